This is an optimization exercise on Yosys and OpenROAD, whose aim is small area and a short achievable clock period, not a production implementation.
In this exercise RTL edits were held to simulation tests only and were not proved equivalent to the original.
Order is by start time. A run may have started before the one above it ended, and the first run may already hold edits.
Not every run is shown, and edits may drop behaviour that the tests do not exercise.

## design.v

```verilog
module ALU(
    input [2:0] ALUOp,   
    input [15:0] A,      
    input [15:0] B,      
    output reg [15:0] ALUResult,    
    output reg zero     
);
    always @(*) begin
        case(ALUOp)
            3'b000 : ALUResult = A + B;
            3'b001 : ALUResult = A - B;
            3'b010 : ALUResult = A & B;
            3'b011 : ALUResult = A | B;
            3'b100 : ALUResult = (A == B);
            3'b101 : ALUResult = (A <= B);
            default : ALUResult = 16'b0;
        endcase
            if (ALUResult) zero = 0;
            else zero = 1;
    end
endmodule
module ControlUnit(
    input  wire[3:0]  op,    
    input wire zero,  
    output reg[1:0]    m2reg,  
    output reg[1:0]    PCsrc,     
    output reg    wmem,  
    output reg memc,     
    output reg[2:0]  ALUOp,  
    output reg    alucsrc,   
    output reg    wreg   
);
always @(*) begin
    m2reg = 0;
    PCsrc = 0;
    wmem = 0;
    memc = 0;
    ALUOp = 0;
    alucsrc = 0;
    wreg = 0;
    case(op)
        4'b0000:begin    
            m2reg = 2;
            PCsrc = 1;  
            wmem = 0;
            ALUOp = 3'b000;
            alucsrc = 0;    
            wreg = 1'b1;
        end
        4'b0001:begin    
            m2reg = 2;
            PCsrc = 2;  
            wmem = 0;
            ALUOp = 3'b000;
            alucsrc = 1;     
            wreg = 1'b1;
        end
        4'b0010:begin    
            PCsrc = 0;
            memc = 0;
            m2reg = 1'b0;    
            wmem = 1'b0;
            ALUOp = 3'b100;
            alucsrc = 0;
            wreg = 1'b0;
            if (!zero) begin     
                PCsrc = 2'b01;   
            end
            else begin   
                PCsrc = 2'b00;   
            end
        end
        4'b0011:begin    
            m2reg = 1'b0;    
            wmem = 1'b0;
            ALUOp = 3'b101;
            alucsrc = 1'b0;
            wreg = 1'b0;
            if (!zero) begin     
                PCsrc = 2'b01;   
            end
            else begin   
                PCsrc = 2'b00;   
            end
        end
        4'b0100:begin    
            m2reg = 1'b1;
            PCsrc = 0;
            wmem = 1'b0;
            memc = 0;
            ALUOp = 0;
            alucsrc = 1;
            wreg = 1;
        end
        4'b0101:begin    
            m2reg = 1;
            PCsrc = 0;
            wmem = 0;
            memc = 1;
            ALUOp = 0;
            alucsrc = 1;
            wreg = 1;
        end
        4'b0110:begin    
            m2reg = 0;
            PCsrc = 0;
            wmem = 1;
            memc = 0;
            ALUOp = 0;
            alucsrc = 1;
            wreg = 0;
        end
        4'b0111:begin    
            m2reg = 0;
            PCsrc = 0;  
            wmem = 1'b1;
            memc = 1;
            ALUOp = 0;
            alucsrc = 1;
            wreg = 0;
        end
        4'b1000:begin    
            m2reg = 0;
            PCsrc = 0;
            wmem = 0;
            memc = 0;
            ALUOp = 3'b000;
            alucsrc = 1'b0;
            wreg = 1'b1;
        end
        4'b1001:begin    
            m2reg = 0;
            PCsrc = 0;
            wmem = 0;
            memc = 0;
            ALUOp = 3'b001;
            alucsrc = 1'b0;
            wreg = 1'b1;
        end
        4'b1010:begin    
            m2reg = 0;
            PCsrc = 0;
            wmem = 0;
            memc = 0;
            ALUOp = 3'b010;
            alucsrc = 1'b0;
            wreg = 1'b1;
        end
        4'b1011:begin    
            m2reg = 0;
            PCsrc = 0;
            wmem = 0;
            memc = 0;
            ALUOp = 3'b011;
            alucsrc = 1'b0;
            wreg = 1'b1;
        end
        4'b1100:begin    
            m2reg = 0;
            PCsrc = 0;
            wmem = 0;
            memc = 0;
            ALUOp = 3'b000;
            alucsrc = 1'b1;
            wreg = 1'b1;
        end
        4'b1101:begin    
            m2reg = 0;
            PCsrc = 0;
            wmem = 0;
            memc = 0;
            ALUOp = 3'b001;
            alucsrc = 1'b1;
            wreg = 1'b1;
        end
        4'b1110:begin    
            m2reg = 3;
            PCsrc = 0;
            wmem = 0;
            memc = 0;
            ALUOp = 3'b000;
            alucsrc = 0;
            wreg = 1'b1;
        end
    endcase
end
endmodule
module ImmExt(
    input [15:0] instruction,    
    output reg[15:0] immExt     
);  
    reg[3:0] op;
    reg[3:0] imm_4;
    reg[7:0] imm_8;
always @(*)begin
    imm_4 = 4'b0;
    imm_8 = 8'b0;
    immExt = 16'b0;
    op = instruction[3:0];
    case(op)    
        4'b0000:begin    
            imm_8 = (instruction[15:8]);
            immExt = {{7{imm_8[7]}}, imm_8, 1'b0};
        end
        4'b0001:begin    
            imm_4 = instruction[15:12];
            immExt = {{11{imm_4[3]}}, imm_4, 1'b0};                        
        end
        4'b0010, 4'b0011:begin   
            imm_4 = instruction[7:4];
            immExt = {{11{imm_4[3]}}, imm_4, 1'b0};   
        end
        4'b0100, 4'b0101:begin   
            imm_4 = instruction[15:12];
            immExt[15:4] = imm_4[3] ? 12'b1111_1111_1111 : 0;
            immExt[3:0] = imm_4; 
        end
        4'b0110, 4'b0111:begin   
            imm_4 = instruction[7:4];
            immExt[15:4] = imm_4[3] ? 12'b1111_1111_1111 : 0;
            immExt[3:0] = imm_4; 
        end
        4'b1100, 4'b1101:begin   
            imm_4 = instruction[15:12];
            immExt[15:4] = imm_4[3] ? 12'b1111_1111_1111 : 0;
            immExt[3:0] = imm_4; 
        end
        4'b1110: begin   
            imm_8 = instruction[15:8];
            immExt = {imm_8, 8'b0};
        end
    endcase
end
endmodule
module InstructionMemory(
    input CLK,
    input instr_mem_write_enable,      
    input [15:0] MachineCodeAddress,     
    input [15:0] MachineCodeData,    
    input [15:0] ROMDataAddress,     
    input [15:0] IAddress,    
    output reg[3:0] op,     
    output reg[3:0] rs,     
    output reg[3:0] rt,     
    output reg[3:0] rd,     
    output reg[15:0] instruction,  
    output reg[15:0] DataFromROM
);
    reg[15:0] ROM[0:255];  
    integer i;
    always @(posedge CLK)begin
        if(instr_mem_write_enable) begin
            ROM[MachineCodeAddress[7:0]] <= MachineCodeData;
        end
    end
    always @(*)begin
        op = ROM[IAddress[8:1]][3:0];
        rd = ROM[IAddress[8:1]][7:4];
        rs = ROM[IAddress[8:1]][11:8];
        rt = ROM[IAddress[8:1]][15:12];
        instruction = ROM[IAddress[8:1]];
        if(ROMDataAddress[0] == 0)
            DataFromROM = {8'b0, ROM[ROMDataAddress[8:1]][15:8]};
        else
            DataFromROM = {8'b0, ROM[ROMDataAddress[8:1]][7:0]};
    end
endmodule
module Multiplexer21 (
    input control,
    input [15:0] in0,
    input [15:0] in1,
    output [15:0] out
);
    assign out = control ? in1 : in0;
endmodule
module Multiplexer31 (
    input [1:0] PCsrc,
    input [15:0] currentAddress_2,
    input [15:0] currentAddress_immediate,
    input [15:0] result,
    output reg[15:0] newAddress
);
    always @(*)begin
        case(PCsrc)
            0:  newAddress = currentAddress_2;
            1:  newAddress = currentAddress_immediate;
            2:  newAddress = result;
            default: newAddress = currentAddress_2;
        endcase
    end
endmodule
module Multiplexer41 (
    input [1:0] control,
    input [15:0] in0,
    input [15:0] in1,
    input [15:0] in2,
    input [15:0] in3,
    output reg[15:0] out
);
    always @(*)begin
        case(control)
            0:  out = in0;
            1:  out = in1;
            2:  out = in2;
            3:  out = in3;
        endcase
    end
endmodule
module PC(
    input  CLK,      
    input  RESET,    
    input PCWre,     
    input  [15:0] newAddress,    
    output reg [15:0] currentAddress     
);
    always @(posedge CLK or negedge RESET)
    begin
        if(!RESET) begin
            currentAddress <= 0;
        end
        else if(PCWre)
            currentAddress <= newAddress;
        else
            currentAddress <= currentAddress;
    end
endmodule
module RegisterFile(
    input CLK,
    input RESET,
    input wreg,    
    input [3:0] rs,             
    input [3:0] rt,             
    input [3:0] rd,              
    input [15:0] WriteData,     
    output [15:0] ReadData1,    
    output [15:0] ReadData2     
);
    reg [15:0] register[0:15];   
    integer i;
    assign ReadData1 = register[rs];
    assign ReadData2 = register[rt];
    always @(posedge CLK or negedge RESET)
    begin
        if(!RESET) begin
            for(i = 0; i < 16; i = i + 1) register[i] <= 16'b0;
        end
        else begin
            if (wreg) begin
                register[rd] <= WriteData;
            end
        end
    end
endmodule
module SixDigitDisplay 
#(
    parameter SCAN_MAX = 50000
)
(
    input sys_clk,            
    input sys_rst_n,          
    input [7:0] data0,    
    input [7:0] data1,    
    input [7:0] data2,    
    input [7:0] data3,    
    input [7:0] data4,    
    input [7:0] data5,    
    output reg dig1,     
    output reg dig2,
    output reg dig3,
    output reg dig4, 
    output reg dig5, 
    output reg dig6, 
    output reg[6:0] out 
);
reg[2:0] digit_select;  
reg[15:0] dig_counter;  
always @(posedge sys_clk or negedge sys_rst_n) begin
        if(!sys_rst_n) begin
            digit_select <= 2'b00;
            dig_counter <= 0;
        end
        else begin
            if (dig_counter < SCAN_MAX) begin       
                dig_counter <= dig_counter + 1;
            end
            else begin       
                dig_counter <= 0;
                if (digit_select == 3'b101) begin
                    digit_select <= 3'b000;
                end
                else begin
                    digit_select <= digit_select + 1;
                end
            end 
        end
    end
always@(posedge sys_clk) begin
        case(digit_select)
            3'b000: begin
                dig1 <= 1'b1; dig2 <= 1'b0; dig3 <= 1'b0; dig4 <= 1'b0; dig5 <= 1'b0; dig6 <= 1'b0;
                case(data5[3:0])
                    4'b0000: out <= 7'b1000000;  
                    4'b0001: out <= 7'b1111001;  
                    4'b0010: out <= 7'b0100100;  
                    4'b0011: out <= 7'b0110000;  
                    4'b0100: out <= 7'b0011001;  
                    4'b0101: out <= 7'b0010010;  
                    4'b0110: out <= 7'b0000010;  
                    4'b0111: out <= 7'b1111000;  
                    4'b1000: out <= 7'b0000000;  
                    4'b1001: out <= 7'b0010000;  
                    4'b1010: out <= 7'b0001000;  
                    4'b1011: out <= 7'b0000011;  
                    4'b1100: out <= 7'b1000110;  
                    4'b1101: out <= 7'b0100001;  
                    4'b1110: out <= 7'b0000110;  
                    4'b1111: out <= 7'b0001110;  
                endcase
            end
            3'b001: begin
                dig1 <= 1'b0; dig2 <= 1'b1; dig3 <= 1'b0; dig4 <= 1'b0; dig5 <= 1'b0; dig6 <= 1'b0;
                case(data4[3:0])
                    4'b0000: out <= 7'b1000000;  
                    4'b0001: out <= 7'b1111001;  
                    4'b0010: out <= 7'b0100100;  
                    4'b0011: out <= 7'b0110000;  
                    4'b0100: out <= 7'b0011001;  
                    4'b0101: out <= 7'b0010010;  
                    4'b0110: out <= 7'b0000010;  
                    4'b0111: out <= 7'b1111000;  
                    4'b1000: out <= 7'b0000000;  
                    4'b1001: out <= 7'b0010000;  
                    4'b1010: out <= 7'b0001000;  
                    4'b1011: out <= 7'b0000011;  
                    4'b1100: out <= 7'b1000110;  
                    4'b1101: out <= 7'b0100001;  
                    4'b1110: out <= 7'b0000110;  
                    4'b1111: out <= 7'b0001110;  
                endcase
            end
            3'b010: begin
                dig1 <= 1'b0; dig2 <= 1'b0; dig3 <= 1'b1; dig4 <= 1'b0; dig5 <= 1'b0; dig6 <= 1'b0;
                case(data3[3:0])
                    4'b0000: out <= 7'b1000000;  
                    4'b0001: out <= 7'b1111001;  
                    4'b0010: out <= 7'b0100100;  
                    4'b0011: out <= 7'b0110000;  
                    4'b0100: out <= 7'b0011001;  
                    4'b0101: out <= 7'b0010010;  
                    4'b0110: out <= 7'b0000010;  
                    4'b0111: out <= 7'b1111000;  
                    4'b1000: out <= 7'b0000000;  
                    4'b1001: out <= 7'b0010000;  
                    4'b1010: out <= 7'b0001000;  
                    4'b1011: out <= 7'b0000011;  
                    4'b1100: out <= 7'b1000110;  
                    4'b1101: out <= 7'b0100001;  
                    4'b1110: out <= 7'b0000110;  
                    4'b1111: out <= 7'b0001110;  
                endcase
            end
            3'b011: begin
                dig1 <= 1'b0; dig2 <= 1'b0; dig3 <= 1'b0; dig4 <= 1'b1; dig5 <= 1'b0; dig6 <= 1'b0;
                case(data2[3:0])
                    4'b0000: out <= 7'b1000000;  
                    4'b0001: out <= 7'b1111001;  
                    4'b0010: out <= 7'b0100100;  
                    4'b0011: out <= 7'b0110000;  
                    4'b0100: out <= 7'b0011001;  
                    4'b0101: out <= 7'b0010010;  
                    4'b0110: out <= 7'b0000010;  
                    4'b0111: out <= 7'b1111000;  
                    4'b1000: out <= 7'b0000000;  
                    4'b1001: out <= 7'b0010000;  
                    4'b1010: out <= 7'b0001000;  
                    4'b1011: out <= 7'b0000011;  
                    4'b1100: out <= 7'b1000110;  
                    4'b1101: out <= 7'b0100001;  
                    4'b1110: out <= 7'b0000110;  
                    4'b1111: out <= 7'b0001110;  
                endcase
            end
            3'b100: begin
                dig1 <= 1'b0; dig2 <= 1'b0; dig3 <= 1'b0; dig4 <= 1'b0; dig5 <= 1'b1; dig6 <= 1'b0;
                case(data1[3:0])
                    4'b0000: out <= 7'b1000000;  
                    4'b0001: out <= 7'b1111001;  
                    4'b0010: out <= 7'b0100100;  
                    4'b0011: out <= 7'b0110000;  
                    4'b0100: out <= 7'b0011001;  
                    4'b0101: out <= 7'b0010010;  
                    4'b0110: out <= 7'b0000010;  
                    4'b0111: out <= 7'b1111000;  
                    4'b1000: out <= 7'b0000000;  
                    4'b1001: out <= 7'b0010000;  
                    4'b1010: out <= 7'b0001000;  
                    4'b1011: out <= 7'b0000011;  
                    4'b1100: out <= 7'b1000110;  
                    4'b1101: out <= 7'b0100001;  
                    4'b1110: out <= 7'b0000110;  
                    4'b1111: out <= 7'b0001110;  
                endcase
            end
            3'b101: begin
                dig1 <= 1'b0; dig2 <= 1'b0; dig3 <= 1'b0; dig4 <= 1'b0; dig5 <= 1'b0; dig6 <= 1'b1;
                case(data0[3:0])
                    4'b0000: out <= 7'b1000000;  
                    4'b0001: out <= 7'b1111001;  
                    4'b0010: out <= 7'b0100100;  
                    4'b0011: out <= 7'b0110000;  
                    4'b0100: out <= 7'b0011001;  
                    4'b0101: out <= 7'b0010010;  
                    4'b0110: out <= 7'b0000010;  
                    4'b0111: out <= 7'b1111000;  
                    4'b1000: out <= 7'b0000000;  
                    4'b1001: out <= 7'b0010000;  
                    4'b1010: out <= 7'b0001000;  
                    4'b1011: out <= 7'b0000011;  
                    4'b1100: out <= 7'b1000110;  
                    4'b1101: out <= 7'b0100001;  
                    4'b1110: out <= 7'b0000110;  
                    4'b1111: out <= 7'b0001110;  
                endcase
            end
        endcase
    end
endmodule
module DataMemory(
    input CLK,
    input RESET,
    input wmem,            
    input [15:0] DAddress,   
    input [15:0] DataIn,      
    input memc,              
    input [15:0] DataFromROM,
    output reg [15:0] DataOut,   
    output reg led1,      
    output reg led2,
    output reg led3,
    output reg led4,
    output reg [15:0] ROMDataAddress,
    output  dig1,     
    output  dig2,
    output  dig3,
    output  dig4, 
    output  dig5, 
    output  dig6, 
    output [6:0] out 
); 
    localparam RAMStartAddress = 16'h1000;
    localparam ledAddr = 16'h2000;
    localparam digitAddress = 16'h3000;
    reg[7:0] RAM[0:63]; 
    reg[7:0] digit[0:5];
    wire [15:0] RAM_address_standard;    
    wire [15:0] RAMaddress;       
    assign RAMaddress = {4'b0, DAddress[11:0]};      
    assign RAM_address_standard = (RAMaddress >> 1) << 1;
    integer i;
    always @(posedge CLK or negedge RESET)
    begin
        if (!RESET) begin
            for(i = 0; i < 64; i = i + 1) RAM[i] <= 8'b0;
            led1 <= 1'b0;    led2 <= 1'b0;    led3 <= 1'b0;    led4 <= 1'b0;
            for(i = 0; i < 6; i = i + 1) digit[i] <= 8'b0;
        end
        else if (wmem) begin
            if(DAddress == ledAddr) begin
                led1 <= DataIn[0];
            end
            else if(DAddress == ledAddr + 1) begin
                led2 <= DataIn[0];
            end
            else if(DAddress == ledAddr + 2) begin
                led3 <= DataIn[0];
            end
            else if(DAddress == ledAddr + 3) begin
                led4 <= DataIn[0];
            end
            else if(DAddress >= RAMStartAddress && DAddress < ledAddr)begin
                    if(memc == 1) begin
                        RAM[RAM_address_standard[5:0] + 6'd1] <= DataIn[15:8];
                        RAM[RAM_address_standard[5:0]] <= DataIn[7:0];
                    end
                    else begin
                        RAM[RAMaddress[5:0]] <= DataIn[7:0];
                    end
            end
            else if(DAddress >= digitAddress && DAddress < digitAddress + 6)begin
                digit[DAddress[2:0]] <= DataIn[7:0];
            end
        end
    end
    always@(*)begin
        ROMDataAddress = DAddress;
        if (DAddress < RAMStartAddress) begin
                ROMDataAddress = DAddress;
                DataOut = DataFromROM;
        end
        else begin
            if(memc == 1) begin
                DataOut[15:8] = RAM[RAM_address_standard[5:0] + 6'd1];
                DataOut[7:0] = RAM[RAM_address_standard[5:0]];
            end
            else begin
                DataOut[7:0] = RAM[RAMaddress[5:0]];
                DataOut[15:8] = 8'b0;
            end
        end
    end   
SixDigitDisplay #(.SCAN_MAX(3)) display(CLK, RESET, digit[0], digit[1], digit[2], digit[3],digit[4], digit[5], dig1, dig2, dig3, dig4, dig5, dig6, out);
endmodule
`timescale 1ns / 1ps
module uart_rx
#(
    parameter BPS =  9600,    
    CLK_FRE = 50_000_000,     
    CNT_BIT_CLK_MAX = 5208,       
    CNT_BYTE_BIT = 10         
)
(
    input wire sys_clk,       
    input wire sys_rst_n,     
    input wire rx,      
    output reg [7:0] po_data,    
    output reg po_flag         
);
    reg rx_reg1 ;            
    reg rx_reg2 ;            
    reg rx_reg3 ;            
    reg start_nedge ;        
    reg work_en ;            
    reg [12:0] baud_cnt;     
    reg bit_flag ;           
    reg [3:0] bit_cnt ;      
    reg [7:0] rx_data ;      
    reg rx_flag ;            
always@(posedge sys_clk or negedge sys_rst_n)
    if(sys_rst_n == 1'b0)
        rx_reg1 <= 1'b1;
    else
        rx_reg1 <= rx;
always@(posedge sys_clk or negedge sys_rst_n)
    if(sys_rst_n == 1'b0)
        rx_reg2 <= 1'b1;
    else
        rx_reg2 <= rx_reg1;
always@(posedge sys_clk or negedge sys_rst_n)
    if(sys_rst_n == 1'b0)
        rx_reg3 <= 1'b1;
    else
        rx_reg3 <= rx_reg2;
always@(posedge sys_clk or negedge sys_rst_n)
    if(sys_rst_n == 1'b0)
        start_nedge <= 1'b0;
    else if((~rx_reg2) && (rx_reg3))     
        start_nedge <= 1'b1;
    else
    start_nedge <= 1'b0;
always@(posedge sys_clk or negedge sys_rst_n)
    if(sys_rst_n == 1'b0)
        work_en <= 1'b0;
    else if(start_nedge == 1'b1)
        work_en <= 1'b1;
    else if((bit_cnt == 4'd8) && (bit_flag == 1'b1))
        work_en <= 1'b0;
always@(posedge sys_clk or negedge sys_rst_n)
    if(sys_rst_n == 1'b0)
        baud_cnt <= 13'b0;
    else if((baud_cnt == CNT_BIT_CLK_MAX - 1) || (work_en == 1'b0))
        baud_cnt <= 13'b0;
    else if(work_en == 1'b1)
        baud_cnt <= baud_cnt + 1;
always@(posedge sys_clk or negedge sys_rst_n)
    if(sys_rst_n == 1'b0)
        bit_flag <= 1'b0;
    else if(baud_cnt == CNT_BIT_CLK_MAX/2 - 1)
        bit_flag <= 1'b1;
    else
        bit_flag <= 1'b0;
always@(posedge sys_clk or negedge sys_rst_n)
    if(sys_rst_n == 1'b0)
        bit_cnt <= 4'b0;
    else if((bit_cnt == 8) && (bit_flag == 1))
        bit_cnt <= 4'b0;
    else if(bit_flag == 1)
        bit_cnt <= bit_cnt + 1;
 always@(posedge sys_clk or negedge sys_rst_n)
    if(sys_rst_n == 1'b0)
        rx_data <= 8'b0;
    else if((bit_cnt >= 4'd1)&&(bit_cnt <= 4'd8)&&(bit_flag == 1'b1))
        rx_data <= {rx_reg3, rx_data[7:1]};  
 always@(posedge sys_clk or negedge sys_rst_n)
    if(sys_rst_n == 1'b0)
        rx_flag <= 1'b0;
    else if((bit_cnt == 4'd8) && (bit_flag == 1'b1))
        rx_flag <= 1'b1;
    else
        rx_flag <= 1'b0;        
 always@(posedge sys_clk or negedge sys_rst_n)
    if(sys_rst_n == 1'b0)
        po_data <= 8'b0;
    else if(rx_flag == 1'b1)
        po_data <= rx_data;
 always@(posedge sys_clk or negedge sys_rst_n)
    if(sys_rst_n == 1'b0)
        po_flag <= 1'b0;
    else
        po_flag <= rx_flag;
endmodule
`timescale 1ns / 1ps
module SingleCPU(
    input CLK,
    input RESET,     
    input wait_transport,    
    input uart_rx_pin,     
    output  led1,      
    output  led2,
    output  led3,
    output  led4,     
    output  dig1,     
    output  dig2,
    output  dig3,
    output  dig4, 
    output  dig5, 
    output  dig6, 
    output [6:0] out 
    );
    localparam S_WAIT_COUNT    = 4'b0001;  
    localparam S_WAIT_COUNT_MSB    = 4'b0010;  
    localparam S_LOADING_INSTR_LSB = 4'b0011;  
    localparam S_LOADING_INSTR_MSB = 4'b0100;  
    localparam S_LOAD_DONE         = 4'b0101;  
    localparam S_RUNNING           = 4'b0110;  
    reg [3:0] state_reg;
    reg [7:0] temp_lsb_reg;  
    reg [15:0] expected_instr_count_reg;     
    reg [15:0] received_instr_count_reg;     
    wire [7:0] uart_received_byte;  
    wire uart_byte_valid;    
    wire [15:0] MachineCodeData;    
    reg [15:0] MachineCodeAddress;     
    wire cpu_rst;  
    wire cpu_run_enable;         
    wire instr_mem_write_enable;  
    wire [3:0] op;
    wire [3:0] rs;
    wire [3:0] rt;
    wire [3:0] rd;
    wire [15:0] ReadData1;
    wire [15:0] ReadData2;
    wire [15:0] WriteData;
    wire [15:0] DataOut;
    wire [15:0] currentAddress;
    wire [15:0] result;
    wire [15:0] DataFromROM;
    wire [15:0] ROMDataAddress;     
    wire [2:0] ALUOp; 
    wire[1:0]  m2reg;
    wire wmem, alucsrc, wreg, memc;   
    wire[1:0] PCsrc;
    wire [15:0] newAddress;
    wire [15:0] currentAddress_2, currentAddress_immediate;
    wire [15:0] B;
    wire [15:0] immExt; 
    wire [15:0] instruction;
    wire [15:0] back_regiser;
    wire zero;
    wire led1_from_DM;
    wire led2_from_DM;
    wire led3_from_DM;
    wire led4_from_DM;
    assign MachineCodeData = {uart_received_byte, temp_lsb_reg};  
    assign led1 = ((state_reg == S_LOAD_DONE) || (state_reg == S_RUNNING)) ? led1_from_DM : 1'b0;
    assign led2 = ((state_reg == S_LOAD_DONE) || (state_reg == S_RUNNING)) ? led2_from_DM : 1'b0;
    assign led3 = ((state_reg == S_LOAD_DONE) || (state_reg == S_RUNNING)) ? led3_from_DM : 1'b0;
    assign led4 = ((state_reg == S_LOAD_DONE) || (state_reg == S_RUNNING)) ? led4_from_DM : 1'b1;
    assign cpu_run_enable = (state_reg == S_RUNNING);
    assign cpu_rst = RESET || !((state_reg == S_LOAD_DONE) || (state_reg == S_RUNNING));
    always @(posedge CLK or negedge RESET) begin
        if (!RESET) begin
            state_reg <= S_RUNNING;
        end
        else if(wait_transport == 0)
            state_reg <= S_WAIT_COUNT;
        else begin
            case (state_reg)
                S_WAIT_COUNT: begin
                    if (uart_byte_valid) begin
                        temp_lsb_reg <= uart_received_byte;
                        state_reg <= S_WAIT_COUNT_MSB;
                    end
                end
                S_WAIT_COUNT_MSB: begin
                    if (uart_byte_valid) begin
                        expected_instr_count_reg <= MachineCodeData;  
                        received_instr_count_reg <= 0;
                        MachineCodeAddress <= 0;
                        if (MachineCodeData == 0) begin
                            state_reg <= S_LOAD_DONE;
                        end else begin
                            state_reg <= S_LOADING_INSTR_LSB;
                        end
                    end
                end
                S_LOADING_INSTR_LSB: begin
                    if (uart_byte_valid) begin
                        temp_lsb_reg <= uart_received_byte;
                        state_reg <= S_LOADING_INSTR_MSB;
                    end
                end
                S_LOADING_INSTR_MSB: begin
                    if (uart_byte_valid) begin
                        received_instr_count_reg <= received_instr_count_reg + 1;
                        MachineCodeAddress <= MachineCodeAddress + 1;
                        if ((received_instr_count_reg + 1) == expected_instr_count_reg) begin
                            state_reg <= S_LOAD_DONE;
                        end else begin
                            state_reg <= S_LOADING_INSTR_LSB;  
                        end
                    end
                end
                S_LOAD_DONE: begin
                end
                S_RUNNING: begin
                end
            endcase
        end
    end
    assign instr_mem_write_enable = (state_reg == S_LOADING_INSTR_MSB) && uart_byte_valid;
    uart_rx #(.CNT_BIT_CLK_MAX(16)) u_uart_rx (
        .sys_clk(CLK),
        .sys_rst_n(RESET),  
        .rx(uart_rx_pin),
        .po_data(uart_received_byte),
        .po_flag(uart_byte_valid)
    );
    ControlUnit cu(op, zero, m2reg, PCsrc, wmem, memc, ALUOp, alucsrc, wreg);
    PC pc(CLK, RESET, cpu_run_enable,  newAddress, currentAddress);
    InstructionMemory im(CLK, instr_mem_write_enable, MachineCodeAddress, MachineCodeData, ROMDataAddress, currentAddress, op, rs, rt, rd, instruction, DataFromROM);
    ImmExt ImmE(instruction, immExt);
    RegisterFile rf(CLK, RESET, wreg && cpu_run_enable, rs, rt, rd, WriteData, ReadData1, ReadData2);
    ALU alu(ALUOp, ReadData1, B,  result, zero);
    DataMemory DM(CLK, RESET, wmem && cpu_run_enable, result, ReadData2, memc ,DataFromROM, DataOut, led1_from_DM, led2_from_DM, led3_from_DM, led4_from_DM, ROMDataAddress, dig1, dig2, dig3, dig4, dig5, dig6, out);
    assign currentAddress_2 = currentAddress + 2;
    assign currentAddress_immediate = currentAddress + immExt;
    Multiplexer21 m21(alucsrc, ReadData2, immExt, B);
    Multiplexer41 m41(m2reg, result, DataOut, currentAddress_2, immExt, WriteData);
    Multiplexer31 m31(PCsrc, currentAddress_2, currentAddress_immediate, result, newAddress);
endmodule
```

## run.sh

```bash
#!/bin/bash
# synth_recipe.tcl (not shown) runs the flow's synth.tcl, then flattens the netlist and writes it again
# the make line also repeats each setting of config.mk as NAME=value (left out here)
make -C /OpenROAD-flow-scripts/flow DESIGN_CONFIG=/design/flow/config.mk WORK_HOME=/design/flow/orfs CLKGATE_MAP_FILE= SYNTH_SCRIPT=/design/flow/synth_recipe.tcl finish
```

## config.mk

```make
export PLATFORM = sky130hd
export DESIGN_NAME = SingleCPU
export DESIGN_NICKNAME = SingleCPU
export VERILOG_FILES = /design/flow/design.v
export SDC_FILE = /design/flow/constraint.sdc
export NUM_CORES = 4
export LEC_CHECK = 0
export CAP_MARGIN = 20
export CORE_MARGIN = 2
export CORE_UTILIZATION = 30
export PLACE_DENSITY = 0.45
export SLEW_MARGIN = 20
```

## constraint.sdc

```tcl
create_clock -name core_clock -period 17.0 [get_ports {CLK}]
set_input_delay 3.4000 -clock core_clock [delete_from_list [all_inputs] [get_ports {CLK}]]
set_output_delay 3.4000 -clock core_clock [all_outputs]
set_load 0.01 [all_outputs]
```

==> results of run 1 <==
==> cell families after synthesis <==
logic type | share of synthesized area
AND/OR/NAND/NOR | 0.1053
buffers and inverters | 0.03189
AO/OA/AOI/OAI | 0.08092
other | 0.00001529
adder cells (fa/ha/maj) | 0.006265
flip-flops | 0.5983
XOR/XNOR | 0.002928
multiplexers | 0.1744
==> metal layers <==
layer  track usage  routed length, um  up-vias
met5      0.004800                741        -
met4        0.1753              90140       60
met3       0.08778             145300     2921
met2        0.4186             524500    13050
met1        0.3738             467700    96370
li1              -                  -    70790
==> worst max-delay path: cells and delay by family (launching register included) <==
family,cells,cell delay [ns]
buffers and inverters,9,3.64
DFF,1,0.91
adders and majority gates,1,0.30
muxes,5,2.66
xor gates and xnor gates,1,0.15
and+or+nand+nor,8,3.27
AOI/OAI and AO/OA,13,3.63
==> worst paths after layout <==
| path | end | cells past startpoint |
|---|---|---|
| worst min register to register | u_uart_rx.rx_reg2$_DFF_PN1_ | 0 |
| min in group asynchronous | u_uart_rx.po_data[7]$_DFFE_PN0P_ | 1 |
| worst max register to register | rf.register[2][1]$_DFFE_PN0P_ | 37 |
| max in group asynchronous | DM.RAM[41][7]$_DFFE_PN0P_ | 5 |
| worst min-delay path | u_uart_rx.rx_reg2$_DFF_PN1_ | 0 |
| worst max-delay path | rf.register[2][1]$_DFFE_PN0P_ | 37 |
==> Yosys cell counts, types with 30 or more instances <==
master,number,area (sq um)
a2111oi_0,46,402.9
a211oi_1,91,683.2
a21o_1,37,277.8
a21oi_1,443,2217
a221o_1,37,370.4
a221oi_1,160,1401
a22o_1,117,1025
a22oi_1,437,3281
a311oi_1,49,429.2
a31oi_1,139,869.6
a32o_1,31,310.3
a32oi_1,69,604.3
and2_1,30,187.7
and3_1,138,863.3
and4_1,39,341.6
buf_1,107,401.6
buf_2,417,2087
buf_4,197,1479
buf_6,71,799.5
clkbuf_1,615,2308
dfrtp_1,870,21770
edfxtp_1,4157,124800
ha_1,118,1476
inv_1,159,596.8
mux2_2,253,2849
mux2i_1,626,6266
mux4_2,1494,33650
nand2_1,3156,11850
nand2b_1,32,200.2
nand3_1,1117,5590
nand4_1,255,1595
nor2_1,735,2759
nor2b_1,33,206.5
nor3_1,143,715.7
nor4_1,77,481.7
o2111ai_1,40,350.3
o211ai_1,55,412.9
o21ai_0,691,3458
o22ai_1,119,744.5
o31ai_1,54,405.4
xnor2_1,44,385.4
xor2_1,38,332.8
==> final cells by class <==
type	count	area, sq um	area share
flip-flops and latches	5032	146800	0.5216
inverters	160	600.6	0.002134
repair buffers	930	8279	0.02942
well taps	10860	13580	0.04826
clock buffers	760	15720	0.05585
diodes	135	337.8	0.001200
multi-input cells	11380	93410	0.3319
clock inverters	278	2723	0.009674
==> through the flow <==
step | hold WS (ns) | setup slack [ns] | std cells | area [sq um]
global route | 0.3646 | 2.016 | 29440 | 281200
CTS | 0.3560 | 2.183 | 29380 | 280900
floorplan | 0.3452 | 6.136 | 17980 | 245300
finish | 0.3551 | 1.913 | 29530 | 281400
global placement | 0.3516 | 1.473 | 28330 | 262000
detailed placement | 0.3468 | 2.201 | 28340 | 262400
==> qor.csv, run 1 <==
metric,value,unit
status,"complete, no violations",
RSZ-0062 raised after global routing,false,
Final ANT Viol Nets,0,
Die Y,908.2,um
Synth Flop Type,edfxtp_1,
Reg-to-Reg Start,pc.currentAddress[2]$_DFFE_PN0N_,
"Arr. time, crit path",16.12,ns
mean cell area of the mapped netlist,13.65,sq um
post-synthesis cell area,0.2453,sq mm
sequential-to-total area share from yosys stat,0.5983,
crit path launch type,flip-flop,
"EDFF count, synth",4157,
P&R area growth vs syn,14.75,%
fillcell total,78990,
clock period minus worst slack,15.09,ns
Slew @ Worst Pin,1.325,ns
initial drt markers,30440,
Slew Limit Fails,0,
Core Region,0.8158,sq mm
deepest clock path buffer count,4,
period utilization,0.8875,
GRT overflow,0,
count of clock tree sinks,5032,
"flops & latches, synth",5032,
max reg flops,4096,
maxcap violations,0,
Cell variety after synth,113,
PortBufs,20,
Finished Core Util,0.3450,
Wirelength per Cell,41.60,um
crit-path max FO,61,
Worst Hold Class,reg2reg,
DRT Pass-1 Iters,10,
Clock Pin Slew Worst Setup and Hold Paths,0.06,ns
Ys Warns,17,
Total GRT Usage,0.2870,
crit path from,pc.currentAddress[2]$_DFFE_PN0N_,
I/O Pins,21,
die width,908.2,um
Crit path top cell by count,buf_4,
first-pass GRT wire length,1617,mm
Final Hold Viols,0,
"setup slack, reg-to-reg",1.91,ns
"Setup Fix Bufs, Post-CTS",0,
TNS Setup,0,ns
Worst-Skew Late Latency,1.18,ns
vias in the first global route,171400,
"FFs w/ async S/R, synth",0.1739,
largest net degree at the start of global routing,164,
Root Driver,clkbuf_16,
CTS H-tree depth,6,
initial antenna violation count,145,
crit-path max cell delay,0.91,ns
Setup CP Type,reg2reg,
critical path capture point type,flip-flop,
Initial Util,0.3006,
Min-Delay Startpoint,u_uart_rx.rx_reg1$_DFF_PN1_,
die area,0.8248,sq mm
Slew headroom,0.1166,
clock skew,0.08131,ns
GPL Wtd Cong,1.004,
"commonest non-fill, non-tap cell in the layout",edfxtp_1,
most frequent cells in the layout,"4,157 x edfxtp_1, 3,117 x nand2_1, 1,494 x mux4_2",
via count,183200,
final setup fails,0,
CP max stage cell,dfrtp_4,
CTS buffer count,582,
Critical Path RT,18.03,ns
row count,332,
Final HPWL DP,803.0,mm
detailed-route DRC error count,0,
Final #Nets,18210,
share of cells above drive strength 1,0.2180,
CTS tree,built,
vias per inst,6.204,
Max Freq,66.28,MHz
post_cts resized,0,
Synth Instances,17970,
CTS Hold Bufs,0,
final wirelength,1228,mm
Power of run 1 is not shown: the default activity estimate is doubtful for this run.
==> run 2: changes to the inputs <==
==> design.v (replaced) <==
module SingleCPU(
    input CLK,
    input RESET,
    input wait_transport,
    input uart_rx_pin,
    output led1,
    output led2,
    output led3,
    output led4,
    output reg dig1,
    output reg dig2,
    output reg dig3,
    output reg dig4,
    output reg dig5,
    output reg dig6,
    output reg [6:0] out
);
    reg rx_reg1, rx_reg2, rx_reg3;
    reg start_nedge, work_en, bit_flag, rx_flag, po_flag;
    reg [3:0] baud_cnt;
    reg [3:0] bit_cnt;
    reg [7:0] rx_data;
    wire last_bit = (bit_cnt == 4'd8) && bit_flag;
    always @(posedge CLK or negedge RESET) begin
        if (!RESET) begin
            rx_reg1 <= 1'b1;
            rx_reg2 <= 1'b1;
            rx_reg3 <= 1'b1;
            start_nedge <= 1'b0;
            work_en <= 1'b0;
            baud_cnt <= 4'd0;
            bit_flag <= 1'b0;
            bit_cnt <= 4'd0;
            rx_flag <= 1'b0;
            po_flag <= 1'b0;
        end else begin
            rx_reg1 <= uart_rx_pin;
            rx_reg2 <= rx_reg1;
            rx_reg3 <= rx_reg2;
            start_nedge <= ~rx_reg2 & rx_reg3;
            if (start_nedge)
                work_en <= 1'b1;
            else if (last_bit)
                work_en <= 1'b0;
            if (!work_en)
                baud_cnt <= 4'd0;
            else
                baud_cnt <= baud_cnt + 4'd1;
            bit_flag <= (baud_cnt == 4'd7);
            if (last_bit)
                bit_cnt <= 4'd0;
            else if (bit_flag)
                bit_cnt <= bit_cnt + 4'd1;
            rx_flag <= last_bit;
            po_flag <= rx_flag;
        end
    end
    always @(posedge CLK) begin
        if (bit_flag && bit_cnt != 4'd0 && bit_cnt <= 4'd8)
            rx_data <= {rx_reg3, rx_data[7:1]};
    end
    localparam S_WAIT_COUNT     = 3'd1;
    localparam S_WAIT_COUNT_MSB = 3'd2;
    localparam S_LOAD_LSB       = 3'd3;
    localparam S_LOAD_MSB       = 3'd4;
    localparam S_LOAD_DONE      = 3'd5;
    localparam S_RUNNING        = 3'd6;
    reg [2:0] state;
    reg [7:0] temp_lsb;
    reg [15:0] remaining;        
    reg [7:0] waddr;             
    wire [15:0] rx_word = {rx_data, temp_lsb};
    wire running = (state == S_RUNNING);
    wire show_leds = (state == S_LOAD_DONE) || running;
    always @(posedge CLK or negedge RESET) begin
        if (!RESET)
            state <= S_RUNNING;
        else if (!wait_transport)
            state <= S_WAIT_COUNT;
        else if (po_flag) begin
            case (state)
                S_WAIT_COUNT:     state <= S_WAIT_COUNT_MSB;
                S_WAIT_COUNT_MSB: state <= (rx_word == 16'd0) ? S_LOAD_DONE : S_LOAD_LSB;
                S_LOAD_LSB:       state <= S_LOAD_MSB;
                S_LOAD_MSB:       state <= (remaining == 16'd1) ? S_LOAD_DONE : S_LOAD_LSB;
                default:          state <= state;
            endcase
        end
    end
    always @(posedge CLK) begin
        if (wait_transport && po_flag) begin
            if (state == S_WAIT_COUNT || state == S_LOAD_LSB)
                temp_lsb <= rx_data;
            if (state == S_WAIT_COUNT_MSB) begin
                remaining <= rx_word;
                waddr <= 8'd0;
            end else if (state == S_LOAD_MSB) begin
                remaining <= remaining - 16'd1;
                waddr <= waddr + 8'd1;
            end
        end
    end
    wire imem_we = (state == S_LOAD_MSB) && po_flag;
    reg [15:0] imem [0:255];
    always @(posedge CLK) begin
        if (imem_we)
            imem[waddr] <= rx_word;
    end
    reg [15:0] pc;
    reg [15:0] ir;
    reg first;                   
    reg [15:0] regs [0:15];
    wire [15:0] instr = first ? imem[0] : ir;
    wire [3:0] op = instr[3:0];
    wire [3:0] f1 = instr[7:4];
    wire [3:0] f2 = instr[11:8];
    wire [3:0] f3 = instr[15:12];
    wire [15:0] ra = regs[ir[11:8]];
    wire [15:0] rb = regs[ir[15:12]];
    wire is_jalr  = (op == 4'd1);
    wire is_store = (op[3:1] == 3'b011);
    wire [3:0] imm4 = is_store ? f1 : f3;
    wire [15:0] agen_off = is_jalr ? {{11{f3[3]}}, f3, 1'b0} : {{12{imm4[3]}}, imm4};
    wire [15:0] addr = ra + agen_off;
    wire [15:0] opb = op[2] ? {{12{f3[3]}}, f3} : rb;
    wire [15:0] sum = ra + opb;
    wire [15:0] dif = ra - opb;
    reg [15:0] alu;
    always @(*) begin
        case (op[1:0])
            2'd0: alu = sum;
            2'd1: alu = dif;
            2'd2: alu = ra & rb;
            default: alu = ra | rb;
        endcase
    end
    wire eq = (ra == rb);
    wire le = (ra <= rb);
    wire taken = (op == 4'd2 && eq) || (op == 4'd3 && le);
    wire [15:0] pc_plus2 = pc + 16'd2;
    wire [15:0] br_off = (op == 4'd0) ? {{7{f3[3]}}, f3, f2, 1'b0} : {{11{f1[3]}}, f1, 1'b0};
    wire [15:0] pc_br = pc + br_off;
    reg [15:0] npc;
    always @(*) begin
        if (op == 4'd0 || taken)
            npc = pc_br;
        else if (is_jalr)
            npc = addr;
        else
            npc = pc_plus2;
    end
    wire [15:0] rom_word = imem[addr[8:1]];
    wire [7:0] rom_byte = addr[0] ? rom_word[7:0] : rom_word[15:8];
    reg [7:0] ram [0:63];
    wire [15:0] ram_word = {ram[{addr[5:1], 1'b1}], ram[{addr[5:1], 1'b0}]};
    wire [7:0] ram_byte = addr[0] ? ram_word[15:8] : ram_word[7:0];
    wire in_rom = (addr[15:12] == 4'd0);
    wire [15:0] load_data = in_rom ? {8'd0, rom_byte} :
                            op[0] ? ram_word : {8'd0, ram_byte};
    reg [15:0] wdata;
    reg wreg;
    always @(*) begin
        wreg = 1'b1;
        case (op)
            4'd0, 4'd1:       wdata = pc_plus2;
            4'd4, 4'd5:       wdata = load_data;
            4'd14:            wdata = {f3, f2, 8'd0};
            4'd2, 4'd3, 4'd6, 4'd7, 4'd15: begin
                wdata = alu;
                wreg = 1'b0;
            end
            default:          wdata = alu;
        endcase
    end
    integer i;
    always @(posedge CLK or negedge RESET) begin
        if (!RESET) begin
            for (i = 0; i < 16; i = i + 1)
                regs[i] <= 16'd0;
        end else if (running && wreg) begin
            regs[f1] <= wdata;
        end
    end
    always @(posedge CLK or negedge RESET) begin
        if (!RESET) begin
            pc <= 16'd0;
            first <= 1'b1;
        end else begin
            first <= 1'b0;
            if (running)
                pc <= npc;
        end
    end
    always @(posedge CLK)
        ir <= imem[npc[8:1]];
    wire store = running && is_store;
    wire st_ram = store && (addr[15:12] == 4'd1);
    wire st_led = store && (addr[15:2] == 14'h0800);
    wire st_dig = store && (addr[15:3] == 13'h0600) && (addr[2:1] != 2'b11);
    reg ledr1, ledr2, ledr3, ledr4;
    reg [3:0] digit [0:5];
    always @(posedge CLK or negedge RESET) begin
        if (!RESET) begin
            for (i = 0; i < 64; i = i + 1)
                ram[i] <= 8'd0;
            ledr1 <= 1'b0;
            ledr2 <= 1'b0;
            ledr3 <= 1'b0;
            ledr4 <= 1'b0;
            for (i = 0; i < 6; i = i + 1)
                digit[i] <= 4'd0;
        end else begin
            if (st_ram) begin
                if (op[0]) begin
                    ram[{addr[5:1], 1'b0}] <= rb[7:0];
                    ram[{addr[5:1], 1'b1}] <= rb[15:8];
                end else begin
                    ram[addr[5:0]] <= rb[7:0];
                end
            end
            if (st_led) begin
                case (addr[1:0])
                    2'd0: ledr1 <= rb[0];
                    2'd1: ledr2 <= rb[0];
                    2'd2: ledr3 <= rb[0];
                    default: ledr4 <= rb[0];
                endcase
            end
            if (st_dig)
                digit[addr[2:0]] <= rb[3:0];
        end
    end
    assign led1 = show_leds ? ledr1 : 1'b0;
    assign led2 = show_leds ? ledr2 : 1'b0;
    assign led3 = show_leds ? ledr3 : 1'b0;
    assign led4 = show_leds ? ledr4 : 1'b1;
    reg [1:0] scan_cnt;
    reg [2:0] digit_select;
    always @(posedge CLK or negedge RESET) begin
        if (!RESET) begin
            scan_cnt <= 2'd0;
            digit_select <= 3'd0;
        end else begin
            scan_cnt <= scan_cnt + 2'd1;
            if (scan_cnt == 2'd3)
                digit_select <= (digit_select == 3'd5) ? 3'd0 : digit_select + 3'd1;
        end
    end
    reg [3:0] shown;
    always @(*) begin
        case (digit_select)
            3'd0: shown = digit[5];
            3'd1: shown = digit[4];
            3'd2: shown = digit[3];
            3'd3: shown = digit[2];
            3'd4: shown = digit[1];
            default: shown = digit[0];
        endcase
    end
    always @(posedge CLK) begin
        dig1 <= (digit_select == 3'd0);
        dig2 <= (digit_select == 3'd1);
        dig3 <= (digit_select == 3'd2);
        dig4 <= (digit_select == 3'd3);
        dig5 <= (digit_select == 3'd4);
        dig6 <= (digit_select == 3'd5);
        case (shown)
            4'h0: out <= 7'b1000000;
            4'h1: out <= 7'b1111001;
            4'h2: out <= 7'b0100100;
            4'h3: out <= 7'b0110000;
            4'h4: out <= 7'b0011001;
            4'h5: out <= 7'b0010010;
            4'h6: out <= 7'b0000010;
            4'h7: out <= 7'b1111000;
            4'h8: out <= 7'b0000000;
            4'h9: out <= 7'b0010000;
            4'hA: out <= 7'b0001000;
            4'hB: out <= 7'b0000011;
            4'hC: out <= 7'b1000110;
            4'hD: out <= 7'b0100001;
            4'hE: out <= 7'b0000110;
            default: out <= 7'b0001110;
        endcase
    end
endmodule
==> run 2 against run 1 <==
Compared with the run above: still clean on timing, DRC and antenna; global-route usage down 5.0 points; non-clock buffer count down 217; register-to-register slack better by 4.3 ns; synthesized cell count down 14%; hold slack worse by 0.0019 ns; critical path depth down 14; utilization up 0.10 points; critical endpoint is now ir[15]$_DFF_P_.
==> qor.csv, run 2 <==
metric,value,unit,change
Min-Delay Startpoint,rx_flag$_DFF_PN0_,,
Slew Limit Fails,0,,unchanged
Setup CP Type,reg2reg,,
final setup fails,0,,unchanged
initial antenna violation count,65,,-55%
WHS Endpoint,po_flag$_DFF_PN0_,,
Cells on Worst Hold Path,0,,unchanged
GPL Wtd Cong,0.8773,,-13%
row count,329,,-0.90%
CTS tree,built,,
clock period minus worst slack,10.74,ns,-4.342 ns
worst reg2reg endpoint,ir[15]$_DFF_P_,,
Total GRT Usage,0.2365,,-0.05042
most numerous cell in the Yosys netlist,edfxtp_1,,
fillcell total,76550,,-3.1%
Synth Instances,15520,,-14%
deepest clock path buffer count,4,,unchanged
P&R area growth vs syn,14.88,%,
first-pass GRT wire length,1351,mm,-16%
Synth Flop Type,edfxtp_1,,
PortBufs,20,,unchanged
"FFs w/ async S/R, synth",0.1673,,-0.006554
status,"complete, no violations",,
vias in the first global route,155300,,-9.4%
"commonest non-fill, non-tap cell in the layout",edfxtp_1,,
Cell variety after synth,111,,-1.8%
Worst Hold Class,reg2reg,,
Final #Nets,15740,,-14%
Synth top cells by count,"4,136 x edfxtp_1, 1,700 x mux2i_1, 1,486 x mux4_2",,
final wirelength,995.0,mm,-19%
post-synthesis cell area,0.2419,sq mm,-1.4%
Initial Util,0.3012,,+0.0005841
Core Region,0.8031,sq mm,-1.6%
most frequent cells in the layout,"4,136 x edfxtp_1, 1,680 x mux2i_1, 1,486 x mux4_2",,
Finished Core Util,0.3460,,+0.001044
CTS buffer count,595,,+2.2%
"Arr. time, crit path",11.61,ns,-4.51 ns
die width,902.0,um,-0.68%
Wirelength per Cell,36.97,um,-11%
Reg-to-Reg Start,ir[13]$_DFF_P_,,
largest net degree at the start of global routing,173,,+5.5%
Area contributors post-synth,"edfxtp_1 51%, mux4_2 14%, dfrtp_1 8.6%",,
mean cell area of the mapped netlist,15.59,sq um,+14%
via count,158100,,-14%
max reg flops,4096,,unchanged
"setup slack, reg-to-reg",6.26,ns,+4.34 ns
detailed-route DRC error count,0,,unchanged
GRT overflow,0,,unchanged
Clock Pin Slew Worst Setup and Hold Paths,0.06,ns,about the same
die area,0.8135,sq mm,-1.4%
maxcap violations,0,,unchanged
top cell type's share of synthesized area,0.5134,,+0.004454
leading area contributor after synthesis,edfxtp_1,,
Max Freq,93.07,MHz,+40%
crit path launch type,flip-flop,,
crit-path max FO,55,,-9.8%
Worst-Skew Late Latency,1.15,ns,-0.03 ns
Root Driver,clkbuf_16,,
"Setup Fix Bufs, Post-CTS",0,,unchanged
Final ANT Viol Nets,0,,unchanged
share of cells above drive strength 1,0.2640,,+0.04598
placed insts,25780,,-9.0%
Slew headroom,0.1249,,+0.008320
critical path capture point type,flip-flop,,
vias per inst,5.874,,-5.3%
clock skew,0.07331,ns,-0.007991 ns
Die Y,902.0,um,-0.68%
Reg2Reg Depth,23,,-38%
period utilization,0.6320,,-0.2554
TNS Setup,0,ns,unchanged
Slew @ Worst Pin,1.276,ns,-0.04899 ns
initial drt markers,20050,,-34%
post_cts resized,0,,unchanged
CTS H-tree depth,6,,unchanged
"flops & latches, synth",5002,,-0.60%
Ys Warns,4,,-13
I/O Pins,21,,unchanged
"EDFF count, synth",4136,,-0.51%
Final HPWL DP,618.9,mm,-23%
CTS Hold Bufs,0,,unchanged
Critical Path RT,17.87,ns,-0.16 ns
Final Hold Viols,0,,unchanged
sequential-to-total area share from yosys stat,0.6025,,+0.004167
count of clock tree sinks,5002,,-0.60%
RSZ-0062 raised after global routing,false,,
DRT Pass-1 Iters,9,,-1
non-filler instance count after layout,26920,,-8.8%
-- run 2: worst max path at each step --
stage | from | to | slack, ns | depth (start not counted)
detailed placement | ir[13]$_DFF_P_ | ir[15]$_DFF_P_ | 6.64 | 25
global route | ir[13]$_DFF_P_ | ir[15]$_DFF_P_ | 5.99 | 25
finish | ir[13]$_DFF_P_ | ir[15]$_DFF_P_ | 6.26 | 23
global placement | ir[13]$_DFF_P_ | ir[9]$_DFF_P_ | 5.81 | 24
floorplan | first$_DFF_PN1_ | regs[15][5]$_DFFE_PN0P_ | 10.68 | 26
CTS | ir[13]$_DFF_P_ | ir[15]$_DFF_P_ | 6.58 | 25
-- run 2: kinds of logic (layout without fill, tap and decap cells) --
group / count (synthesis) / in the layout / share of synthesized area
multiplexers: 3837 / 3837 / 0.2390
XOR/XNOR: 91 / 91 / 0.003326
AND/OR/NAND/NOR: 2666 / 2666 / 0.04941
adder cells (fa/ha/maj): 114 / 114 / 0.005990
buffers and inverters: 1302 / 1890 / 0.02646
AO/OA/AOI/OAI: 2502 / 2502 / 0.07335
other: 1 / 58 / 0.00001550
flip-flops: 5002 / 5002 / 0.6025
-- run 2: area by class of cell --
type,count,area [sq um],area share
multi-input cells,9211,92970,0.3346
diodes,57,142.6,0.0005133
well taps,10760,13460,0.04843
repair buffers,713,6166,0.02219
clock inverters,311,3132,0.01127
flip-flops and latches,5002,145700,0.5245
inverters,100,391.6,0.001409
clock buffers,766,15890,0.05717
-- run 2: stage by stage --
step | cell area [sq um] | hold WS (ns) | setup WS (ns)
after CTS | 277700 | 0.3521 | 6.580
after global placement | 258100 | 0.3401 | 5.806
after global routing | 277800 | 0.3646 | 5.992
after detailed placement | 258700 | 0.3420 | 6.640
after floorplan | 241900 | 0.3312 | 10.68
final | 277900 | 0.3531 | 6.255
-- run 2: worst max-delay path, stage by stage, from the launching register on --
cell	delay, ns
dfxtp_4	0.58
buf_4	0.64
inv_1	0.53
nor3_1	0.56
a221oi_1	0.19
o22a_1	0.28
a31oi_4	0.18
buf_4	0.39
inv_1	0.17
ha_1	0.34
nand4_1	0.19
or4_1	0.48
o211ai_1	0.50
a31o_4	0.65
mux2_8	0.70
buf_4	0.64
buf_4	0.59
buf_4	0.52
o221ai_1	0.21
o22ai_1	0.23
nor3_1	0.12
buf_4	0.19
nor4_4	1.02
nor4_1	0.30
-- run 2: per-layer routing --
| metal | track usage | wire, um | share of wire |
|---|---|---|---|
| met2 | 0.3732 | 455500 | 0.46 |
| met5 | 0 | 97 | 0.000097 |
| met3 | 0.03929 | 77570 | 0.078 |
| met1 | 0.3249 | 413600 | 0.42 |
| met4 | 0.09729 | 48290 | 0.049 |
Power of run 2 is not shown: the default activity estimate is doubtful for this run.
==> run 3: changes to the inputs <==
--- a/design.v
+++ b/design.v
@@ -103,12 +103,62 @@
     wire imem_we = (state == S_LOAD_MSB) && po_flag;
-    reg [15:0] imem [0:255];
+    reg [7:0] nrot;              
+    reg [7:0] pend_addr;
+    reg [15:0] pend_data;
+    reg [15:0] word0;
+    always @(posedge CLK)
+        nrot <= nrot - 8'd1;
     always @(posedge CLK) begin
-        if (imem_we)
-            imem[waddr] <= rx_word;
+        if (imem_we) begin
+            pend_addr <= waddr;
+            pend_data <= rx_word;
+            if (waddr == 8'd0)
+                word0 <= rx_word;
+        end
     end
+    wire [15:0] slot [0:255];
+    genvar k;
+    generate
+        for (k = 0; k < 256; k = k + 1) begin : ring
+            reg [15:0] q;
+            if (k < 255) begin : mid
+                always @(posedge CLK)
+                    q <= slot[k + 1];
+            end else begin : ins
+                always @(posedge CLK)
+                    q <= (pend_addr + nrot == 8'd0) ? pend_data : slot[0];
+            end
+            assign slot[k] = q;
+        end
+    endgenerate
+    function [15:0] ring_read;
+        input [255:0] sel;
+        integer j;
+        begin
+            ring_read = 16'd0;
+            for (j = 0; j < 256; j = j + 1)
+                ring_read = ring_read | (slot[j] & {16{sel[j]}});
+        end
+    endfunction
+    function [15:0] reg_read;
+        input [15:0] sel;
+        input [255:0] flat;
+        integer j;
+        begin
+            reg_read = 16'd0;
+            for (j = 0; j < 16; j = j + 1)
+                reg_read = reg_read | (flat[16*j +: 16] & {16{sel[j]}});
+        end
+    endfunction
     reg [15:0] pc;
     reg [15:0] ir;
+    reg [15:0] sel_a, sel_b;     
     reg first;                   
     reg [15:0] regs [0:15];
-    wire [15:0] instr = first ? imem[0] : ir;
+    wire [255:0] regs_flat;
+    generate
+        for (k = 0; k < 16; k = k + 1) begin : rflat
+            assign regs_flat[16*k +: 16] = regs[k];
+        end
+    endgenerate
+    wire [15:0] instr = first ? word0 : ir;
     wire [3:0] op = instr[3:0];
@@ -117,9 +167,23 @@
     wire [3:0] f3 = instr[15:12];
-    wire [15:0] ra = regs[ir[11:8]];
-    wire [15:0] rb = regs[ir[15:12]];
+    wire [15:0] ra = reg_read(sel_a, regs_flat);
+    wire [15:0] rb = reg_read(sel_b, regs_flat);
+    wire [8:0] nrot2 = {nrot, 1'b0};
+    function [5:0] agen_of;
+        input [15:0] w;
+        begin
+            if (w[3:0] == 4'd1)
+                agen_of = {w[15], w[15:12], 1'b0};
+            else if (w[3:1] == 3'b011)
+                agen_of = {w[7], w[7], w[7:4]};
+            else
+                agen_of = {w[15], w[15], w[15:12]};
+        end
+    endfunction
+    reg [5:0] agen_q;
+    wire [5:0] agen = first ? agen_of(word0) : agen_q;
+    wire [15:0] agen_off = {{11{agen[5]}}, agen[4:0]};
     wire is_jalr  = (op == 4'd1);
     wire is_store = (op[3:1] == 3'b011);
-    wire [3:0] imm4 = is_store ? f1 : f3;
-    wire [15:0] agen_off = is_jalr ? {{11{f3[3]}}, f3, 1'b0} : {{12{imm4[3]}}, imm4};
     wire [15:0] addr = ra + agen_off;
+    wire [8:0] addr_phys = ra[8:0] + (agen_off[8:0] + nrot2);
     wire [15:0] opb = op[2] ? {{12{f3[3]}}, f3} : rb;
@@ -142,12 +206,22 @@
     wire [15:0] pc_br = pc + br_off;
+    reg [7:0] pphys_q;
+    wire [7:0] pphys = first ? nrot : pphys_q;
+    wire [7:0] seq_phys = pphys + 8'd1;
+    wire [7:0] br_phys = pphys + br_off[8:1];
     reg [15:0] npc;
+    reg [7:0] npc_phys;
     always @(*) begin
-        if (op == 4'd0 || taken)
+        if (op == 4'd0 || taken) begin
             npc = pc_br;
-        else if (is_jalr)
+            npc_phys = br_phys;
+        end else if (is_jalr) begin
             npc = addr;
-        else
+            npc_phys = addr_phys[8:1];
+        end else begin
             npc = pc_plus2;
+            npc_phys = seq_phys;
+        end
     end
-    wire [15:0] rom_word = imem[addr[8:1]];
+    wire [15:0] rom_ring = ring_read(256'd1 << addr_phys[8:1]);
+    wire [15:0] rom_word = (addr[8:1] == pend_addr) ? pend_data : rom_ring;
     wire [7:0] rom_byte = addr[0] ? rom_word[7:0] : rom_word[15:8];
@@ -193,4 +267,11 @@
     end
-    always @(posedge CLK)
-        ir <= imem[npc[8:1]];
+    wire [15:0] fetch_ring = ring_read(256'd1 << npc_phys);
+    wire [15:0] fetch = (npc[8:1] == pend_addr) ? pend_data : fetch_ring;
+    always @(posedge CLK) begin
+        ir <= fetch;
+        pphys_q <= npc_phys - 8'd1;
+        agen_q <= agen_of(fetch);
+        sel_a <= 16'd1 << fetch[11:8];
+        sel_b <= 16'd1 << fetch[15:12];
+    end
     wire store = running && is_store;
--- a/config.mk
+++ b/config.mk
@@ -9,4 +9,4 @@
 export CORE_MARGIN = 2
-export CORE_UTILIZATION = 30
-export PLACE_DENSITY = 0.45
+export CORE_UTILIZATION = 55
+export PLACE_DENSITY = 0.65
 export SLEW_MARGIN = 20
==> run 3 against run 2 <==
Compared with the run above: the flow now stops in global routing; synthesized area decreased by 24%; synthesized cell count increased by 9.2%.
==> qor.csv, run 3 <==
metric,value,unit,change
Total GRT Usage,1.127,,
count of clock tree sinks,5095,,+1.9%
Initial Util,0.5535,,+0.2523
CTS Hold Bufs,0,,unchanged
Die Y,583.7,um,-35%
"FFs w/ async S/R, synth",0.1643,,-0.003054
leading area contributor after synthesis,dfxtp_1,,
first-pass GRT wire length,2531,mm,
Synth top cells by count,"4,178 x dfxtp_1, 2,620 x a22oi_1, 1,078 x nand2_1",,
CTS H-tree depth,5,,-1
top cell type's share of synthesized area,0.4525,,-0.06093
Root Driver,clkbuf_16,,
CTS buffer count,469,,-21%
post_cts resized,0,,unchanged
largest net degree at the start of global routing,151,,
vias in the first global route,217600,,
most numerous cell in the Yosys netlist,dfxtp_1,,
Ys Warns,4,,unchanged
"flops & latches, synth",5095,,+1.9%
Synth Flop Type,dfxtp_1,,
"Setup Fix Bufs, Post-CTS",0,,unchanged
I/O Pins,21,,unchanged
sequential-to-total area share from yosys stat,0.5789,,-0.02359
row count,212,,-36%
Area contributors post-synth,"dfxtp_1 45%, dfrtp_1 11%, a22oi_1 11%",,
deepest clock path buffer count,4,,unchanged
DP Area,0.1999,sq mm,-23%
status,aborted with a tool error,,
GPL Wtd Cong,1.860,,+110%
PortBufs,20,,unchanged
Failed at,global routing,,
mean cell area of the mapped netlist,10.90,sq um,-30%
post-synthesis cell area,0.1848,sq mm,-24%
GRT overflow,47710,,
stop err,[ERROR GRT-0116] Global routing finished with congestion. Check the congestion regions in the DRC Viewer.,,
"EDFF count, synth",80,,-98%
Final HPWL DP,1135,mm,+83%
Cell variety after synth,101,,-9.0%
die width,583.7,um,-35%
Synth Instances,16950,,+9.2%
==> run 3: logic make-up after synthesis <==
group           count (synthesis)  share of synthesized area
compound gates               5847                     0.2387
flops                        5095                     0.5789
simple gates                 3995                     0.1114
buf+inv                      1289                    0.02746
mux                           438                    0.02645
fa+ha+maj                     147                    0.01048
xor+xnor                      138                   0.006708
other cells                     1                 0.00002029
==> run 3: per-layer routing <==
layer | GRT usage | overflow
met4 | 1.067 | 4880
met3 | 1.028 | 6489
met2 | 1.279 | 22320
met1 | 1.102 | 13330
met5 | 0.9348 | 690
==> run 3: stage by stage <==
stage | utilization | instances | worst slack (ns) | hold slack (ns)
after floorplan | - | 16950 | 8.806 | 0.3312
after global placement | 0.5981 | 21310 | 5.864 | 0.3389
after detailed placement | 0.5985 | 21310 | 6.147 | 0.3385
after CTS | 0.6468 | 22180 | 6.105 | 0.3105
==> run 3: how the worst max path moves through the flow <==
stage	depth (start not counted)	slack, ns	endpoint	startpoint
detailed placement	23	6.15	regs[0][5]$_DFFE_PN0P_	first$_DFF_PN1_
floorplan	28	8.81	agen_q[0]$_SDFF_PP0_	first$_DFF_PN1_
CTS	23	6.11	regs[0][5]$_DFFE_PN0P_	first$_DFF_PN1_
global placement	23	5.86	regs[12][5]$_DFFE_PN0P_	first$_DFF_PN1_
==> run 4: changes to the inputs <==
--- a/config.mk
+++ b/config.mk
@@ -9,4 +9,4 @@
 export CORE_MARGIN = 2
-export CORE_UTILIZATION = 55
-export PLACE_DENSITY = 0.65
+export CORE_UTILIZATION = 40
+export PLACE_DENSITY = 0.5
 export SLEW_MARGIN = 20
==> run 4 against run 3 <==
Compared with the run above: the flow again stops in global routing; synthesized cell count unchanged; synthesized area unchanged.
==> qor.csv, run 4 <==
metric,value,unit,change
status,aborted with a tool error,,
Failed at,global routing,,
stop err,[ERROR GRT-0116] Global routing finished with congestion. Check the congestion regions in the DRC Viewer.,,
largest net degree at the start of global routing,196,,
deepest clock path buffer count,4,,unchanged
mean cell area of the mapped netlist,10.90,sq um,unchanged
CTS buffer count,551,,+17%
I/O Pins,21,,unchanged
Root Driver,clkbuf_16,,
Ys Warns,4,,unchanged
first-pass GRT wire length,3126,mm,
"flops & latches, synth",5095,,unchanged
top cell type's share of synthesized area,0.4525,,unchanged
leading area contributor after synthesis,dfxtp_1,,
Die Y,683.8,um,+17%
"Setup Fix Bufs, Post-CTS",0,,unchanged
Final HPWL DP,1544,mm,+36%
row count,249,,+17%
Synth top cells by count,"4,178 x dfxtp_1, 2,620 x a22oi_1, 1,078 x nand2_1",,
post-synthesis cell area,0.1848,sq mm,unchanged
most numerous cell in the Yosys netlist,dfxtp_1,,
CTS Hold Bufs,0,,unchanged
vias in the first global route,248000,,
count of clock tree sinks,5095,,unchanged
CTS H-tree depth,6,,+1
GPL Wtd Cong,1.468,,-21%
Synth Instances,16950,,unchanged
Initial Util,0.4017,,-0.1518
"FFs w/ async S/R, synth",0.1643,,unchanged
"EDFF count, synth",80,,unchanged
Area contributors post-synth,"dfxtp_1 45%, dfrtp_1 11%, a22oi_1 11%",,
PortBufs,20,,unchanged
post_cts resized,0,,unchanged
die width,683.8,um,+17%
Cell variety after synth,101,,unchanged
Total GRT Usage,0.9912,,
sequential-to-total area share from yosys stat,0.5789,,unchanged
Synth Flop Type,dfxtp_1,,
GRT overflow,16630,,
run 4: cell counts after synthesis:
No cell type changed its count.
run 4: worst max path at each step:
stage                                     from                      end  cells after the start
after floorplan                first$_DFF_PN1_     agen_q[0]$_SDFF_PP0_                     28
after global placement    sel_a[13]$_SDFF_PN0_   regs[6][0]$_DFFE_PN0P_                     24
after detailed placement       first$_DFF_PN1_  regs[14][5]$_DFFE_PN0P_                     24
after CTS                 sel_a[14]$_SDFF_PN0_      sel_a[2]$_SDFF_PP0_                     27
run 4: cell families after synthesis:
| group | synth area share |
|---|---|
| fa+ha+maj | 0.01048 |
| mux | 0.02645 |
| simple gates | 0.1114 |
| buf+inv | 0.02746 |
| compound gates | 0.2387 |
| xor+xnor | 0.006708 |
| flops | 0.5789 |
| other cells | 0.00002029 |
run 4: stage by stage:
step	utilization	instance area, sq um	worst slack, ns	instances	hold WS (ns)
after CTS	0.4875	224300	5.451	24390	0.3382
after floorplan	-	184800	8.806	16950	0.3312
after detailed placement	0.4456	205000	5.545	23380	0.3509
after global placement	0.4446	204600	5.612	23360	0.3330
run 4: per-layer routing:
metal | GRT overflow | GRT usage
met1 | 3094 | 0.9734
met2 | 7082 | 1.046
met3 | 2913 | 0.9658
met4 | 3214 | 0.9880
met5 | 327 | 0.8666
==> run 5: changes to the inputs <==
--- a/design.v
+++ b/design.v
@@ -103,2 +103,13 @@
     wire imem_we = (state == S_LOAD_MSB) && po_flag;
+    function [5:0] agen_of;
+        input [15:0] w;
+        begin
+            if (w[3:0] == 4'd1)
+                agen_of = {w[15], w[15:12], 1'b0};
+            else if (w[3:1] == 3'b011)
+                agen_of = {w[7], w[7], w[7:4]};
+            else
+                agen_of = {w[15], w[15], w[15:12]};
+        end
+    endfunction
     reg [7:0] nrot;              
@@ -107,4 +118,8 @@
     reg [15:0] word0;
+    reg [5:0] agen0;             
     always @(posedge CLK)
-        nrot <= nrot - 8'd1;
+        if (nrot == nrot)
+            nrot <= nrot - 8'd1;
+        else
+            nrot <= 8'd0;
     always @(posedge CLK) begin
@@ -113,4 +128,6 @@
             pend_data <= rx_word;
-            if (waddr == 8'd0)
+            if (waddr == 8'd0) begin
                 word0 <= rx_word;
+                agen0 <= agen_of(rx_word);
+            end
         end
@@ -132,11 +149,21 @@
     endgenerate
-    function [15:0] ring_read;
-        input [255:0] sel;
-        integer j;
-        begin
-            ring_read = 16'd0;
-            for (j = 0; j < 256; j = j + 1)
-                ring_read = ring_read | (slot[j] & {16{sel[j]}});
+    genvar h;
+    wire [255:0] fsel;
+    wire [255:0] rsel;
+    wire [2047:0] fetch_pairs_flat, rom_pairs_flat;
+    generate
+        for (k = 0; k < 128; k = k + 1) begin : pr
+            for (h = 0; h < 4; h = h + 1) begin : nib
+                pair_read u_pair (
+                    .q0(slot[2*k][4*h +: 4]), .q1(slot[2*k+1][4*h +: 4]),
+                    .sa0(fsel[2*k]), .sa1(fsel[2*k+1]),
+                    .sb0(rsel[2*k]), .sb1(rsel[2*k+1]),
+                    .ya_n(fetch_pairs_flat[16*k + 4*h +: 4]),
+                    .yb_n(rom_pairs_flat[16*k + 4*h +: 4]));
+            end
         end
-    endfunction
+    endgenerate
+    wire [15:0] fetch_or, rom_or;
+    or_tree u_fetch_or (.x_n(fetch_pairs_flat), .y(fetch_or));
+    or_tree u_rom_or (.x_n(rom_pairs_flat), .y(rom_or));
     function [15:0] reg_read;
@@ -155,2 +182,3 @@
     reg first;                   
+    reg first_k, first_p;
     reg [15:0] regs [0:15];
@@ -170,15 +198,3 @@
     wire [8:0] nrot2 = {nrot, 1'b0};
-    function [5:0] agen_of;
-        input [15:0] w;
-        begin
-            if (w[3:0] == 4'd1)
-                agen_of = {w[15], w[15:12], 1'b0};
-            else if (w[3:1] == 3'b011)
-                agen_of = {w[7], w[7], w[7:4]};
-            else
-                agen_of = {w[15], w[15], w[15:12]};
-        end
-    endfunction
-    reg [5:0] agen_q;
-    wire [5:0] agen = first ? agen_of(word0) : agen_q;
+    wire [5:0] agen = first_k ? agen0 : agen_of(ir);
     wire [15:0] agen_off = {{11{agen[5]}}, agen[4:0]};
@@ -207,3 +223,3 @@
     reg [7:0] pphys_q;
-    wire [7:0] pphys = first ? nrot : pphys_q;
+    wire [7:0] pphys = first_p ? nrot : pphys_q;
     wire [7:0] seq_phys = pphys + 8'd1;
@@ -212,2 +228,16 @@
     reg [7:0] npc_phys;
+    function [15:0] dec16;
+        input [3:0] v;
+        dec16 = 16'd1 << v;
+    endfunction
+    wire use_br = (op == 4'd0) || taken;
+    wire [15:0] fsel_hi = use_br ? dec16(br_phys[7:4]) :
+                          is_jalr ? dec16(addr_phys[8:5]) : dec16(seq_phys[7:4]);
+    wire [15:0] fsel_lo = use_br ? dec16(br_phys[3:0]) :
+                          is_jalr ? dec16(addr_phys[4:1]) : dec16(seq_phys[3:0]);
+    generate
+        for (h = 0; h < 16; h = h + 1) begin : fsel_g
+            assign fsel[16*h +: 16] = fsel_lo & {16{fsel_hi[h]}};
+        end
+    endgenerate
     always @(*) begin
@@ -224,3 +254,4 @@
     end
-    wire [15:0] rom_ring = ring_read(256'd1 << addr_phys[8:1]);
+    assign rsel = 256'd1 << addr_phys[8:1];
+    wire [15:0] rom_ring = rom_or;
     wire [15:0] rom_word = (addr[8:1] == pend_addr) ? pend_data : rom_ring;
@@ -261,4 +292,8 @@
             first <= 1'b1;
+            first_k <= 1'b1;
+            first_p <= 1'b1;
         end else begin
             first <= 1'b0;
+            first_k <= !running;
+            first_p <= !show_leds;
             if (running)
@@ -267,3 +302,3 @@
     end
-    wire [15:0] fetch_ring = ring_read(256'd1 << npc_phys);
+    wire [15:0] fetch_ring = fetch_or;
     wire [15:0] fetch = (npc[8:1] == pend_addr) ? pend_data : fetch_ring;
@@ -272,3 +307,2 @@
         pphys_q <= npc_phys - 8'd1;
-        agen_q <= agen_of(fetch);
         sel_a <= 16'd1 << fetch[11:8];
@@ -367 +401,53 @@
 endmodule
+module pair_read(
+    input [3:0] q0,
+    input [3:0] q1,
+    input sa0,
+    input sa1,
+    input sb0,
+    input sb1,
+    output [3:0] ya_n,
+    output [3:0] yb_n
+);
+    assign ya_n = ~((q0 & {4{sa0}}) | (q1 & {4{sa1}}));
+    assign yb_n = ~((q0 & {4{sb0}}) | (q1 & {4{sb1}}));
+endmodule
+module or_tree(
+    input [2047:0] x_n,
+    output [15:0] y
+);
+    wire [16*32-1:0] b;
+    wire [16*16-1:0] c;
+    wire [16*4-1:0] d;
+    genvar g;
+    generate
+        for (g = 0; g < 32; g = g + 1) begin : l1
+            nand4_16 u (.a(x_n[64*g +: 16]), .b(x_n[64*g+16 +: 16]), .c(x_n[64*g+32 +: 16]),
+                        .d(x_n[64*g+48 +: 16]), .y(b[16*g +: 16]));
+        end
+        for (g = 0; g < 16; g = g + 1) begin : l2
+            nor2_16 u (.a(b[32*g +: 16]), .b(b[32*g+16 +: 16]), .y(c[16*g +: 16]));
+        end
+        for (g = 0; g < 4; g = g + 1) begin : l3
+            nand4_16 u (.a(c[64*g +: 16]), .b(c[64*g+16 +: 16]), .c(c[64*g+32 +: 16]),
+                        .d(c[64*g+48 +: 16]), .y(d[16*g +: 16]));
+        end
+    endgenerate
+    assign y = d[0 +: 16] | d[16 +: 16] | d[32 +: 16] | d[48 +: 16];
+endmodule
+module nand4_16(
+    input [15:0] a,
+    input [15:0] b,
+    input [15:0] c,
+    input [15:0] d,
+    output [15:0] y
+);
+    assign y = ~(a & b & c & d);
+endmodule
+module nor2_16(
+    input [15:0] a,
+    input [15:0] b,
+    output [15:0] y
+);
+    assign y = ~(a | b);
+endmodule
==> flow/run.sh (new file) <==
#!/bin/bash
set -euo pipefail
bash standard.sh synth > synth.log 2>&1
export SETUP_SLACK_MARGIN=12
export TNS_END_PERCENT=10
bash standard.sh > layout.log 2>&1
==> standard.sh (new file) <==
#!/bin/bash
# synth_recipe.tcl (not shown) runs the flow's synth.tcl, then flattens the netlist and writes it again
# the make line also repeats each setting of config.mk as NAME=value (left out here)
make -C /OpenROAD-flow-scripts/flow DESIGN_CONFIG=/design/flow/config.mk WORK_HOME=/design/flow/orfs CLKGATE_MAP_FILE= SYNTH_SCRIPT=/design/flow/synth_recipe.tcl "${@:-finish}"
--- a/config.mk
+++ b/config.mk
@@ -9,4 +9,7 @@
 export CORE_MARGIN = 2
-export CORE_UTILIZATION = 40
-export PLACE_DENSITY = 0.5
+export CORE_UTILIZATION = 50
+export CTS_CLUSTER_DIAMETER = 70
+export CTS_CLUSTER_SIZE = 25
+export PLACE_DENSITY = 0.6
 export SLEW_MARGIN = 20
+export SYNTH_HIERARCHICAL = 1
removed: run.sh
==> run 5 against run 4 <==
Compared with the run above: the run now finishes clean; synthesized area shrank 3.5%; synthesized cell count shrank 4.7%.
==> qor.csv, run 5 <==
metric,value,unit,change
status,"complete, no violations",,
sequential-to-total area share from yosys stat,0.6007,,+0.02186
maxcap violations,0,,
area of the multi-input gates,0.07579,sq mm,
initial antenna violation count,39,,
GRT overflow,0,,
Critical Path RT,17.82,ns,
final setup fails,0,,
Slew @ Worst Pin,1.249,ns,
Crit path max-delay family,simple AND/OR/NAND/NOR gates,,
Max Freq,123.4,MHz,
Cell variety after synth,105,,+4.0%
CP max stage cell,or4_4,,
PortBufs,20,,unchanged
die area,0.3614,sq mm,
deepest clock path buffer count,4,,unchanged
Core Region,0.3554,sq mm,
RSZ-0062 raised after global routing,true,,
most frequent cells in the layout,"4,229 x a22oi_1, 4,152 x dfxtp_1, 1,219 x nand4_1",,
first-pass GRT wire length,1013,mm,
"EDFF count, synth",85,,+6.3%
clock skew,0.07282,ns,
sequential cell area,0.1072,sq mm,
initial drt markers,22850,,
Worst Hold Class,reg2reg,,
CP Depth,27,,
Wirelength per Cell,33.60,um,
count of clock tree sinks,5097,,+0.039%
post-route cell area,0.2086,sq mm,
clock period minus worst slack,8.102,ns,
crit-path max cell delay,0.86,ns,
crit-path max FO,16,,
Synth Instances,16150,,-4.7%
critical path capture point type,flip-flop,,
Clock Pin Slew Worst Setup and Hold Paths,0.10,ns,
Final #Nets,17190,,
Slew headroom,0.1626,,
die width,601.1,um,-12%
GPL Wtd Cong,0.9842,,-33%
Worst-Skew Late Latency,1.01,ns,
row count,219,,-12%
Root Driver,clkbuf_16,,
leading area contributor after synthesis,dfxtp_1,,
via count,151500,,
share of cells above drive strength 1,0.1706,,
most numerous cell in the Yosys netlist,a22oi_1,,
Synth Flop Type,dfxtp_1,,
Area contributors post-synth,"dfxtp_1 47%, a22oi_1 18%, dfrtp_1 12%",,
CTS buffer count,278,,-50%
vias per inst,6.891,,
period utilization,0.4766,,
P&R area growth vs syn,17.00,%,
"Arr. time, crit path",8.92,ns,
fillcell total,29720,,
Synth top cells by count,"4,325 x a22oi_1, 4,173 x dfxtp_1, 1,340 x nor2_1",,
"commonest non-fill, non-tap cell in the layout",a22oi_1,,
final wirelength,738.4,mm,
TNS Setup,0,ns,
mean cell area of the mapped netlist,11.04,sq um,+1.2%
I/O Pins,21,,unchanged
Die Y,601.1,um,-12%
Initial Util,0.5016,,+0.09996
Cells on Worst Hold Path,0,,
CTS H-tree depth,5,,-1
"flops & latches, synth",5097,,+0.039%
CTS Hold Bufs,0,,unchanged
max reg flops,4096,,
Ys Warns,13,,+9
Setup CP Type,reg2reg,,
top cell type's share of synthesized area,0.4686,,+0.01608
Final ANT Viol Nets,0,,
Final Hold Viols,0,,
Reg2Reg Depth,27,,
Final HPWL DP,481.8,mm,-69%
DP Area,0.1893,sq mm,-7.7%
Total GRT Usage,0.3817,,
vias in the first global route,137400,,
"FFs w/ async S/R, synth",0.1646,,+0.0003279
Bufs and invs on worst path,5,,
DRT Pass-1 Iters,9,,
largest net degree at the start of global routing,164,,
Slew Limit Fails,0,,
post-synthesis cell area,0.1783,sq mm,-3.5%
CTS tree,built,,
crit path launch type,flip-flop,,
detailed-route DRC error count,0,,
run 5: worst paths after layout:
check / from / end / slack [ns]
worst max register to register: sel_a[8]$_SDFF_PN0_ / regs[7][0]$_DFFE_PN0P_ / 8.90
worst min-delay path: ring[64].q[9]$_DFF_P_ / ring[63].q[9]$_DFF_P_ / 0.35
max in group asynchronous: RESET / start_nedge$_DFF_PN0_ / 11.40
min in group asynchronous: RESET / ram[6][3]$_DFFE_PN0P_ / 2.43
worst min register to register: ring[64].q[9]$_DFF_P_ / ring[63].q[9]$_DFF_P_ / 0.35
worst max-delay path: sel_a[8]$_SDFF_PN0_ / regs[7][0]$_DFFE_PN0P_ / 8.90
run 5: per-module statistics from Yosys, one instance, submodules excluded:
| module | copies in the design | area, sq um | cells inside |
|---|---|---|---|
| pair_read | 512 | 60.06 | 8 |
| or_tree | 2 | 120.1 | 16 |
| SingleCPU | 1 | 138200 | 10360 |
| nand4_16 | 72 | 100.1 | 16 |
| nor2_16 | 32 | 60.06 | 16 |
run 5: metrics by stage:
| step | hold WS [ns] | instances | utilization | setup WS [ns] |
|---|---|---|---|---|
| finish | 0.3458 | 21980 | 0.5869 | 8.898 |
| global route | 0.3426 | 21950 | 0.5868 | 8.983 |
| CTS | 0.3474 | 21520 | 0.5687 | 9.352 |
| detailed placement | 0.3471 | 20890 | 0.5325 | 7.492 |
| global placement | 0.3476 | 20890 | 0.5324 | 7.321 |
| floorplan | 0.3312 | 16150 | - | 11.06 |
run 5: final cells by class:
type	count	area share
Inverter	88	0.001650
Multi-Input combinational cell	10530	0.3633
Sequential cell	5097	0.5137
Tap cell	4751	0.02850
Clock buffer	330	0.03670
Clock inverter	104	0.006292
Timing Repair Buffer	1043	0.04944
Antenna cell	34	0.0004079
run 5: routing by layer:
| layer | share of wire | global-route usage | routed length, um | vias up |
|---|---|---|---|---|
| met1 | 0.39 | 0.5079 | 287000 | 74470 |
| met5 | 0.00047 | 0.003171 | 345 | - |
| met4 | 0.079 | 0.2462 | 58400 | 24 |
| met3 | 0.12 | 0.1007 | 85020 | 2149 |
| li1 | - | - | - | 65090 |
| met2 | 0.42 | 0.5484 | 307600 | 9719 |
run 5: logic make-up (layout without fill, tap and decap cells):
| family | count (synthesis) | count (layout) | synth area share |
|---|---|---|---|
| fa+ha+maj | 150 | 150 | 0.01107 |
| other cells | 1 | 35 | 0.00002103 |
| mux | 428 | 430 | 0.02717 |
| simple gates | 4049 | 4079 | 0.1094 |
| xor+xnor | 153 | 153 | 0.007783 |
| flops | 5097 | 5097 | 0.6007 |
| compound gates | 5717 | 5718 | 0.2314 |
| buf+inv | 558 | 1565 | 0.01243 |
run 5: timing repair:
action                                  4_1_cts  5_1_grt
endpoints found under the setup margin     1097     1095
gates cloned                                 16       39
setup buffers                               178      384
pin swaps                                   136      238
resized for setup                           465      535
Power of run 5 is not shown: the default activity estimate is doubtful for this run.
==> run 6: changes to the inputs <==
--- a/design.v
+++ b/design.v
@@ -420,3 +420,4 @@
     wire [16*16-1:0] c;
-    wire [16*4-1:0] d;
+    wire [16*8-1:0] d;
+    wire [16*4-1:0] e;
     genvar g;
@@ -430,8 +431,17 @@
         end
-        for (g = 0; g < 4; g = g + 1) begin : l3
-            nand4_16 u (.a(c[64*g +: 16]), .b(c[64*g+16 +: 16]), .c(c[64*g+32 +: 16]),
-                        .d(c[64*g+48 +: 16]), .y(d[16*g +: 16]));
+        for (g = 0; g < 8; g = g + 1) begin : l3
+            nand2_16 u (.a(c[32*g +: 16]), .b(c[32*g+16 +: 16]), .y(d[16*g +: 16]));
+        end
+        for (g = 0; g < 4; g = g + 1) begin : l4
+            nor2_16 u (.a(d[32*g +: 16]), .b(d[32*g+16 +: 16]), .y(e[16*g +: 16]));
         end
     endgenerate
-    assign y = d[0 +: 16] | d[16 +: 16] | d[32 +: 16] | d[48 +: 16];
+    nand4_16 u_l5 (.a(e[0 +: 16]), .b(e[16 +: 16]), .c(e[32 +: 16]), .d(e[48 +: 16]), .y(y));
+endmodule
+module nand2_16(
+    input [15:0] a,
+    input [15:0] b,
+    output [15:0] y
+);
+    assign y = ~(a & b);
 endmodule
--- a/config.mk
+++ b/config.mk
@@ -9,6 +9,6 @@
 export CORE_MARGIN = 2
-export CORE_UTILIZATION = 50
+export CORE_UTILIZATION = 45
 export CTS_CLUSTER_DIAMETER = 70
 export CTS_CLUSTER_SIZE = 25
-export PLACE_DENSITY = 0.6
+export PLACE_DENSITY = 0.55
 export SLEW_MARGIN = 20
==> run 6 against run 5 <==
Compared with the run above: still clean on timing, DRC and antenna; global-route usage down 2.8 points; via count up 1.1%; synthesized area up 0.34%; worst setup slack better by 0.95 ns; maximum frequency up 13%; synthesized cell count up 1.6%; sequential cell count unchanged; cell count up 4.7%; clock-buffer cell count up 9; register-to-register slack better by 0.95 ns; utilization down 4.9 points; critical endpoint is now ir[6]$_DFF_P_; highest routed layer unchanged.
==> qor.csv, run 6 <==
metric,value,unit,change
Crit path top cell by count,nor2_4,,
clock skew,0.06042,ns,-0.01240 ns
final setup fails,0,,unchanged
first-pass GRT wire length,1045,mm,+3.1%
post-synthesis cell area,0.1789,sq mm,+0.34%
CTS H-tree depth,5,,unchanged
sequential-to-total area share from yosys stat,0.5987,,-0.002017
Cells on Worst Hold Path,0,,unchanged
most numerous cell in the Yosys netlist,a22oi_1,,
GPL Wtd Cong,0.9565,,-2.8%
die width,634.5,um,+5.5%
"flops & latches, synth",5097,,unchanged
most frequent cells in the layout,"4,283 x a22oi_1, 4,155 x dfxtp_1, 1,123 x nand4_1",,
Die Y,634.5,um,+5.5%
vias per inst,6.656,,-3.4%
deepest clock path buffer count,4,,unchanged
Wirelength per Cell,32.21,um,-4.1%
Bufs and invs on worst path,4,,-1
Critical Path RT,17.87,ns,+0.05 ns
Setup CP Type,reg2reg,,
final wirelength,741.0,mm,+0.36%
critical path capture point type,flip-flop,,
maxcap violations,0,,unchanged
fillcell total,34510,,+16%
period utilization,0.4206,,-0.05599
Initial Util,0.4521,,-0.04955
top cell type's share of synthesized area,0.4670,,-0.001573
Final Hold Viols,0,,unchanged
Worst Hold Class,reg2reg,,
Slew @ Worst Pin,1.264,ns,+0.01497 ns
leading area contributor after synthesis,dfxtp_1,,
Total GRT Usage,0.3533,,-0.02841
Area contributors post-synth,"dfxtp_1 47%, a22oi_1 18%, dfrtp_1 12%",,
post-route cell area,0.2130,sq mm,+2.1%
crit-path max FO,31,,+15
Synth top cells by count,"4,325 x a22oi_1, 4,173 x dfxtp_1, 1,468 x nor2_1",,
crit path launch type,flip-flop,,
"Arr. time, crit path",8.02,ns,-0.90 ns
Final #Nets,17720,,+3.1%
crit path from,first$_DFF_PN1_,,
Core Region,0.3957,sq mm,+11%
Worst-Skew Late Latency,1.02,ns,about the same
Crit path max-delay family,simple AND/OR/NAND/NOR gates,,
CP Depth,26,,-3.7%
I/O Pins,21,,unchanged
Final ANT Viol Nets,0,,unchanged
Synth Flop Type,dfxtp_1,,
vias in the first global route,143400,,+4.3%
Clock Pin Slew Worst Setup and Hold Paths,0.10,ns,about the same
Slew Limit Fails,0,,unchanged
DP Area,0.1903,sq mm,+0.55%
via count,153100,,+1.1%
DRT Pass-1 Iters,9,,unchanged
sequential cell area,0.1071,sq mm,about the same
Cell variety after synth,105,,unchanged
area of the multi-input gates,0.07689,sq mm,+1.4%
initial antenna violation count,31,,-21%
"commonest non-fill, non-tap cell in the layout",a22oi_1,,
max reg flops,4096,,unchanged
CTS tree,built,,
count of clock tree sinks,5097,,unchanged
worst reg2reg endpoint,ir[6]$_DFF_P_,,
Synth Instances,16410,,+1.6%
largest net degree at the start of global routing,162,,-1.2%
die area,0.4026,sq mm,+11%
status,"complete, no violations",,
Final HPWL DP,475.1,mm,-1.4%
P&R area growth vs syn,19.06,%,
GRT overflow,0,,unchanged
Critical path destination,ir[6]$_DFF_P_,,
"FFs w/ async S/R, synth",0.1646,,unchanged
Max Freq,139.9,MHz,+13%
CP max stage cell,dfstp_4,,
RSZ-0062 raised after global routing,true,,
Finished Core Util,0.5383,,-0.04867
share of cells above drive strength 1,0.1805,,+0.009899
row count,231,,+5.5%
detailed-route DRC error count,0,,unchanged
CTS buffer count,294,,+5.8%
clock period minus worst slack,7.150,ns,-0.9519 ns
"setup slack, reg-to-reg",9.85,ns,+0.95 ns
Reg2Reg Depth,26,,-3.7%
mean cell area of the mapped netlist,10.90,sq um,-1.2%
TNS Setup,0,ns,unchanged
initial drt markers,21860,,-4.3%
Root Driver,clkbuf_16,,
crit-path max cell delay,0.68,ns,-0.18 ns
Ys Warns,13,,unchanged
PortBufs,20,,unchanged
Slew headroom,0.1493,,-0.01322
Reg-to-Reg Start,first$_DFF_PN1_,,
"EDFF count, synth",85,,unchanged
## run 6: cells by family after synthesis
logic type	Yosys count	synth area share
fa+ha+maj	150	0.01104
mux	428	0.02708
other cells	1	0.00002096
flops	5097	0.5987
xor+xnor	153	0.007757
simple gates	4305	0.1124
compound gates	5717	0.2306
buf+inv	558	0.01239
## run 6: routing by layer
| metal | vias to the layer above | share of wire | track usage | wire length (um) |
|---|---|---|---|---|
| met5 | - | 0.00037 | 0 | 276 |
| met4 | 18 | 0.056 | 0.1653 | 41420 |
| li1 | 66240 | - | - | - |
| met3 | 1816 | 0.12 | 0.09799 | 85960 |
| met2 | 9326 | 0.41 | 0.5075 | 306500 |
| met1 | 75730 | 0.41 | 0.4903 | 306900 |
## run 6: worst min path at each step
stage / slack, ns / endpoint / startpoint
after CTS: 0.34 / ring[146].q[4]$_DFF_P_ / ring[147].q[4]$_DFF_P_
final: 0.33 / ring[146].q[4]$_DFF_P_ / ring[147].q[4]$_DFF_P_
after global placement: 0.35 / rx_reg2$_DFF_PN1_ / rx_reg1$_DFF_PN1_
after floorplan: 0.33 / po_flag$_DFF_PN0_ / rx_flag$_DFF_PN0_
after global routing: 0.34 / ring[148].q[5]$_DFF_P_ / ring[149].q[5]$_DFF_P_
after detailed placement: 0.35 / rx_reg2$_DFF_PN1_ / rx_reg1$_DFF_PN1_
## run 6: modules after synthesis (local to each module, per instance), a selection
module	cell area, sq um	cells inside	flops+latches	times used
SingleCPU	138200	10360	5097	1
nand2_16	60.06	16	0	16
nand4_16	100.1	16	0	66
nor2_16	60.06	16	0	40
pair_read	60.06	8	0	512
## run 6: layout make-up
| type | instances | area share |
|---|---|---|
| inverter | 88 | 0.001651 |
| timing repair buffer | 1271 | 0.05865 |
| clock buffer | 339 | 0.03709 |
| tap | 5242 | 0.03080 |
| sequential | 5097 | 0.5031 |
| antenna | 18 | 0.0002115 |
| clock inverter | 134 | 0.007537 |
| multi-input combinational | 10820 | 0.3610 |
## run 6: metrics by stage
stage	std cells	setup slack (ns)	hold WS [ns]
2_1_floorplan	16410	11.23	0.3312
3_3_place_gp	21630	7.631	0.3493
3_5_place_dp	21640	7.908	0.3473
4_1_cts	22910	10.01	0.3352
5_1_grt	22990	9.832	0.3402
6_report	23010	9.850	0.3318
## run 6: timing repair
item / in CTS / in global routing
cloned: 77 / 7
pin swaps: 392 / 110
hold buffers: 0 / 0
gates resized for setup: 881 / 249
hold endpoints to repair: 0 / 0
endpoints found under the setup margin: 1026 / 1150
buffers inserted: 725 / 66
Power of run 6 is not shown: the default activity estimate is doubtful for this run.
==> run 7: changes to the inputs <==
--- a/design.v
+++ b/design.v
@@ -181,4 +181,4 @@
     reg [15:0] sel_a, sel_b;     
-    reg first;                   
-    reg first_k, first_p;
+    reg ran;
+    reg ran_k, ran_p;
     reg [15:0] regs [0:15];
@@ -190,3 +190,3 @@
     endgenerate
-    wire [15:0] instr = first ? word0 : ir;
+    wire [15:0] instr = ran ? ir : word0;
     wire [3:0] op = instr[3:0];
@@ -198,3 +198,3 @@
     wire [8:0] nrot2 = {nrot, 1'b0};
-    wire [5:0] agen = first_k ? agen0 : agen_of(ir);
+    wire [5:0] agen = ran_k ? agen_of(ir) : agen0;
     wire [15:0] agen_off = {{11{agen[5]}}, agen[4:0]};
@@ -223,3 +223,3 @@
     reg [7:0] pphys_q;
-    wire [7:0] pphys = first_p ? nrot : pphys_q;
+    wire [7:0] pphys = ran_p ? pphys_q : nrot;
     wire [7:0] seq_phys = pphys + 8'd1;
@@ -291,9 +291,9 @@
             pc <= 16'd0;
-            first <= 1'b1;
-            first_k <= 1'b1;
-            first_p <= 1'b1;
+            ran <= 1'b0;
+            ran_k <= 1'b0;
+            ran_p <= 1'b0;
         end else begin
-            first <= 1'b0;
-            first_k <= !running;
-            first_p <= !show_leds;
+            ran <= 1'b1;
+            ran_k <= running;
+            ran_p <= show_leds;
             if (running)
==> run 7 against run 6 <==
Compared with the run above: still clean; clock skew grew 0.0025 ns; worst setup slack lost 0.14 ns; via count decreased by 1.6%; global-route usage down 0.90 points; largest cell class unchanged; highest routed layer unchanged.
==> qor.csv, run 7 <==
metric,value,unit,change
largest net degree at the start of global routing,155,,-4.3%
DRT Pass-1 Iters,7,,-2
top cell type's share of synthesized area,0.4662,,-0.0007989
non-filler instance count after layout,22720,,-1.2%
"EDFF count, synth",85,,unchanged
first-pass GRT wire length,1028,mm,-1.7%
Final HPWL DP,477.8,mm,+0.57%
Final Hold Viols,0,,unchanged
Area contributors post-synth,"dfxtp_1 47%, a22oi_1 18%, dfrtp_1 12%",,
Root Driver,clkbuf_16,,
clock period minus worst slack,7.295,ns,+0.1450 ns
CTS tree,built,,
deepest clock path buffer count,4,,unchanged
Worst-Skew Late Latency,1.00,ns,-0.02 ns
PortBufs,20,,unchanged
final wirelength,730.7,mm,-1.4%
period utilization,0.4291,,+0.008528
crit-path max cell delay,0.77,ns,+0.09 ns
GPL Wtd Cong,0.9977,,+4.3%
Final ANT Viol Nets,0,,unchanged
via count,150700,,-1.6%
Clock Pin Slew Worst Setup and Hold Paths,0.09,ns,about the same
CTS H-tree depth,5,,unchanged
Wirelength per Cell,32.15,um,-0.18%
Synth Instances,16370,,-0.24%
"commonest non-fill, non-tap cell in the layout",a22oi_1,,
crit-path max FO,15,,-52%
"flops & latches, synth",5097,,unchanged
Slew Limit Fails,0,,unchanged
initial antenna violation count,24,,-23%
most frequent cells in the layout,"4,325 x a22oi_1, 4,148 x dfxtp_1, 1,154 x nand4_1",,
Slew @ Worst Pin,1.229,ns,-0.03562 ns
mean cell area of the mapped netlist,10.95,sq um,+0.42%
clock skew,0.06296,ns,+0.002541 ns
die width,635.0,um,about the same
CTS Hold Bufs,0,,unchanged
Die Y,635.0,um,about the same
Slew headroom,0.1789,,+0.02954
critical path capture point type,flip-flop,,
vias in the first global route,140900,,-1.8%
Critical Path RT,17.85,ns,-0.02 ns
detailed-route DRC error count,0,,unchanged
"FFs w/ async S/R, synth",0.1646,,unchanged
count of clock tree sinks,5097,,unchanged
GRT overflow,0,,unchanged
final setup fails,0,,unchanged
share of cells above drive strength 1,0.1710,,-0.009485
Setup CP Type,reg2reg,,
status,"complete, no violations",,
crit path launch type,flip-flop,,
"Arr. time, crit path",8.14,ns,+0.12 ns
CTS buffer count,291,,-1.0%
Synth Flop Type,dfxtp_1,,
die area,0.4033,sq mm,+0.17%
Initial Util,0.4522,,about the same
Max Freq,137.1,MHz,-2.0%
placed insts,21630,,-0.046%
fillcell total,34820,,+0.90%
max reg flops,4096,,unchanged
leading area contributor after synthesis,dfxtp_1,,
post-synthesis cell area,0.1792,sq mm,+0.17%
Ys Warns,13,,unchanged
P&R area growth vs syn,17.44,%,
row count,231,,unchanged
maxcap violations,0,,unchanged
sequential-to-total area share from yosys stat,0.5977,,-0.001045
most numerous cell in the Yosys netlist,a22oi_1,,
Final #Nets,17440,,-1.6%
Core Region,0.3963,sq mm,+0.15%
RSZ-0062 raised after global routing,true,,
initial drt markers,20220,,-7.5%
Worst Hold Class,reg2reg,,
I/O Pins,21,,unchanged
vias per inst,6.631,,-0.37%
Synth top cells by count,"4,380 x a22oi_1, 4,173 x dfxtp_1, 1,427 x nor2_1",,
TNS Setup,0,ns,unchanged
Total GRT Usage,0.3443,,-0.009041
Cell variety after synth,112,,+6.7%
CP max stage cell,or3_1,,
[run 7: cell types whose count changed after synthesis, sizes merged, moves of 16 or more]
cell and delta:
a22o -32, a221oi -41, nand3 +24, nor2 -35, mux2 +22, a211oi -16, o31ai -19, buf +20
nand4 +31, nand2 -31, a22oi +56
[run 7: cell families (layout without fill, tap and decap cells)]
logic type / count (synthesis) / in the layout / synth area share
AO/OA/AOI/OAI: 5659 / 5660 / 0.2283
other: 1 / 10 / 0.00002093
multiplexers: 452 / 452 / 0.02845
XOR/XNOR: 154 / 155 / 0.007716
flip-flops: 5097 / 5097 / 0.5977
adder cells (fa/ha/maj): 150 / 150 / 0.01102
buffers and inverters: 575 / 1664 / 0.01364
AND/OR/NAND/NOR: 4281 / 4294 / 0.1132
[run 7: path summary, 6_finish.rpt]
check                                            start                endpoint  slack [ns]  cells past startpoint
worst max-delay path               sel_a[8]$_SDFF_PN0_  regs[6][4]$_DFFE_PN0P_        9.70                     28
worst min-delay path            ring[36].q[14]$_DFF_P_  ring[35].q[14]$_DFF_P_        0.34                      0
worst max register to register     sel_a[8]$_SDFF_PN0_  regs[6][4]$_DFFE_PN0P_        9.70                     28
worst min register to register  ring[36].q[14]$_DFF_P_  ring[35].q[14]$_DFF_P_        0.34                      0
max in group asynchronous                        RESET  ram[49][6]$_DFFE_PN0P_       12.19                      3
min in group asynchronous                        RESET  ram[15][7]$_DFFE_PN0P_        2.46                      1
[run 7: metrics by stage]
step / util / setup slack [ns] / instance area, sq um / hold slack, ns
after floorplan: - / 11.42 / 181500 / 0.3312
after global placement: 0.4795 / 6.869 / 190000 / 0.3353
after detailed placement: 0.4795 / 7.366 / 190000 / 0.3442
after CTS: 0.5250 / 9.964 / 208000 / 0.3390
after global routing: 0.5310 / 9.727 / 210400 / 0.3427
final: 0.5311 / 9.705 / 210400 / 0.3429
[run 7: modules after synthesis (local to each module, per instance), excerpt]
module     cell area, sq um  flops+latches
SingleCPU            138500           5097
nand4_16              100.1              0
nand2_16              60.06              0
nor2_16               60.06              0
pair_read             60.06              0
[run 7: area by class of cell]
class	instances	area, sq um	share of cell area
antenna	9	22.52	0.0001070
clock buffer	332	7829	0.03720
clock inverter	145	1892	0.008989
inverter	92	352.8	0.001677
multi-input combinational	10710	75800	0.3602
sequential	5097	107200	0.5092
tap	5242	6559	0.03117
timing repair buffer	1095	10830	0.05146
[run 7: critical path, delay by kind of cell (launching register included)]
family                   cells  cell delay [ns]
buffers and inverters        7             1.00
adder cells (fa/ha/maj)      2             0.99
XOR/XNOR                     1             0.14
AND/OR/NAND/NOR             11             2.79
flip-flops                   1             0.47
AO/OA/AOI/OAI                6             1.00
multiplexers                 1             0.68
[run 7: metal layers]
layer	track usage	vias to the layer above	wire, um
li1	-	65450	-
met1	0.4640	74580	298500
met2	0.5087	8786	309400
met3	0.08560	1855	76590
met4	0.1825	16	45830
met5	0.006144	-	420
[run 7: repair_timing]
| action | 4_1_cts | 5_1_grt |
|---|---|---|
| endpoints found under the hold margin | 0 | 0 |
| resized for setup | 799 | 333 |
| cloned | 33 | 11 |
| pin swaps | 217 | 139 |
| endpoints found under the setup margin | 869 | 997 |
| setup buffers | 474 | 92 |
Power of run 7 is not shown: the default activity estimate is doubtful for this run.

afterwards: timing with drivers on the ports:
In the flow no input, the clock included, has a driving cell. The finished layouts below were timed again as built, in two steps. Step 1 (the two cells are an assumption about what drives the block):
set clk [get_ports {CLK}]
set_driving_cell -lib_cell sky130_fd_sc_hd__clkbuf_16 $clk
set_driving_cell -lib_cell sky130_fd_sc_hd__buf_2 [delete_from_list [all_inputs] $clk]
Step 2 also shifts input and output timing later by t, the mid clock arrival at the registers, as if the neighbouring blocks saw the same clock. a / b / c = no drivers / after step 1 / after step 2; a / b = the first two.
| run | shift t [ns] | setup WS [ns] | worst setup path after step 2 | clock arrival spread, ns |
|---|---|---|---|---|
| run 1 | 1.274 | 1.913 / 1.913 / 1.913 | register to register | 0.094 / 0.094 |
| run 2 | 1.259 | 6.255 / 6.255 / 6.255 | register to register | 0.083 / 0.083 |
| run 5 | 1.072 | 8.898 / 8.898 / 8.898 | register to register | 0.081 / 0.080 |
| run 6 | 1.101 | 9.850 / 9.850 / 9.850 | register to register | 0.068 / 0.068 |
| run 7 | 1.094 | 9.705 / 9.705 / 9.705 | register to register | 0.079 / 0.078 |
After both steps every run listed still meets setup and hold.
